This is an optimization exercise on Yosys and OpenROAD, whose aim is a short achievable clock period and few clock cycles, not a production implementation.
Only simulation tests tie the RTL to the original design; equivalence was not proved.
Runs are listed by start time; runs that overlapped did not see each other's results, and the first one shown may already differ from the original design.
Some runs may be left out. An edit can pass the tests and still lose a function that they never use.
No activity file was given, so power comes from the tool's default toggle rates.

--- config.mk ---
export PLATFORM = sky130hd
export DESIGN_NAME = luu_core
export DESIGN_NICKNAME = luu_core
export VERILOG_FILES = /design/flow/design.v
export SDC_FILE = /design/flow/constraint.sdc
export NUM_CORES = 4
export LEC_CHECK = 0
export CAP_MARGIN = 20
export CORE_MARGIN = 2
export CORE_UTILIZATION = 40
export SLEW_MARGIN = 20
--- constraint.sdc ---
create_clock -name core_clock -period 7.0 [get_ports {clk}]
set_input_delay 1.4000 -clock core_clock [delete_from_list [all_inputs] [get_ports {clk}]]
set_output_delay 1.4000 -clock core_clock [all_outputs]
set_load 0.01 [all_outputs]
--- design.v ---
module alu(
	input wire		  clk,
	input wire 		  rst,
	input wire[31:0]  op1,
	input wire[31:0]  op2,
	input wire[3:0]   oprt,
	input wire  	  en,
	output reg[31:0]  res,
	output reg[10:0]  flag  
);
	wire[31:0] add1;
	wire[32:0] neg_op2, add_res;
	reg[32:0] add2;
	assign neg_op2 = (~op2 + 32'b1);
	assign add1 = op1;
	assign add_res = add1 + add2; 
	always @(*) begin
		case(oprt)
			4'b0000: begin  
				add2 = op2;
			end
			4'b0001: begin  
				add2 = neg_op2[31:0];
			end
			default: add2 = op2;
		endcase
		case(oprt)
			4'b0000: begin  
				res = add_res[31:0];
			end
			4'b0001: begin  
				res = add_res[31:0];
			end
			4'b0100: begin
				res = op1 >> op2;
			end
			4'b0101: begin
				res = op1 << op2;
			end
			4'b0110: begin
				res = op1 & op2;
			end
			4'b0111: begin
				res = op1 | op2;
			end
			4'b1000: begin
				res = ~op1;
			end
			4'b1001: begin
				res = op1 >>> op2;
			end
			4'b1010: begin
				res = op1 ^ op2;
			end
			4'b1011: begin
				res = op1 && op2;
			end
			4'b1100: begin
				res = op1 || op2;
			end
			4'b1101: begin
				res = !op1;
			end
			default: begin
				add2 = op2;
				res = 32'h80000000;
			end
		endcase
	end
	always @(posedge clk) begin
		if (~rst) begin
			flag <= 11'b0;  
		end
		else begin
			flag[0] <= res[31];
			flag[1] <= &(~res);
			flag[2] <= add_res[32];
			flag[3] <= (~(add1[31] ^ add2[31])) & (res[31] ^ add1[31]);
			flag[10:4] <= 7'b0;
		end
	end
endmodule
module ex(
	input wire[4:0]   rd_addr_i,
	input wire        ram_en_i,  
	input wire		  ram_rw_i, 
	input wire 	  	  J_i,
	input wire[3:0]   flag_t_i,
	input wire[3:0]   oprt_i,
	input wire		  wen_i,
	input wire[31:0]  op1_i,
	input wire[31:0]  op2_i, 
	input wire[31:0]  ram_indata_i,
	input wire[10:0]  flags_i,  
	input wire[31:0]  res_i,  
	input wire[31:0]  ram_data_i,  
	output wire[31:0] pc_addr_set_o,  
	output reg		  pc_set_o,  
	output reg 	  	  flush_o,  
	output wire  	  regs_wen_o,
	output wire[4:0]  regs_rd_o,
	output wire[31:0] regs_rd_data_o,
	output wire[3:0]  alu_oprt_o,  
 	output wire[31:0] alu_op1_o,  
	output wire[31:0] alu_op2_o,  
	output wire  	  alu_en_o,
	output wire 	  ram_en_o,
	output wire[31:0] ram_addr_o,  
	output wire  	  ram_rw_o,  
	output wire[31:0] ram_data_o  
);
	wire[15:0] flag_t;
	assign flag_t[7:0] = {~flags_i[3],flags_i[3],~flags_i[0],flags_i[0],~flags_i[2],flags_i[2],~flags_i[1],1'b0};
	assign flag_t[8] = flags_i[2] & (~flags_i[1]);
	assign flag_t[9] = ~flag_t[8];
	assign flag_t[11] = flags_i[0] ^ flags_i[3];
	assign flag_t[10] = ~flag_t[11];
	assign flag_t[13] = flags_i[1] | (flags_i[0] ^ flags_i[3]);
	assign flag_t[12] = ~flag_t[13];
	assign flag_t[15] = 1;
	assign flag_t[14] = flags_i[1];
	assign pc_addr_set_o = res_i;
	always @(*) begin
		if(J_i) begin  
			pc_set_o = 1'b1;
			flush_o = 1'b0;
		end
		else if(~(&(~flag_t_i)) && flag_t[flag_t_i]) begin  
			pc_set_o = 1'b1;
			flush_o = 1'b0;
		end
		else begin
			pc_set_o = 1'b0;
			flush_o = 1'b1;
		end
	end
	assign regs_wen_o = wen_i;
	assign regs_rd_o = rd_addr_i;
	assign alu_op1_o = op1_i;
	assign alu_op2_o = op2_i;
	assign alu_oprt_o = oprt_i;
	assign alu_en_o = ~ram_en_o | ram_rw_o;
	assign ram_en_o = ram_en_i;
	assign ram_rw_o = ram_rw_i;
	assign ram_addr_o = op1_i;
	assign ram_data_o = ram_indata_i;
	assign regs_rd_data_o = (ram_en_i & ~ram_rw_i) ? ram_data_i : res_i;
endmodule
module id(
	input wire[31:0]  inst_i,
	input wire[31:0]  inst_addr_i,
	input wire[31:0]  op1_i,op2_i,
	output wire[31:0] inst_o, 
	output wire[31:0] inst_addr_o,
	output wire[4:0]  rs1_addr_o, 
	output wire[4:0]  rs2_addr_o, 
	output reg[4:0]   rd_addr_o,
	output reg        ram_en_o,  
	output reg		  ram_rw_o, 
	output reg 	      J_o,
	output reg[3:0]   flag_t_o,
	output reg[3:0]   oprt_o,
	output reg		  wen_o,
	output reg[31:0]  op1_o,
	output reg[31:0]  op2_o,
	output reg[31:0]  ram_indata_o
);
	wire[2:0]  opcode;
	wire[3:0]  func;
	wire[4:0]  rs1;
	wire[4:0]  rs2;
	wire[4:0]  rd;
	wire[19:0] imm20;
	wire[14:0] imm15;
	assign opcode = inst_i[2:0];
	assign func = inst_i[6:3];
	assign rs1 = inst_i[11:7];
	assign rs2 = inst_i[16:12];
	assign rd =  inst_i[21:17];
	assign imm20 = inst_i[31:12];
	assign imm15 = inst_i[31:17];
	assign rs1_addr_o = rs1;
	assign rs2_addr_o = rs2;
	assign inst_addr_o = inst_addr_i;
	assign inst_o = inst_i;
	always @(*) begin
		if (opcode == 3'b101) begin
			ram_indata_o = op2_i;
		end
		else begin
			ram_indata_o = 32'b0;
		end
		case(opcode)
			3'b000:  begin
				case(func[1:0])
					2'b00: begin 
						op1_o = 32'b0;
						op2_o = {{12{imm20[19]}}, imm20};
						rd_addr_o = rs1;
						ram_en_o = 0;
						ram_rw_o = 0;
						J_o = 0;
						flag_t_o = 4'b0;
						oprt_o = 4'b0;
						wen_o = 1;
					end
					2'b01: begin 
						op1_o = op1_i;
						op2_o = ({{17{1'b0}}, imm15} << 17);
						rd_addr_o = rs1;
						ram_en_o = 0;
						ram_rw_o = 0;
						J_o = 0;
						flag_t_o = 4'b0;
						oprt_o = 4'b0;
						wen_o = 1;
					end
					2'b11: begin 
						op1_o = op1_i;
						op2_o = {{17{imm15[14]}}, imm15};
						rd_addr_o = rs2;
						ram_en_o = 0;
						ram_rw_o = 0;
						J_o = 0;
						flag_t_o = 4'b0;
						oprt_o = 4'b0;
						wen_o = 1;
					end
					default: begin
						op1_o = 32'b0;
						op2_o = 32'b0;
						rd_addr_o = 5'b0;
						ram_en_o = 0;
						ram_rw_o = 0;
						J_o = 0;
						flag_t_o = 4'b0;
						oprt_o = 4'b0;
						wen_o = 0;
					end
				endcase
			end
			3'b001: begin  
				op1_o = op1_i;
				op2_o = op2_i;
				rd_addr_o = rd;
				ram_en_o = 0;
				ram_rw_o = 0;
				J_o = 0;
				flag_t_o = 4'b0;
				oprt_o = func;
				wen_o = 1;
			end
			3'b010: begin 
				case(func[0]) 
					1'b0: begin  
						op1_o = op1_i;
						op2_o = {{12{imm20[19]}}, imm20};
						rd_addr_o = rd;
						ram_en_o = 0;
						ram_rw_o = 0;
						J_o = 1;
						flag_t_o = 4'b0;
						oprt_o = 4'b0;
						wen_o = 0;
					end
					1'b1: begin  
						op1_o = inst_addr_i;
						op2_o = {{12{imm20[19]}}, imm20};
						rd_addr_o = rs1;
						ram_en_o = 0;
						ram_rw_o = 0;
						J_o = 0;
						flag_t_o = 4'b0;
						oprt_o = 4'b0;
						wen_o = 1;
					end
					default: begin
						op1_o = 32'b0;
						op2_o = 32'b0;
						rd_addr_o = 5'b0;
						ram_en_o = 0;
						ram_rw_o = 0;
						J_o = 0;
						flag_t_o = 4'b0;
						oprt_o = 4'b0;
						wen_o = 0;
					end
				endcase
			end
			3'b011: begin  
				op1_o = op1_i;
				op2_o = {{12{imm20[19]}}, imm20};
				rd_addr_o = rd;
				ram_en_o = 0;
				ram_rw_o = 0;
				J_o = 0;
				flag_t_o = func;
				oprt_o = 4'b0;
				wen_o = 0;		
			end
			3'b100: begin  
				op1_o = op1_i;  
				op2_o = op2_i;
				rd_addr_o = rd; 
				ram_en_o = 1;
				ram_rw_o = 0;
				J_o = 0;
				flag_t_o = 4'b0;
				oprt_o = 4'b0;
				wen_o = 1;		
			end
			3'b101: begin  
				op1_o = op1_i;  
				op2_o = {{17{imm15[14]}}, imm15};  
				rd_addr_o = rs1;
				ram_en_o = 1;
				ram_rw_o = 1;
				J_o = 0;
				flag_t_o = 4'b0;
				oprt_o = 4'b0;
				wen_o = func[0];
			end
			default: begin
				op1_o = 32'b0;
				op2_o = 32'b0;
				rd_addr_o = 5'b0;
				ram_en_o = 0;
				ram_rw_o = 0;
				J_o = 0;
				flag_t_o = 4'b0;
				oprt_o = 4'b0;
				wen_o = 0;
			end
		endcase
	end
endmodule
module id_ex(
	input wire 	 	  clk,
	input wire  	  rst,
	input wire[4:0]   rd_addr_i,
	input wire        ram_en_i,  
	input wire		  ram_rw_i, 
	input wire 	  	  J_i,
	input wire[3:0]   flag_t_i,
	input wire[3:0]   oprt_i,
	input wire		  wen_i,
	input wire[31:0]  op1_i,
	input wire[31:0]  op2_i,
	input wire[31:0]  ram_ind_i,
	output reg[4:0]   rd_addr_o,
	output reg        ram_en_o,  
	output reg		  ram_rw_o, 
	output reg 	  	  J_o,
	output reg[3:0]   flag_t_o,
	output reg[3:0]   oprt_o,
	output reg		  wen_o,
	output reg[31:0]  op1_o,
	output reg[31:0]  op2_o,
	output reg[31:0]  ram_ind_o
);
	always @(posedge clk) begin
		if (~rst) begin  
			rd_addr_o <= 5'b0;
			ram_en_o <= 1'b0;  
			ram_rw_o <= 1'b0; 
			J_o <= 1'b0;
			flag_t_o <= 4'b0;
			oprt_o <= 4'b0;
			wen_o <= 1'b0;
			op1_o <= 32'b0;
			op2_o <= 32'b0;
			ram_ind_o <= 32'b0;
		end
		else begin
			rd_addr_o <= rd_addr_i;
			ram_en_o <= ram_en_i;  
			ram_rw_o <= ram_rw_i; 
			J_o <= J_i;
			flag_t_o <= flag_t_i;
			oprt_o <= oprt_i;
			wen_o <= wen_i;
			op1_o <= op1_i;
			op2_o <= op2_i;
			ram_ind_o <= ram_ind_i;
		end
	end
endmodule
module if_id(
	input wire 		 clk,
	input wire 		 rst,
	input wire[31:0] inst_i,
	input wire[31:0] inst_addr_i,
	output reg[31:0] inst_o,
	output reg[31:0] inst_addr_o
);
	always @(posedge clk) begin
		if (~rst) begin
			inst_o <= 32'b0;
			inst_addr_o <= 32'b0;
		end
		else begin
			inst_o <= inst_i;
			inst_addr_o <= inst_addr_i; 
		end
	end
endmodule
module ifetch(
	input wire[31:0]  inst_addr_i, 
	input wire[31:0]  inst_i,  
	output wire[31:0] inst_addr_2rom_o,  
	output wire[31:0] inst_addr_2nex_o,  
	output wire[31:0] inst_o  
);
	assign inst_addr_2rom_o = inst_addr_i;
	assign inst_addr_2nex_o = inst_addr_i;
	assign inst_o = inst_i;
endmodule
module pc(
	input wire       clk,
	input wire       rst,
	input wire		 set,
	input wire[31:0] set_pc,
	output reg[31:0] pc_o
);
	always @(posedge clk) begin
		if (~rst) begin
			pc_o <= 32'b0;  
		end
		else if(set) begin
			pc_o <= set_pc;
		end
		else begin
			pc_o <= pc_o + 32'd4;
		end
	end
endmodule
module regs(
	input wire 		  clk,
	input wire 		  rst,
	input wire[4:0]   rs1_i,
	input wire[4:0]   rs2_i,
	input wire[4:0]   rd_i,
	input wire 		  wen_i,
	input wire[31:0]  rd_data_i,
	output reg[31:0]  op1_o,
	output reg[31:0]  op2_o
);
	reg[31:0] registers[31:0];
	integer i;
	always @(posedge clk) begin
		if (!rst) begin
			for(i = 0;i < 32;i = i + 1) begin  
				registers[i] <= 32'b0;
			end
		end
		else begin
			if(wen_i) begin
				registers[rd_i] <= rd_data_i;
			end
		end
	end
	always @(*) begin
		if(rs1_i == 5'b0) begin
			op1_o = 32'b0;
		end
		else if(wen_i && (rs1_i == rd_i) ) begin
			op1_o = rd_data_i;
		end
		else begin
			op1_o = registers[rs1_i];
		end
		if(rs2_i == 5'b0) begin
			op2_o = 32'b0;
		end
		else if(wen_i && (rs2_i == rd_i) ) begin
			op2_o = rd_data_i; 
		end
		else begin
			op2_o = registers[rs2_i];
		end
	end
endmodule
module luu_core(
	input wire        clk,
	input wire        rst,  
	output wire[31:0] imem_addr,  
	input wire[31:0]  imem_data,  
	output wire       dmem_en,  
	output wire       dmem_we,
	output wire[31:0] dmem_addr,
	output wire[31:0] dmem_wdata,
	input wire[31:0]  dmem_rdata  
);
	wire[31:0] ifetch_rom_addr;
	wire[31:0] rom_ifetch_inst;
	wire[31:0] pc_ifetch_addr;
	wire[31:0] ifetch_ifid_addr;
	wire[31:0] ifetch_ifid_inst;
	wire[31:0] ifid_id_inst;
	wire[31:0] ifid_id_addr;
	wire[4:0]  id_regs_rs1_addr;
	wire[4:0]  id_regs_rs2_addr;
	wire[31:0] regs_id_op1;
	wire[31:0] regs_id_op2;
	wire       id_idex_ram_en, id_idex_ram_rw, id_idex_J, id_idex_wen;
	wire[3:0]  id_idex_flag, id_idex_oprt;
	wire[4:0]  id_idex_rd_addr;
	wire[31:0] id_idex_op1, id_idex_op2, id_idex_ram_ind;
	wire       idex_ex_ram_en, idex_ex_ram_rw, idex_ex_J, idex_ex_wen;
	wire[3:0]  idex_ex_flag, idex_ex_oprt;
	wire[4:0]  idex_ex_rd_addr;
	wire[31:0] idex_ex_op1, idex_ex_op2, idex_ex_ram_ind;
	wire	   ex_flush, ex_pc_set;
	wire[31:0] ex_pc_addr;
	wire  	   ex_ram_en;
	wire 	   ex_ram_rw;
	wire[31:0] ex_ram_addr, ex_ram_data, ram_ex_data;
	wire[31:0] ex_regs_rd_data;
	wire[4:0]  ex_regs_rd_addr;
	wire 	   ex_regs_wen;
	wire  	   ex_alu_en;
	wire[3:0]  ex_alu_oprt;
	wire[31:0] ex_alu_op1, ex_alu_op2, alu_ex_res;
	wire[10:0] alu_ex_flag;
	assign imem_addr = ifetch_rom_addr;
	assign rom_ifetch_inst = imem_data;
	assign dmem_en = ex_ram_en;
	assign dmem_we = ex_ram_rw;
	assign dmem_addr = ex_ram_addr;
	assign dmem_wdata = ex_ram_data;
	assign ram_ex_data = dmem_rdata;
	pc pc_insc(
		.clk   (clk),
		.rst   (rst),
		.set   (ex_pc_set),
		.set_pc(ex_pc_addr),
		.pc_o  (pc_ifetch_addr)
	);
	ifetch ifetch_insc(
		.inst_addr_i	 (pc_ifetch_addr),  
		.inst_i 		 (rom_ifetch_inst),  
		.inst_addr_2rom_o(ifetch_rom_addr),  
		.inst_addr_2nex_o(ifetch_ifid_addr),  
		.inst_o 		 (ifetch_ifid_inst)  
	);
	if_id if_id_insc(
		.clk 		(clk),
		.rst 		(rst & ex_flush),
		.inst_i 	(ifetch_ifid_inst),  
		.inst_addr_i(ifetch_ifid_addr),  
		.inst_o 	(ifid_id_inst),  
		.inst_addr_o(ifid_id_addr)  
	);
	id id_insc(
		.inst_i      (ifid_id_inst),
		.inst_addr_i (ifid_id_addr),
		.op1_i		 (regs_id_op1),
		.op2_i 		 (regs_id_op2),
		.inst_o 	 (), 
		.inst_addr_o (),
		.rs1_addr_o  (id_regs_rs1_addr), 
		.rs2_addr_o  (id_regs_rs2_addr), 
		.rd_addr_o   (id_idex_rd_addr),
		.ram_en_o    (id_idex_ram_en),  
		.ram_rw_o    (id_idex_ram_rw), 
		.J_o  	  	 (id_idex_J),
		.flag_t_o 	 (id_idex_flag),
		.oprt_o 	 (id_idex_oprt),
		.wen_o 		 (id_idex_wen),
		.op1_o		 (id_idex_op1),
		.op2_o		 (id_idex_op2),
		.ram_indata_o(id_idex_ram_ind)
	);
	id_ex id_ex_insc(
		.clk 	   (clk),
		.rst 	   (rst & ex_flush),
		.rd_addr_i (id_idex_rd_addr),
		.ram_en_i  (id_idex_ram_en),  
		.ram_rw_i  (id_idex_ram_rw), 
		.J_i	   (id_idex_J),
		.flag_t_i  (id_idex_flag),
		.oprt_i    (id_idex_oprt),
		.wen_i	   (id_idex_wen),
		.op1_i	   (id_idex_op1),
		.op2_i	   (id_idex_op2),
		.ram_ind_i (id_idex_ram_ind),
		.rd_addr_o (idex_ex_rd_addr),
		.ram_en_o  (idex_ex_ram_en),  
		.ram_rw_o  (idex_ex_ram_rw), 
		.J_o       (idex_ex_J),
		.flag_t_o  (idex_ex_flag),
		.oprt_o    (idex_ex_oprt),
		.wen_o     (idex_ex_wen),
		.op1_o     (idex_ex_op1),
		.op2_o     (idex_ex_op2),
		.ram_ind_o (idex_ex_ram_ind)
	);
	ex ex_insc(
		.rd_addr_i     (idex_ex_rd_addr),
		.ram_en_i      (idex_ex_ram_en),  
		.ram_rw_i      (idex_ex_ram_rw), 
		.J_i   	  	   (idex_ex_J),
		.flag_t_i      (idex_ex_flag),
		.oprt_i        (idex_ex_oprt),
		.wen_i         (idex_ex_wen),
		.op1_i         (idex_ex_op1),
		.op2_i         (idex_ex_op2), 
		.ram_indata_i  (idex_ex_ram_ind),
		.flags_i       (alu_ex_flag),  
		.res_i         (alu_ex_res),  
		.ram_data_i    (ram_ex_data),  
		.pc_addr_set_o (ex_pc_addr),  
		.pc_set_o      (ex_pc_set),  
		.flush_o       (ex_flush),  
		.regs_wen_o    (ex_regs_wen),
		.regs_rd_o 	   (ex_regs_rd_addr),
		.regs_rd_data_o(ex_regs_rd_data),
		.alu_oprt_o    (ex_alu_oprt),  
	 	.alu_op1_o     (ex_alu_op1),  
		.alu_op2_o     (ex_alu_op2),  
		.alu_en_o 	   (ex_alu_en),
		.ram_en_o      (ex_ram_en),
		.ram_addr_o    (ex_ram_addr),  
		.ram_rw_o      (ex_ram_rw),  
		.ram_data_o    (ex_ram_data)  
	);
	regs regs_insc(
		.clk  	   (clk),
		.rst  	   (rst),
		.rs1_i     (id_regs_rs1_addr),
		.rs2_i     (id_regs_rs2_addr),
		.rd_i      (ex_regs_rd_addr),
		.wen_i     (ex_regs_wen),
		.rd_data_i (ex_regs_rd_data),
		.op1_o 	   (regs_id_op1),
		.op2_o 	   (regs_id_op2)
	);
	alu alu_insc(
		.clk  (clk),
		.rst  (rst),
		.op1  (ex_alu_op1),
		.op2  (ex_alu_op2),
		.oprt (ex_alu_oprt),
		.en   (ex_alu_en),
		.res  (alu_ex_res),
		.flag (alu_ex_flag)  
	);
endmodule
--- run.sh ---
#!/bin/bash
# synth_recipe.tcl (not shown) runs the flow's synth.tcl, then flattens the netlist and writes it again
# the make line also repeats each setting of config.mk as NAME=value (left out here)
make -C /OpenROAD-flow-scripts/flow DESIGN_CONFIG=/design/flow/config.mk WORK_HOME=/design/flow/orfs CLKGATE_MAP_FILE= SYNTH_SCRIPT=/design/flow/synth_recipe.tcl finish
==> impl_results.md, run 1 <==
* Status: finished clean
* Max FFs per register at 1024
* Fraction of registers with async set/reset at 0%
* Synth cell types at 83
* Post-synth EDFFs at 1024
* Worst R2R End: id_ex_insc.op2_o[25]$_SDFF_PN0_
* Num ports at 164
* First-pass GRT wire length at 399.5 mm
* Hold Crit Class: flop to flop
* Post-route setup TNS at 0 ns
* GRT Util Overall at 33.01%
* Total number of vias at 51450
* Worst Min Path Start: if_id_insc.inst_addr_o[11]$_SDFF_PN0_
* Crit path required time at 7.68 ns
* Register name with the most flops: regs_insc.registers
* Synth Register Bits at 1237
* Vias in the first global route at 50440
* Place WS at 1.018 ns
* CP arrival at 6.81 ns
* Final ANT Viol Nets at 0
* Share of layout cells above drive strength 1 at 23.77%
* Pre-Repair DR Iteration Count at 7
* Critical path capture point type: flop
* Area growth syn-to-layout at 13.49%
* Detail Placement HPWL at 187.2 mm
* Reg2Reg Depth at 19
* Clk_skew at 0.04705 ns
* Hold-fix buffers at CTS at 0
* Final Hold Vio Count at 0
* Switching pwr at 5.848 mW
* Die area at 174700 um^2
* Die Ht at 418.0 um
* CP Class: flop to flop
* Clock power share at 37.5%
* Comb pwr share at 18.5%
* H-tree depth at 4
* Min-Delay Endpoint: id_ex_insc.op1_o[11]$_SDFF_PN0_
* Total core area at 169800 um^2
* Placed instance area at 73360 um^2
* Seq pwr share at 44.1%
* Fin crit share at 87.69%
* Achievable Freq at 162.9 MHz
* Power Density at 249.0 nW/um^2
* Startpoint class of the critical path: flop
* Largest net degree at the start of global routing at 115
* Max clock buf depth at 3
* Clock latency (worst-skew pair) at 0.82 ns
* Avg Cell Area, Syn at 12.87 um^2
* Top cell by count, worst path: a21oi_1
* Initial antenna violation count at 11
* Die Span X at 418.0 um
* Internal power at 13.52 mW
* Root Buffer: clkbuf_16
* Clock transition at path regs at 0.07 ns
* Drt drc at 0
* Final hold slack at 0.4417 ns
* TritonCTS clock tree: built
* Syn Inst Count at 5326
* Slowest cell on crit path: a21boi_0
* Clock sinks at 1237
* CTS Buf Count at 139
* RR Startpoint: id_ex_insc.op2_o[1]$_SDFF_PN0_
* CP cell instances: inv_2, ha_1, and4b_1, nand2_1, nor2_1, a31oi_1, xnor2_1, ha_1, a21oi_1, a21boi_0, and2_1, nand4_1, a21boi_0, o311ai_0, o31ai_4, buf_4, a21oi_1, a21oi_1, nor2_1
* Final setup margin at 0.8615 ns
* Initial core utilization at 40.37%
* Total congestion overflow at 0
* Register area share after synthesis at 51.07%
* Drt first-iter violations at 8487
* DRT Wirelength at 292.0 mm
* Post-CTS Setup Bufs at 0
* Unrepaired setup endpoints after global routing: no
* Critical path peak fanout at 34
* Synth Cell Area at 68560 um^2
* CP max stage delay at 0.52 ns
* Peak supply drop at 0.2562 mV
* Placement Rows at 151
* Synth warn at 7
* Buf/Inv on CP at 2
* Max-capacitance violation count at 0
* Crit path max-delay family: compound AO/OA/AOI/OAI gates
* Final critical-path required period at 6.139 ns
* Sw frac at 30.19%
* Tightest Pin Transition at 1.218 ns
* Predominant post-synthesis flop cell: edfxtp_1
* Design Area, Final at 77820 um^2
* Reg2Reg Setup Slack at 0.86 ns
* Fin. max-slew vios at 0
* Leak pwr at 26.28 nW
* Hold Path Stages at 1
* Resized Gates After CTS at 0
* Final nets at 5490
* Slew headroom at 18.26%
* Vias per cell at 6.729
* Avg WL per Cell at 38.19 um
* GP Congestion at 0.9958
* Port Buffers at 163
* # setup viols final at 0
placed cells by master, fill, tap and decap left out, types with 16 or more instances in the layout:
cell             count
ha_1               106
o221ai_1            18
o22ai_1             30
clkdlybuf4s50_1    162
clkinv_1            26
nand2_1            190
xor2_1              28
clkbuf_16          139
nand2_2             60
nor2_1            1222
a222oi_1            18
o21ai_0             87
buf_12              16
nand4_1             28
a21oi_1            130
nor2b_1             33
and3_1              89
nor3b_1             16
nand3_1             50
nor4_1              27
dfxtp_1            199
a31oi_1             25
buf_4              214
a32o_1              22
mux2_2              37
mux2i_1             91
a21o_1              21
a211oi_1            50
clkbuf_1            34
clkinv_2            20
mux4_2             691
edfxtp_1          1024
mux2i_4             19
nor3_1              43
xnor2_1             55
a22oi_1             31
inv_1               94
worst reg2reg max path, stage by stage, from the launching register on:
cell	delay, ns
dfxtp_2	0.34
inv_2	0.26
ha_1	0.33
and4b_1	0.33
nand2_1	0.15
nor2_1	0.32
a31oi_1	0.15
xnor2_1	0.23
ha_1	0.37
a21oi_1	0.30
a21boi_0	0.42
and2_1	0.21
nand4_1	0.13
a21boi_0	0.52
o311ai_0	0.38
o31ai_4	0.50
buf_4	0.42
a21oi_1	0.30
a21oi_1	0.26
nor2_1	0.08
routing by layer:
layer | wire length (um) | GRT usage [%]
met5 | 53 | 0
met4 | 21870 | 20.83
met3 | 33340 | 7.648
met2 | 137600 | 53.02
met1 | 99230 | 40.25
power groups by stage:
stage | logic [mW] | clock network (mW) | registers (mW)
CTS | 3.49 | 7.28 | 8.52
global route | 3.67 | 7.55 | 8.55
detailed placement | 3.48 | 0 | 8.68
floorplan | 2.09 | 0 | 8.51
global placement | 3.47 | 0 | 8.66
finish | 3.58 | 7.26 | 8.54
how the worst max path moves through the flow:
stage	start	endpoint	slack (ns)	depth (start not counted)
finish	id_ex_insc.op2_o[1]$_SDFF_PN0_	id_ex_insc.op2_o[25]$_SDFF_PN0_	0.86	19
global route	id_ex_insc.op2_o[2]$_SDFF_PN0_	id_ex_insc.op2_o[25]$_SDFF_PN0_	0.53	20
CTS	id_ex_insc.op2_o[1]$_SDFF_PN0_	id_ex_insc.op2_o[25]$_SDFF_PN0_	1.0	19
detailed placement	id_ex_insc.op2_o[1]$_SDFF_PN0_	id_ex_insc.op2_o[25]$_SDFF_PN0_	1.02	19
global placement	id_ex_insc.op2_o[1]$_SDFF_PN0_	id_ex_insc.op2_o[25]$_SDFF_PN0_	1.06	19
floorplan	id_ex_insc.oprt_o[2]$_SDFF_PN0_	id_ex_insc.op2_o[27]$_SDFF_PN0_	1.86	21
cell type report:
cell class                      instances  area, um^2
Multi-Input combinational cell       3449       31640
Clock inverter                         74       770.7
Fill cell                           15040       92030
Tap cell                             2218        2775
Sequential cell                      1237       35060
Clock buffer                          177        3646
Inverter                               98       367.9
Antenna cell                            2       5.005
Timing Repair Buffer                  392        3548
cells by family (layout without fill, tap and decap cells):
| logic type | count (synthesis) | in the layout | synth area share [%] |
|---|---|---|---|
| and+or+nand+nor | 1843 | 1843 | 11.39 |
| xor gates and xnor gates | 83 | 83 | 1.060 |
| AOI/OAI and AO/OA | 570 | 570 | 5.721 |
| other | 0 | 2 | 0 |
| adders and majority gates | 107 | 107 | 1.964 |
| muxes | 846 | 846 | 25.22 |
| buffers and inverters | 640 | 741 | 3.577 |
| DFF | 1237 | 1237 | 51.07 |
synthesized netlist by cell type (13+ instances only):
cell / number / area [um^2]
a31oi_1: 25 / 156.4
clkbuf_1: 449 / 1685
buf_1: 75 / 281.5
o22ai_1: 30 / 187.7
inv_1: 94 / 352.8
mux2i_1: 110 / 1101
nand2b_1: 16 / 100.1
nand3_1: 51 / 255.2
dfxtp_1: 213 / 4264
o221ai_1: 19 / 166.4
o21ai_0: 88 / 440.4
a21oi_1: 130 / 650.6
edfxtp_1: 1024 / 30750
nor4_1: 27 / 168.9
buf_2: 15 / 75.07
xor2_1: 28 / 245.2
nor3_1: 46 / 230.2
and3_1: 89 / 556.8
xnor2_1: 55 / 481.7
a32o_1: 22 / 220.2
mux2_2: 37 / 416.7
nor3b_1: 16 / 120.1
a22oi_1: 31 / 232.7
ha_1: 106 / 1326
nor2_1: 1223 / 4591
a21o_1: 21 / 157.7
a211oi_1: 53 / 397.9
nand2_1: 254 / 953.4
o211ai_1: 13 / 97.59
nor2b_1: 33 / 206.5
a222oi_1: 18 / 180.2
mux4_2: 691 / 15560
nand4_1: 28 / 175.2
metrics by stage:
stage / std cells / util [%] / power (mW)
floorplan: 5326 / - / 10.59
global placement: 7393 / 43.18 / 12.13
detailed placement: 7393 / 43.19 / 12.16
CTS: 7644 / 45.79 / 19.29
global route: 7645 / 45.81 / 19.78
finish: 7647 / 45.81 / 19.37
Testbench counts, summed over its fixed seeds: cycles 82,572.
==> run 2: changes to the inputs <==
==> design.v (replaced) <==
module luu_core(
	input wire        clk,
	input wire        rst,  
	output wire[31:0] imem_addr,  
	input wire[31:0]  imem_data,  
	output wire       dmem_en,  
	output wire       dmem_we,
	output wire[31:0] dmem_addr,
	output wire[31:0] dmem_wdata,
	input wire[31:0]  dmem_rdata  
);
	reg rst_q;
	always @(posedge clk) rst_q <= rst;
	reg [31:0] pc;
	wire       redirect;
	wire [31:0] redirect_pc;
	wire [31:0] fw = imem_data;
	wire [31:0] f_sx20 = {{12{fw[31]}}, fw[31:12]};
	wire        f_rs1z = (fw[11:7] == 5'd0);
	wire        f_isj  = (fw[2:0] == 3'b010) & ~fw[3];
	wire        f_isb  = (fw[2:0] == 3'b011);
	wire        f_back = (f_sx20 < pc);
	wire        f_pred = f_rs1z & (f_isj | (f_isb & ((fw[6:3] == 4'b1111) |
	                      ((fw[6:3] != 4'b0000) & f_back))));
	wire [31:0] pc_plus4 = pc + 32'd4;
	always @(posedge clk) begin
		if (~rst)
			pc <= 32'd0;
		else if (redirect)
			pc <= redirect_pc;
		else if (f_pred)
			pc <= f_sx20;
		else
			pc <= pc_plus4;
	end
	assign imem_addr = pc;
	reg        d_valid;
	reg [31:0] d_ir;
	reg [31:0] d_pc;
	reg        d_pred;
	always @(posedge clk) begin
		if (~rst)
			d_valid <= 1'b0;
		else
			d_valid <= ~redirect;
		d_ir   <= fw;
		d_pc   <= pc;
		d_pred <= f_pred;
	end
	wire [2:0]  op   = d_ir[2:0];
	wire [3:0]  func = d_ir[6:3];
	wire [4:0]  rs1  = d_ir[11:7];
	wire [4:0]  rs2  = d_ir[16:12];
	wire [4:0]  rdf  = d_ir[21:17];
	wire [31:0] sx20 = {{12{d_ir[31]}}, d_ir[31:12]};
	wire [31:0] sx15 = {{17{d_ir[31]}}, d_ir[31:17]};
	wire [31:0] hi15 = {d_ir[31:17], 17'd0};
	wire i_imm  = (op == 3'b000) & (func[1:0] == 2'b00);
	wire i_imls = (op == 3'b000) & (func[1:0] == 2'b01);
	wire i_addi = (op == 3'b000) & (func[1:0] == 2'b11);
	wire i_cal  = (op == 3'b001);
	wire i_j    = (op == 3'b010) & ~func[0];
	wire i_link = (op == 3'b010) &  func[0];
	wire i_b    = (op == 3'b011);
	wire i_ld   = (op == 3'b100);
	wire i_st   = (op == 3'b101);
	reg [31:0] rf [1:31];
	wire [31:0] e_wb;
	wire        e_rf_we;
	reg  [4:0]  e_rd;
	wire [31:0] rf1 = (rs1 == 5'd0) ? 32'd0 : rf[rs1];
	wire [31:0] rf2 = (rs2 == 5'd0) ? 32'd0 : rf[rs2];
	wire byp1 = e_rf_we & (e_rd == rs1) & (rs1 != 5'd0);
	wire byp2 = e_rf_we & (e_rd == rs2) & (rs2 != 5'd0);
	wire [31:0] r1 = byp1 ? e_wb : rf1;
	wire [31:0] r2 = byp2 ? e_wb : rf2;
	integer k;
	always @(posedge clk) begin
		if (~rst_q) begin
			for (k = 1; k < 32; k = k + 1) rf[k] <= 32'd0;
		end else if (e_rf_we & (e_rd != 5'd0)) begin
			rf[e_rd] <= e_wb;
		end
	end
	wire a_pc   = i_link;
	wire a_zero = i_imm | ~(i_imls | i_addi | i_cal | i_j | i_link | i_b | i_ld | i_st);
	wire [31:0] d_a = a_pc ? d_pc : (a_zero ? 32'd0 : r1);
	wire b_reg  = i_cal | i_ld;
	wire b_20   = i_imm | i_j | i_link | i_b;
	wire b_15   = i_addi | i_st;
	wire b_hi   = i_imls;
	wire [31:0] d_bimm = b_20 ? sx20 : b_15 ? sx15 : b_hi ? hi15 : 32'd0;
	wire d_sub = i_cal & (func == 4'b0001);
	wire [31:0] d_b = b_reg ? (d_sub ? ~r2 : r2) : d_bimm;
	wire s_sum  = ~i_cal | (func == 4'b0000) | (func == 4'b0001);
	wire s_shr  = i_cal & ((func == 4'b0100) | (func == 4'b1001));
	wire s_shl  = i_cal & (func == 4'b0101);
	wire s_and  = i_cal & (func == 4'b0110);
	wire s_or   = i_cal & (func == 4'b0111);
	wire s_not  = i_cal & (func == 4'b1000);
	wire s_xor  = i_cal & (func == 4'b1010);
	wire s_land = i_cal & (func == 4'b1011);
	wire s_lor  = i_cal & (func == 4'b1100);
	wire s_lnot = i_cal & (func == 4'b1101);
	wire s_def  = i_cal & ((func == 4'b0010) | (func == 4'b0011) |
	                       (func == 4'b1110) | (func == 4'b1111));
	wire d_wen = i_imm | i_imls | i_addi | i_cal | i_link | i_ld | (i_st & func[0]);
	wire [4:0] d_rd = (i_imm | i_imls | i_link | i_st) ? rs1 : i_addi ? rs2 : rdf;
	reg        e_valid;
	reg [31:0] e_a, e_b, e_sd, e_pc;
	reg        e_sub, e_wen, e_ld, e_j, e_b_, e_pred;
	reg [3:0]  e_cond;
	reg        e_men, e_mwe;
	reg        e_s_sum, e_s_shr, e_s_shl, e_s_and, e_s_or, e_s_not, e_s_xor,
	           e_s_land, e_s_lor, e_s_lnot, e_s_def;
	wire d_go = d_valid & ~redirect;
	always @(posedge clk) begin
		if (~rst) begin
			e_valid <= 1'b0;
			e_men   <= 1'b0;
			e_mwe   <= 1'b0;
		end else begin
			e_valid <= d_go;
			e_men   <= d_go & (i_ld | i_st);
			e_mwe   <= d_go & i_st;
		end
		e_a    <= d_a;
		e_b    <= d_b;
		e_sd   <= r2;
		e_pc   <= d_pc;
		e_sub  <= d_sub;
		e_wen  <= d_wen;
		e_rd   <= d_rd;
		e_ld   <= i_ld;
		e_j    <= i_j;
		e_b_   <= i_b;
		e_cond <= func;
		e_pred <= d_pred;
		e_s_sum <= s_sum; e_s_shr <= s_shr; e_s_shl <= s_shl; e_s_and <= s_and;
		e_s_or <= s_or; e_s_not <= s_not; e_s_xor <= s_xor; e_s_land <= s_land;
		e_s_lor <= s_lor; e_s_lnot <= s_lnot; e_s_def <= s_def;
	end
	wire [32:0] sum = {1'b0, e_a} + {1'b0, e_b} + {32'd0, e_sub};
	wire [31:0] b_true = e_sub ? ~e_b : e_b;        
	wire        big = |e_b[31:5];
	wire [31:0] shr = big ? 32'd0 : (e_a >> e_b[4:0]);
	wire [31:0] shl = big ? 32'd0 : (e_a << e_b[4:0]);
	wire a_nz = |e_a;
	wire b_nz = |e_b;
	wire [31:0] res =
		({32{e_s_sum}}  & sum[31:0]) |
		({32{e_s_shr}}  & shr) |
		({32{e_s_shl}}  & shl) |
		({32{e_s_and}}  & (e_a & e_b)) |
		({32{e_s_or}}   & (e_a | e_b)) |
		({32{e_s_not}}  & ~e_a) |
		({32{e_s_xor}}  & (e_a ^ e_b)) |
		{31'd0, e_s_land & a_nz & b_nz} |
		{31'd0, e_s_lor & (a_nz | b_nz)} |
		{31'd0, e_s_lnot & ~a_nz} |
		{e_s_def, 31'd0};
	wire bz_sub  = &e_b;                               
	wire bp31    = e_sub ? (e_b[31] ^ (&e_b[30:0])) : e_b[31];
	wire c_now   = sum[32] & ~(e_sub & bz_sub);
	wire v_now   = (e_a[31] == bp31) & (res[31] != e_a[31]);
	reg [31:0] fr;
	reg        fc, fv;
	wire fN = fr[31];
	wire fZ = (fr == 32'd0);
	wire fC = fc;
	wire fV = fv;
	reg cond_ok;
	always @(*) begin
		case (e_cond)
			4'b0000: cond_ok = 1'b0;
			4'b0001: cond_ok = ~fZ;
			4'b0010: cond_ok = fC;
			4'b0011: cond_ok = ~fC;
			4'b0100: cond_ok = fN;
			4'b0101: cond_ok = ~fN;
			4'b0110: cond_ok = fV;
			4'b0111: cond_ok = ~fV;
			4'b1000: cond_ok = fC & ~fZ;
			4'b1001: cond_ok = ~(fC & ~fZ);
			4'b1010: cond_ok = (fN == fV);
			4'b1011: cond_ok = (fN != fV);
			4'b1100: cond_ok = ~fZ & (fN == fV);
			4'b1101: cond_ok = fZ | (fN != fV);
			4'b1110: cond_ok = fZ;
			default: cond_ok = 1'b1;
		endcase
	end
	wire taken = e_j | (e_b_ & cond_ok);
	assign redirect = e_valid & (taken != e_pred);
	assign redirect_pc = taken ? sum[31:0] : (e_pc + 32'd4);
	always @(posedge clk) begin
		if (~rst) begin
			fr <= 32'd0;
			fc <= 1'b0;
			fv <= 1'b0;
		end else if (e_valid) begin
			fr <= taken ? 32'd0 : res;
			fc <= ~taken & c_now;
			fv <= ~taken & v_now;
		end
	end
	assign e_wb    = e_ld ? dmem_rdata : res;
	assign e_rf_we = e_valid & e_wen;
	assign dmem_en    = e_men;
	assign dmem_we    = e_mwe;
	assign dmem_addr  = e_a;
	assign dmem_wdata = e_sd;
endmodule
==> run 2 against run 1 <==
Net effect:
- synthesized area rose by 4.7%
- still clean on timing, DRC and antenna
- maximum frequency rose by 18%
- final area rose by 3.9%
- clock skew fell by 0.015 ns
- register-to-register slack improved by 0.92 ns
==> impl_results.md, run 2 <==
* Fin. max-slew vios at 0 (unchanged)
* Worst R2R End: e_b[4]$_DFF_P_
* Sw frac at 30.70% (+0.51 points)
* Crit path required time at 7.64 ns (-0.04 ns)
* Reg2Reg Depth at 11 (-8)
* Area growth syn-to-layout at 12.55%
* Max FFs per register at 1024 (unchanged)
* Port Buffers at 163 (unchanged)
* First-pass GRT wire length at 394.0 mm (-1.4%)
* Die area at 182900 um^2 (+4.7%)
* Worst Min Path Start: d_pred$_DFF_P_
* CP cell instances: buf_4, mux4_2, mux2_2, mux2i_1, nor2_1, o311ai_1, a41o_1, buf_4, o22ai_1, xnor2_1, o21ai_1
* Final nets at 5818 (+6.0%)
* Total number of vias at 53230 (+3.5%)
* Pwr Total at 21.11 mW (+9.0%)
* Startpoint class of the critical path: flop
* Fin crit share at 74.49% (-13 points)
* Resized Gates After CTS at 0 (unchanged)
* Clock latency (worst-skew pair) at 0.81 ns (about the same)
* Critical path capture point type: flop
* Max-capacitance violation count at 0 (unchanged)
* Max clock buf depth at 3 (unchanged)
* Peak supply drop at 0.2118 mV (-17%)
* CTS Buf Count at 145 (+4.3%)
* RR Startpoint: e_b[0]$_DFF_P_
* Pre-Repair DR Iteration Count at 7 (unchanged)
* GP Congestion at 0.9943 (-0.15%)
* Num ports at 164 (unchanged)
* Synth area leaders: edfxtp_1 43%, mux4_2 22%, dfxtp_1 8.1%
* Initial core utilization at 40.25% (-0.12 points)
* Commonest non-fill, non-tap cells in the layout: 1176 x nor2_1, 1024 x edfxtp_1, 692 x mux4_2
* Vias in the first global route at 52250 (+3.6%)
* H-tree depth at 4 (unchanged)
* DRT Wirelength at 282.1 mm (-3.4%)
* Vias per cell at 6.546 (-2.7%)
* Total congestion overflow at 0 (unchanged)
* Internal power at 14.63 mW (+8.2%)
* Placement Rows at 155 (+2.6%)
* Final Hold Vio Count at 0 (unchanged)
* Synth warn at 1 (-6)
* Final critical-path required period at 5.215 ns (-0.9240 ns)
* Post-CTS Setup Bufs at 0 (unchanged)
* Min-Delay Endpoint: e_pred$_DFF_P_
* Top cell type's share of synthesized area at 42.82% (-2.0 points)
* Seq pwr share at 43.9% (-0.2 points)
* Register area share after synthesis at 50.90% (-0.16 points)
* Reg area at 36600 um^2 (+4.4%)
* Share of layout cells above drive strength 1 at 21.96% (-1.8 points)
* Status: finished clean
* Avg WL per Cell at 34.69 um (-9.2%)
* Final setup margin at 1.785 ns (+0.9240 ns)
* Die Ht at 427.7 um (+2.3%)
* Final ANT Viol Nets at 0 (unchanged)
* Power Density at 261.2 nW/um^2 (+4.9%)
* Top-count cell post-synth: nor2_1
* Layout Utilization at 45.30% (-0.51 points)
* Critical path peak fanout at 42 (+24%)
* Switching pwr at 6.482 mW (+11%)
* Multi-input gate area in the final layout at 32730 um^2 (+3.4%)
* Achievable Freq at 191.8 MHz (+18%)
* Synth top cells by count: 1177 x nor2_1, 1024 x edfxtp_1, 692 x mux4_2
* Hold Path Stages at 0 (-1)
* Drt first-iter violations at 7526 (-11%)
* Top cell by count, worst path: buf_4
* Predominant post-synthesis flop cell: edfxtp_1
* Slowest cell on crit path: dfxtp_4
* TritonCTS clock tree: built
* Leak pwr at 28.93 nW (+10%)
* CP Class: flop to flop
* Initial antenna violation count at 13 (+2)
* CP max stage delay at 0.78 ns (+0.26 ns)
* Clk_skew at 0.03172 ns (-0.01533 ns)
* Avg Cell Area, Syn at 12.66 um^2 (-1.7%)
* Largest net degree at the start of global routing at 100 (-13%)
* Detail Placement HPWL at 183.2 mm (-2.1%)
* Slew headroom at 13.07% (-5.2 points)
* Most common cell after layout, fill and taps aside: nor2_1
* Unrepaired setup endpoints after global routing: no
* # setup viols final at 0 (unchanged)
* Clock power share at 36.8% (-0.7 points)
* Root Buffer: clkbuf_16
* Total core area at 178400 um^2 (+5.0%)
* Synth Register Bits at 1314 (+6.2%)
* Comb pwr share at 19.3% (+0.8 points)
* Reg2Reg Setup Slack at 1.79 ns (+0.92 ns)
* Place WS at 1.760 ns (+0.7426 ns)
* Hold Crit Class: flop to flop
* Hold-fix buffers at CTS at 0 (unchanged)
* Tightest Pin Transition at 1.304 ns (+0.08615 ns)
* Drt drc at 0 (unchanged)
* Post-route setup TNS at 0 ns (unchanged)
* Cell accounting for the most synthesized area: edfxtp_1
* CP arrival at 5.85 ns (-0.96 ns)
* Post-synth EDFFs at 1024 (unchanged)
* Clock transition at path regs at 0.06 ns (about the same)
* Die Span X at 427.7 um (+2.3%)
* Syn Inst Count at 5673 (+6.5%)
* Final hold slack at 0.3287 ns (-0.1131 ns)
* Fraction of registers with async set/reset at 0% (unchanged)
* GRT Util Overall at 30.53% (-2.5 points)
* Synth Cell Area at 71810 um^2 (+4.7%)
* Clock sinks at 1314 (+6.2%)
* Synth cell types at 99 (+19%)
* Filler Cell Count at 15910 (+5.8%)
* Register name with the most flops: rf
## run 2: worst max-delay path, delay by kind of cell (launching register included)
kind                   cells  cell delay [ns]
XOR/XNOR                   1             0.20
flip-flops                 1             0.78
AO/OA/AOI/OAI              4             1.61
AND/OR/NAND/NOR            1             0.06
multiplexers               3             1.18
buffers and inverters      2             1.11
## run 2: worst max path at each step
stage / from / endpoint / slack [ns] / depth (start not counted)
after floorplan: imem_data[31] / pc[1]$_SDFFE_PN0P_ / 3.01 / 9
final: e_b[0]$_DFF_P_ / e_b[4]$_DFF_P_ / 1.79 / 11
after CTS: e_b[0]$_DFF_P_ / e_b[27]$_DFF_P_ / 1.99 / 11
after global routing: e_b[0]$_DFF_P_ / e_b[4]$_DFF_P_ / 1.73 / 11
after detailed placement: imem_data[31] / pc[25]$_SDFF_PN0_ / 1.76 / 9
after global placement: imem_data[31] / pc[25]$_SDFF_PN0_ / 1.82 / 9
## run 2: cell type report
type / count / area share [%]
Clock inverter: 91 / 1.124
Sequential cell: 1314 / 45.28
Inverter: 167 / 0.7755
Multi-Input combinational cell: 3677 / 40.49
Antenna cell: 2 / 0.006192
Timing Repair Buffer: 347 / 3.885
Tap cell: 2355 / 3.646
Clock buffer: 179 / 4.789
## run 2: power by group through the flow
| stage | Combinational (mW) | Clock [mW] | Sequential (mW) |
|---|---|---|---|
| 6_report | 4.08 | 7.76 | 9.27 |
| 5_1_grt | 4.27 | 8.09 | 9.29 |
| 4_1_cts | 3.96 | 7.80 | 9.24 |
| 3_5_place_dp | 3.95 | 0 | 9.41 |
| 3_3_place_gp | 3.93 | 0 | 9.38 |
| 2_1_floorplan | 2.62 | 0 | 9.13 |
## run 2: per-layer routing
metal  part of all wire [%]  GRT usage, %  up-vias
li1                       -             -    21510
met1                     35         37.83    27290
met2                     46         47.83     3626
met3                     11         8.170      791
met4                    7.2         18.59       12
met5                  0.030             0        -
## run 2: cells by family after synthesis
family	synth area share, %
compound gates	7.419
fa+ha+maj	1.763
mux	23.83
buf+inv	4.056
flops	50.90
simple gates	10.89
other cells	0.005222
xor+xnor	1.134
## run 2: per-stage QoR
stage / cell area (um^2) / instances
after floorplan: 71930 / 5704
after global placement: 75950 / 7856
after detailed placement: 75980 / 7857
after CTS: 80760 / 8127
after global routing: 80820 / 8130
final: 80830 / 8132
Testbench counts for the RTL of run 2, summed over its fixed seeds: cycles 78,198.
==> run 3: changes to the inputs <==
--- a/config.mk
+++ b/config.mk
@@ -6,6 +6,8 @@
 export NUM_CORES = 4
 export LEC_CHECK = 0
+export ABC_CLOCK_PERIOD_IN_PS = 2000
 export CAP_MARGIN = 20
 export CORE_MARGIN = 2
 export CORE_UTILIZATION = 40
+export SETUP_SLACK_MARGIN = 4.5
 export SLEW_MARGIN = 20
==> run 3 against run 2 <==
Net effect:
- still clean
- routed wire length up 21%
- synthesized cell count unchanged
- sequential share of layout area down 8.4 points
- sequential cell count unchanged
- via count up 15%
- critical path depth unchanged
- clock power up 1%
- non-clock buffer count up 777
- maximum frequency up 42%
- sequential power down 1%
- synthesized area unchanged
- utilization up 11 points
- critical path type is now input port to flop
- largest power group unchanged
- highest routed layer unchanged
==> impl_results.md, run 3 <==
* Seq pwr share at 35.3% (-8.6 points)
* Detail Placement HPWL at 178.1 mm (-2.8%)
* Sw frac at 33.41% (+2.7 points)
* Root Buffer: clkbuf_16
* CTS Buf Count at 146 (+0.69%)
* Synth area leaders: edfxtp_1 43%, mux4_2 22%, dfxtp_1 8.1%
* Fin. max-slew vios at 0 (unchanged)
* Register name with the most flops: rf
* Placement Rows at 155 (unchanged)
* Synth Cell Area at 71810 um^2 (unchanged)
* Post-synth EDFFs at 1024 (unchanged)
* Most common cell after layout, fill and taps aside: edfxtp_1
* Synth warn at 1 (unchanged)
* Cell accounting for the most synthesized area: edfxtp_1
* First-pass GRT wire length at 454.0 mm (+15%)
* Max-capacitance violation count at 0 (unchanged)
* Drt drc at 0 (unchanged)
* Slew headroom at 14.15% (+1.1 points)
* Unrepaired setup endpoints after global routing: yes
* # setup viols final at 0 (unchanged)
* Hold Crit Class: flop to flop
* Slowest cell on crit path: nand4_1
* Clock sinks at 1314 (unchanged)
* Clock latency (worst-skew pair) at 0.83 ns (+0.02 ns)
* TritonCTS clock tree: built
* Area growth syn-to-layout at 39.70%
* Vias per cell at 6.841 (+4.5%)
* Critical path peak fanout at 4 (-90%)
* CP Class: input port to flop
* XOR/XNOR Fraction of Synth Area at 1.134% (unchanged)
* Top-count cell post-synth: nor2_1
* Synth Register Bits at 1314 (unchanged)
* Non-Filler Instances at 8938 (+9.9%)
* Avg WL per Cell at 38.11 um (+9.9%)
* Share of layout cells above drive strength 1 at 48.76% (+27 points)
* Fin crit share at 52.33% (-22 points)
* Crit path required time at 7.68 ns (+0.04 ns)
* Top cell type's share of synthesized area at 42.82% (unchanged)
* Num ports at 164 (unchanged)
* Final nets at 6630 (+14%)
* Largest net degree at the start of global routing at 79 (-21%)
* Placed cells at 7829 (-0.36%)
* Drt first-iter violations at 10140 (+35%)
* Filler Cell Count at 13780 (-13%)
* Pre-Repair DR Iteration Count at 9 (+2)
* Commonest non-fill, non-tap cells in the layout: 1024 x edfxtp_1, 711 x nor2_1, 692 x mux4_2
* Final Hold Vio Count at 0 (unchanged)
* Initial antenna violation count at 13 (unchanged)
* Syn Inst Count at 5673 (unchanged)
* Switching pwr at 8.683 mW (+34%)
* Peak supply drop at 0.1778 mV (-16%)
* Achievable Freq at 273.0 MHz (+42%)
* Clk_skew at 0.04880 ns (+0.01708 ns)
* Die area at 182900 um^2 (unchanged)
* Register area share after synthesis at 50.90% (unchanged)
* Fraction of registers with async set/reset at 0% (unchanged)
* Leak pwr at 35.54 nW (+23%)
* CP arrival at 4.34 ns (-1.51 ns)
* Hold-fix buffers at CTS at 0 (unchanged)
* Max FFs per register at 1024 (unchanged)
* Critical path capture point type: flop
* Comb pwr share at 34.5% (+15 points)
* Port Buffers at 163 (unchanged)
* Vias in the first global route at 58130 (+11%)
* Mux cell area share after synthesis at 23.83% (unchanged)
* Clock transition at path regs at 0.06 ns (about the same)
* Initial core utilization at 40.25% (unchanged)
* Synth top cells by count: 1177 x nor2_1, 1024 x edfxtp_1, 692 x mux4_2
* Die Ht at 427.7 um (unchanged)
* GRT Util Overall at 35.84% (+5.3 points)
* CP cell instances: buf_12, ha_4, nand4_1, a2111o_1, o211ai_1, buf_4, buf_6, a2111oi_4, buf_4, buf_6, a2111o_1
* Internal power at 17.31 mW (+18%)
* Predominant post-synthesis flop cell: edfxtp_1
* GP Congestion at 0.9704 (-2.4%)
* Synth Area in Compound Gates at 7.419% (unchanged)
* DRT Wirelength at 340.6 mm (+21%)
* H-tree depth at 4 (unchanged)
* Power Density at 259.0 nW/um^2 (-0.83%)
* Final ANT Viol Nets at 0 (unchanged)
* Post-route setup TNS at 0 ns (unchanged)
* Clock power share at 30.3% (-6.5 points)
* Status: finished clean
* Die Span X at 427.7 um (unchanged)
* Adder-cell share of the synthesized area at 1.763% (unchanged)
* Tightest Pin Transition at 1.288 ns (-0.01621 ns)
* Avg Cell Area, Syn at 12.66 um^2 (unchanged)
* Simple-gate share of the synthesized area at 10.89% (unchanged)
* Total congestion overflow at 0 (unchanged)
* Main combinational cell family by area after synthesis: multiplexers
* Startpoint class of the critical path: input port
* CP max stage delay at 0.65 ns (-0.13 ns)
* Final critical-path required period at 3.663 ns (-1.552 ns)
* Pwr Total at 25.99 mW (+23%)
* Synth cell types at 99 (unchanged)
* Total core area at 178400 um^2 (unchanged)
* Max clock buf depth at 3 (unchanged)
* Total number of vias at 61150 (+15%)
[run 3: cell counts after synthesis]
No cell type changed its count.
[run 3: cells by family after synthesis]
kind of cell               Yosys count
and+or+nand+nor                   1857
DFF                               1314
muxes                              837
AOI/OAI and AO/OA                  758
buffers and inverters              713
adders and majority gates          100
xor gates and xnor gates            93
other                                1
[run 3: worst max-delay path: cells and delay by family]
| kind | cells | cell delay, ns |
|---|---|---|
| AO/OA/AOI/OAI | 4 | 1.31 |
| adder cells (fa/ha/maj) | 1 | 0.26 |
| buffers and inverters | 5 | 0.70 |
| AND/OR/NAND/NOR | 1 | 0.65 |
[run 3: power groups by stage]
stage / registers [mW] / logic (mW) / clock network, mW
final: 9.17 / 8.96 / 7.87
after global routing: 9.18 / 9.02 / 8.16
after CTS: 9.12 / 7.47 / 7.84
after detailed placement: 9.38 / 4.09 / 0
after global placement: 9.36 / 4.06 / 0
after floorplan: 9.13 / 3.11 / 0
[run 3: worst paths after layout]
kind	from	to	slack [ns]	cells after the start
setup / recovery	imem_data[26]	pc[29]$_SDFF_PN0_	3.34	11
setup reg to reg	e_b[0]$_DFF_P_	rf[28][22]$_SDFFCE_PN0P_	3.35	16
hold reg to reg	d_pred$_DFF_P_	e_pred$_DFF_P_	0.33	0
hold / removal	d_pred$_DFF_P_	e_pred$_DFF_P_	0.33	0
[run 3: timing repair]
item	4_1_cts	5_1_grt
gates resized for setup	1716	1065
cloned	122	26
buffers inserted	543	151
pin swaps	199	252
endpoints found under the setup margin	2282	1771
[run 3: stage by stage]
step	cell area, um^2	util, %	hold WS [ns]	setup slack (ns)
finish	100300	56.23	0.3321	3.337
global route	100300	56.22	0.3549	3.335
CTS	94440	52.93	0.3372	3.449
detailed placement	76470	42.86	0.3179	1.565
global placement	76450	42.85	0.3110	1.588
floorplan	73930	-	0.3096	3.223
[run 3: layout make-up]
type | instances | area (um^2) | area share, %
diodes | 10 | 25.02 | 0.02494
clock buffers | 185 | 3892 | 3.880
repair inverters | 3 | 28.78 | 0.02868
flip-flops and latches | 1314 | 36960 | 36.84
clock inverters | 72 | 922.1 | 0.9191
inverters | 167 | 725.7 | 0.7233
well taps | 2355 | 2947 | 2.937
repair buffers | 1124 | 14840 | 14.79
multi-input cells | 3708 | 39990 | 39.86
[run 3: per-layer routing]
metal | track usage, % | share of wire, % | up-vias
li1 | - | - | 23380
met1 | 42.78 | 32 | 30730
met2 | 53.90 | 44 | 5600
met3 | 13.25 | 15 | 1439
met4 | 24.69 | 8.6 | 6
met5 | 0.05208 | 0.010 | -
==> run 4: changes to the inputs <==
--- a/design.v
+++ b/design.v
@@ -24,15 +24,16 @@
 	                      ((fw[6:3] != 4'b0000) & f_back))));
 	wire [31:0] pc_plus4 = pc + 32'd4;
-	always @(posedge clk) begin
-		if (~rst)
-			pc <= 32'd0;
-		else if (redirect)
-			pc <= redirect_pc;
-		else if (f_pred)
-			pc <= f_sx20;
-		else
-			pc <= pc_plus4;
-	end
-	assign imem_addr = pc;
+	wire [31:0] next_pc = redirect ? redirect_pc : (f_pred ? f_sx20 : pc_plus4);
+	reg [31:0] pc_n;
+	always @(posedge clk) begin
+		if (~rst) begin
+			pc   <= 32'd0;
+			pc_n <= 32'hFFFFFFFF;
+		end else begin
+			pc   <= next_pc;
+			pc_n <= ~next_pc;
+		end
+	end
+	assign imem_addr = ~pc_n;
 	reg        d_valid;
 	reg [31:0] d_ir;
@@ -66,24 +67,36 @@
 	wire i_st   = (op == 3'b101);
 	reg [31:0] rf [1:31];
-	wire [31:0] e_wb;
-	wire        e_rf_we;
-	reg  [4:0]  e_rd;
+	reg        w_we;
+	reg [4:0]  w_rd;
+	reg [31:0] w_data;
+	integer k;
+	always @(posedge clk) begin
+		if (~rst_q) begin
+			for (k = 1; k < 32; k = k + 1) rf[k] <= 32'd0;
+		end else if (w_we) begin
+			rf[w_rd] <= w_data;
+		end
+	end
 	wire [31:0] rf1 = (rs1 == 5'd0) ? 32'd0 : rf[rs1];
 	wire [31:0] rf2 = (rs2 == 5'd0) ? 32'd0 : rf[rs2];
-	wire byp1 = e_rf_we & (e_rd == rs1) & (rs1 != 5'd0);
-	wire byp2 = e_rf_we & (e_rd == rs2) & (rs2 != 5'd0);
-	wire [31:0] r1 = byp1 ? e_wb : rf1;
-	wire [31:0] r2 = byp2 ? e_wb : rf2;
-	integer k;
-	always @(posedge clk) begin
-		if (~rst_q) begin
-			for (k = 1; k < 32; k = k + 1) rf[k] <= 32'd0;
-		end else if (e_rf_we & (e_rd != 5'd0)) begin
-			rf[e_rd] <= e_wb;
-		end
-	end
+	reg         e_valid, e_wen, e_ld;
+	reg  [4:0]  e_rd;
+	wire [31:0] res;
+	wire        e_wr = e_valid & e_wen;      
+	wire be1 = e_wr & (e_rd == rs1);
+	wire be2 = e_wr & (e_rd == rs2);
+	wire bw1 = w_we & (w_rd == rs1);
+	wire bw2 = w_we & (w_rd == rs2);
+	wire [31:0] r1_early = (be1 & e_ld) ? dmem_rdata : bw1 ? w_data : rf1;
+	wire [31:0] r2_early = (be2 & e_ld) ? dmem_rdata : bw2 ? w_data : rf2;
+	wire ba1 = be1 & ~e_ld;
+	wire ba2 = be2 & ~e_ld;
+	wire [31:0] r1 = ba1 ? res : r1_early;
+	wire [31:0] r2 = ba2 ? res : r2_early;
 	wire a_pc   = i_link;
 	wire a_zero = i_imm | ~(i_imls | i_addi | i_cal | i_j | i_link | i_b | i_ld | i_st);
-	wire [31:0] d_a = a_pc ? d_pc : (a_zero ? 32'd0 : r1);
+	wire [31:0] a_other = a_pc ? d_pc : (a_zero ? 32'd0 : r1_early);
+	wire        a_res   = ba1 & ~a_pc & ~a_zero;
+	wire [31:0] d_a = a_res ? res : a_other;
 	wire b_reg  = i_cal | i_ld;
 	wire b_20   = i_imm | i_j | i_link | i_b;
@@ -92,5 +105,7 @@
 	wire [31:0] d_bimm = b_20 ? sx20 : b_15 ? sx15 : b_hi ? hi15 : 32'd0;
 	wire d_sub = i_cal & (func == 4'b0001);
-	wire [31:0] d_b = b_reg ? (d_sub ? ~r2 : r2) : d_bimm;
+	wire [31:0] b_other = b_reg ? (r2_early ^ {32{d_sub}}) : d_bimm;
+	wire        b_res   = ba2 & b_reg;
+	wire [31:0] d_b = b_res ? (res ^ {32{d_sub}}) : b_other;
 	wire s_sum  = ~i_cal | (func == 4'b0000) | (func == 4'b0001);
 	wire s_shr  = i_cal & ((func == 4'b0100) | (func == 4'b1001));
@@ -107,7 +122,7 @@
 	wire d_wen = i_imm | i_imls | i_addi | i_cal | i_link | i_ld | (i_st & func[0]);
 	wire [4:0] d_rd = (i_imm | i_imls | i_link | i_st) ? rs1 : i_addi ? rs2 : rdf;
-	reg        e_valid;
-	reg [31:0] e_a, e_b, e_sd, e_pc;
-	reg        e_sub, e_wen, e_ld, e_j, e_b_, e_pred;
+	reg [31:0] e_a, e_b, e_pc;
+	reg [31:0] m_addr, m_wdata;
+	reg        e_sub, e_j, e_b_, e_pred;
 	reg [3:0]  e_cond;
 	reg        e_men, e_mwe;
@@ -125,22 +140,26 @@
 			e_mwe   <= d_go & i_st;
 		end
-		e_a    <= d_a;
-		e_b    <= d_b;
-		e_sd   <= r2;
-		e_pc   <= d_pc;
-		e_sub  <= d_sub;
-		e_wen  <= d_wen;
-		e_rd   <= d_rd;
-		e_ld   <= i_ld;
-		e_j    <= i_j;
-		e_b_   <= i_b;
-		e_cond <= func;
-		e_pred <= d_pred;
+		e_a     <= d_a;
+		e_b     <= d_b;
+		m_addr  <= r1;
+		m_wdata <= r2;
+		e_pc    <= d_pc;
+		e_sub   <= d_sub;
+		e_wen   <= d_wen & (d_rd != 5'd0);
+		e_rd    <= d_rd;
+		e_ld    <= i_ld;
+		e_j     <= i_j;
+		e_b_    <= i_b;
+		e_cond  <= func;
+		e_pred  <= d_pred;
 		e_s_sum <= s_sum; e_s_shr <= s_shr; e_s_shl <= s_shl; e_s_and <= s_and;
 		e_s_or <= s_or; e_s_not <= s_not; e_s_xor <= s_xor; e_s_land <= s_land;
 		e_s_lor <= s_lor; e_s_lnot <= s_lnot; e_s_def <= s_def;
 	end
-	wire [32:0] sum = {1'b0, e_a} + {1'b0, e_b} + {32'd0, e_sub};
-	wire [31:0] b_true = e_sub ? ~e_b : e_b;        
+	wire [31:0] sum;
+	wire        cout;
+	wire [33:0] sum34 = {1'b0, e_a, 1'b1} + {1'b0, e_b, e_sub};
+	assign sum  = sum34[32:1];
+	assign cout = sum34[33];
 	wire        big = |e_b[31:5];
 	wire [31:0] shr = big ? 32'd0 : (e_a >> e_b[4:0]);
@@ -148,6 +167,5 @@
 	wire a_nz = |e_a;
 	wire b_nz = |e_b;
-	wire [31:0] res =
-		({32{e_s_sum}}  & sum[31:0]) |
+	wire [31:0] other =
 		({32{e_s_shr}}  & shr) |
 		({32{e_s_shl}}  & shl) |
@@ -160,7 +178,8 @@
 		{31'd0, e_s_lnot & ~a_nz} |
 		{e_s_def, 31'd0};
+	assign res = e_s_sum ? sum : other;
 	wire bz_sub  = &e_b;                               
 	wire bp31    = e_sub ? (e_b[31] ^ (&e_b[30:0])) : e_b[31];
-	wire c_now   = sum[32] & ~(e_sub & bz_sub);
+	wire c_now   = cout & ~(e_sub & bz_sub);
 	wire v_now   = (e_a[31] == bp31) & (res[31] != e_a[31]);
 	reg [31:0] fr;
@@ -193,5 +212,5 @@
 	wire taken = e_j | (e_b_ & cond_ok);
 	assign redirect = e_valid & (taken != e_pred);
-	assign redirect_pc = taken ? sum[31:0] : (e_pc + 32'd4);
+	assign redirect_pc = taken ? sum : (e_pc + 32'd4);
 	always @(posedge clk) begin
 		if (~rst) begin
@@ -205,9 +224,15 @@
 		end
 	end
-	assign e_wb    = e_ld ? dmem_rdata : res;
-	assign e_rf_we = e_valid & e_wen;
+	always @(posedge clk) begin
+		if (~rst)
+			w_we <= 1'b0;
+		else
+			w_we <= e_wr;
+		w_rd   <= e_rd;
+		w_data <= e_ld ? dmem_rdata : res;
+	end
 	assign dmem_en    = e_men;
 	assign dmem_we    = e_mwe;
-	assign dmem_addr  = e_a;
-	assign dmem_wdata = e_sd;
+	assign dmem_addr  = m_addr;
+	assign dmem_wdata = m_wdata;
 endmodule
==> run 4 against run 3 <==
Net effect:
- critical path type is now flop to flop
- die area up 9.1%
- sequential power is 9% higher
- clock skew is 0.030 ns higher
- sequential cell count grew 102
- first-iteration DRC count is 7.8% lower
- critical path depth up 5
- routed wire length grew 8.4%
- synthesized area increased by 9.2%
- synthesized cell count up 11%
- final area grew 3.7%
- sequential share of layout area grew 0.62 points
==> impl_results.md, run 4 <==
* Register name with the most flops: rf
* Port Buffers at 163 (unchanged)
* Crit path max-delay family: compound AO/OA/AOI/OAI gates
* Post-synth EDFFs at 1024 (unchanged)
* Fin. max-slew vios at 0 (unchanged)
* CP arrival at 4.30 ns (-0.04 ns)
* Syn Inst Count at 6291 (+11%)
* Final ANT Viol Nets at 0 (unchanged)
* Drt drc at 0 (unchanged)
* Hold Path Stages at 0 (unchanged)
* Die area at 199600 um^2 (+9.1%)
* Final hold slack at 0.3276 ns (-0.004490 ns)
* Synth area leaders: edfxtp_1 39%, mux4_2 17%, dfxtp_1 10%
* Power Density at 248.1 nW/um^2 (-4.2%)
* Min-Delay Endpoint: e_pred$_DFF_P_
* Share of layout cells above drive strength 1 at 41.97% (-6.8 points)
* Drt first-iter violations at 9353 (-7.8%)
* Top cell type's share of synthesized area at 39.22% (-3.6 points)
* Status: finished clean
* Num ports at 164 (unchanged)
* Reg2Reg Depth at 16 (unchanged)
* Worst R2R End: e_a[3]$_DFF_P_
* Synth cell types at 96 (-3.0%)
* CTS Buf Count at 159 (+8.9%)
* Total core area at 194800 um^2 (+9.2%)
* CP Class: flop to flop
* Initial core utilization at 40.25% (about the same)
* Worst Min Path Start: d_pred$_DFF_P_
* Total congestion overflow at 0 (unchanged)
* CP cell instances: buf_12, buf_4, buf_12, buf_12, buf_6, buf_6, buf_6, mux4_2, mux2i_4, nand3_2, o21a_1, o2111a_2, a211o_4, mux2i_4, a21oi_4, a22o_1
* Avg WL per Cell at 38.00 um (-0.30%)
* Commonest non-fill, non-tap cells in the layout: 1024 x edfxtp_1, 1014 x and2_1, 576 x mux4_2
* Fin crit share at 50.78% (-1.5 points)
* Initial antenna violation count at 26 (+13)
* Fraction of registers with async set/reset at 0% (unchanged)
* Clock latency (worst-skew pair) at 0.88 ns (+0.05 ns)
* Top-count cell post-synth: edfxtp_1
* Final Hold Vio Count at 0 (unchanged)
* First-pass GRT wire length at 503.4 mm (+11%)
* Slowest cell on crit path: mux4_2
* Largest net degree at the start of global routing at 58 (-27%)
* Leak pwr at 38.31 nW (+7.8%)
* Max clock buf depth at 3 (unchanged)
* Most common cell after layout, fill and taps aside: edfxtp_1
* Pre-Repair DR Iteration Count at 6 (-3)
* H-tree depth at 4 (unchanged)
* CP max stage delay at 0.44 ns (-0.21 ns)
* Avg Cell Area, Syn at 12.46 um^2 (-1.5%)
* Synth warn at 1 (unchanged)
* Reg2Reg Setup Slack at 3.45 ns (+0.10 ns)
* Synth Cell Area at 78400 um^2 (+9.2%)
* Die Ht at 446.7 um (+4.4%)
* Vias per cell at 6.558 (-4.1%)
* TritonCTS clock tree: built
* Cell accounting for the most synthesized area: edfxtp_1
* Synth top cells by count: 1024 x edfxtp_1, 1020 x and2_1, 576 x mux4_2
* DRT Wirelength at 369.3 mm (+8.4%)
* Tightest Pin Transition at 1.180 ns (-0.1080 ns)
* Placement Rows at 162 (+4.5%)
* Critical path peak fanout at 5 (+1)
* Slew headroom at 21.11% (+7.0 points)
* Root Buffer: clkbuf_16
* Detail Placement HPWL at 219.2 mm (+23%)
* RR Startpoint: e_b[1]$_DFF_P_
* Startpoint class of the critical path: flop
* Clock transition at path regs at 0.06 ns (about the same)
* Predominant post-synthesis flop cell: edfxtp_1
* Final nets at 7131 (+7.6%)
* Clock sinks at 1416 (+7.8%)
* GRT Util Overall at 36.42% (+0.58 points)
* Max-capacitance violation count at 0 (unchanged)
* Crit path required time at 7.74 ns (+0.06 ns)
* Final critical-path required period at 3.554 ns (-0.1084 ns)
* Peak supply drop at 0.2630 mV (+48%)
* Buf/Inv on CP at 7 (+2)
* Vias in the first global route at 61510 (+5.8%)
* GP Congestion at 1.026 (+5.8%)
* Critical path capture point type: flop
* Post-route setup TNS at 0 ns (unchanged)
* # setup viols final at 0 (unchanged)
* Hold Crit Class: flop to flop
* Clk_skew at 0.07881 ns (+0.03001 ns)
* Area growth syn-to-layout at 32.76%
* Register area share after synthesis at 49.23% (-1.7 points)
* Unrepaired setup endpoints after global routing: yes
* Synth Register Bits at 1416 (+7.8%)
* Achievable Freq at 281.3 MHz (+3.1%)
* Max FFs per register at 1024 (unchanged)
* Die Span X at 446.7 um (+4.4%)
* Total number of vias at 63740 (+4.2%)
==> run 4: cell types whose count changed after synthesis, sizes merged, moves of 49 or more <==
cell    before   now
and2        20  1021
nor2      1177   267
mux2i      107   240
mux4       693   576
dfxtp      290   392
clkbuf     365   436
a21oi      140   203
mux2        37    86
==> run 4: timing repair <==
| item | in CTS | in global routing |
|---|---|---|
| pin swaps | 283 | 186 |
| cloned | 63 | 3 |
| hold buffers | 0 | 0 |
| buffers inserted | 512 | 160 |
| gates resized for setup | 1960 | 381 |
| setup endpoints to repair | 2169 | 643 |
==> run 4: power breakdown <==
group          internal, mW  switching [mW]  leakage [nW]
Combinational          3.13            4.36          22.1
Clock                  4.59            3.72          2.43
Sequential             9.43           0.596          13.8
==> run 4: cell families (layout without fill, tap and decap cells) <==
group / count (synthesis) / in the layout / share of synthesized area (%)
and+or+nand+nor: 1918 / 1923 / 13.52
DFF: 1416 / 1416 / 49.23
AOI/OAI and AO/OA: 1042 / 1043 / 9.187
muxes: 902 / 902 / 20.85
buffers and inverters: 797 / 1589 / 4.317
xor gates and xnor gates: 117 / 117 / 1.307
adders and majority gates: 99 / 99 / 1.589
other: 0 / 7 / 0
==> run 4: worst max path at each step <==
stage	depth (start not counted)	startpoint	slack [ns]	end
after floorplan	10	imem_data[31]	3.68	pc[30]$_SDFF_PN0_
after global placement	10	imem_data[8]	0.07	pc[9]$_SDFF_PN0_
after detailed placement	9	imem_data[7]	1.45	pc[3]$_SDFF_PN0_
after CTS	16	e_b[1]$_DFF_P_	3.61	e_a[18]$_DFF_P_
after global routing	16	e_b[1]$_DFF_P_	3.46	e_a[3]$_DFF_P_
final	16	e_b[1]$_DFF_P_	3.45	e_a[3]$_DFF_P_
==> run 4: area by class of cell <==
| class | count | area, um^2 |
|---|---|---|
| Timing Repair Buffer | 1116 | 12820 |
| Multi-Input combinational cell | 4084 | 43140 |
| Timing Repair inverter | 4 | 41.29 |
| Inverter | 185 | 782.0 |
| Sequential cell | 1416 | 38990 |
| Fill cell | 15890 | 90700 |
| Clock inverter | 83 | 805.8 |
| Tap cell | 2624 | 3283 |
| Antenna cell | 7 | 17.52 |
| Clock buffer | 201 | 4207 |
==> run 4: per-stage QoR <==
| stage | cells | util [%] | cell area, um^2 | power [mW] | setup WS (ns) |
|---|---|---|---|---|---|
| final | 9720 | 53.44 | 104100 | 25.83 | 3.446 |
| after global routing | 9714 | 53.43 | 104100 | 26.23 | 3.459 |
| after CTS | 9550 | 51.87 | 101000 | 24.88 | 3.614 |
| after detailed placement | 8691 | 43.01 | 83780 | 14.84 | 1.449 |
| after global placement | 8688 | 42.99 | 83740 | 14.81 | 0.06512 |
| after floorplan | 6291 | - | 79990 | 12.60 | 3.684 |
==> run 4: routing by layer <==
metal,part of all wire [%],vias up,global-route usage (%)
met5,0.044,-,0
met4,11,24,31.55
met2,42,4874,52.53
li1,-,25180,-
met1,34,32160,42.79
met3,13,1501,13.36
Testbench counts for the RTL of run 4, summed over its fixed seeds: cycles 78,198.
==> run 5: changes to the inputs <==
==> design.v (replaced) <==
module luu_core(
	input wire        clk,
	input wire        rst,  
	output wire[31:0] imem_addr,  
	input wire[31:0]  imem_data,  
	output wire       dmem_en,  
	output wire       dmem_we,
	output wire[31:0] dmem_addr,
	output wire[31:0] dmem_wdata,
	input wire[31:0]  dmem_rdata  
);
	reg rst_q;
	always @(posedge clk) rst_q <= rst;
	reg [31:0] pc;
	reg [31:0] pc_n;           
	wire       redirect;       
	wire [31:0] redirect_pc;
	reg        pend;           
	reg [31:0] tgt_q;
	wire [31:0] fw = imem_data;
	wire [2:0]  f_op   = fw[2:0];
	wire [3:0]  f_func = fw[6:3];
	wire [4:0]  f_rs1  = fw[11:7];
	wire [4:0]  f_rs2  = fw[16:12];
	wire [31:0] f_sx20 = {{12{fw[31]}}, fw[31:12]};
	wire        f_rs1z = (f_rs1 == 5'd0);
	wire        f_isj  = (f_op == 3'b010) & ~f_func[0];
	wire        f_isb  = (f_op == 3'b011);
	wire        f_back = (fw[25:14] < pc[13:2]);
	wire        f_pred = f_rs1z & (f_isj | (f_isb & ((f_func == 4'b1111) |
	                      ((f_func != 4'b0000) & f_back))));
	wire [31:0] pc_plus4 = pc + 32'd4;
	wire        stall;          
	wire        hold_f = pend | redirect | stall;
	wire [31:0] seq_pc = pend ? tgt_q : redirect ? redirect_pc :
	                     stall ? pc : pc_plus4;
	wire [31:0] next_pc = (f_pred & ~hold_f) ? f_sx20 : seq_pc;
	always @(posedge clk) begin
		if (~rst) begin
			pc   <= 32'd0;
			pc_n <= 32'hFFFFFFFF;
		end else begin
			pc   <= next_pc;
			pc_n <= ~next_pc;
		end
	end
	assign imem_addr = ~pc_n;
	wire f_imm  = (f_op == 3'b000) & (f_func[1:0] == 2'b00);
	wire f_imls = (f_op == 3'b000) & (f_func[1:0] == 2'b01);
	wire f_addi = (f_op == 3'b000) & (f_func[1:0] == 2'b11);
	wire f_cal  = (f_op == 3'b001);
	wire f_link = (f_op == 3'b010) &  f_func[0];
	wire f_ld   = (f_op == 3'b100);
	wire f_st   = (f_op == 3'b101);
	wire [4:0] f_rdf = fw[21:17];
	wire f_wen = f_imm | f_imls | f_addi | f_cal | f_link | f_ld | (f_st & f_func[0]);
	wire [4:0] f_rd = (f_imm | f_imls | f_link | f_st) ? f_rs1 : f_addi ? f_rs2 : f_rdf;
	reg        d_valid;
	reg [31:0] d_ir;
	reg [31:0] d_pc;
	reg        d_pred;
	reg [31:1] d_oh1, d_oh2;            
	reg        d_a_pc, d_a_zero, d_b_reg, d_b_20, d_b_15, d_b_hi, d_sub;
	reg        d_s_oth;
	reg        d_s_sum, d_s_shr, d_s_shl, d_s_and, d_s_or, d_s_not, d_s_xor,
	           d_s_land, d_s_lor, d_s_lnot, d_s_def;
	reg        d_ld, d_st, d_j, d_b, d_wen, d_tfast;
	reg [4:0]  d_rd;
	integer j;
	always @(posedge clk) begin
		if (~rst)
			d_valid <= 1'b0;
		else if (redirect | pend)
			d_valid <= 1'b0;
		else if (~stall)
			d_valid <= 1'b1;
	end
	always @(posedge clk) if (~stall) begin
		d_ir   <= fw;
		d_pc   <= pc;
		d_pred <= f_pred;
		for (j = 1; j < 32; j = j + 1) begin
			d_oh1[j] <= (f_rs1 == j);
			d_oh2[j] <= (f_rs2 == j);
		end
		d_a_pc   <= f_link;
		d_a_zero <= f_imm | (f_op == 3'b000 & f_func[1:0] == 2'b10) | f_op[2] & f_op[1];
		d_b_reg  <= f_cal | f_ld;
		d_b_20   <= f_imm | (f_op == 3'b010) | f_isb;
		d_b_15   <= f_addi | f_st;
		d_b_hi   <= f_imls;
		d_sub    <= f_cal & (f_func == 4'b0001);
		d_s_sum  <= ~f_cal | (f_func == 4'b0000) | (f_func == 4'b0001);
		d_s_oth  <= f_cal & ~((f_func == 4'b0000) | (f_func == 4'b0001));
		d_s_shr  <= f_cal & ((f_func == 4'b0100) | (f_func == 4'b1001));
		d_s_shl  <= f_cal & (f_func == 4'b0101);
		d_s_and  <= f_cal & (f_func == 4'b0110);
		d_s_or   <= f_cal & (f_func == 4'b0111);
		d_s_not  <= f_cal & (f_func == 4'b1000);
		d_s_xor  <= f_cal & (f_func == 4'b1010);
		d_s_land <= f_cal & (f_func == 4'b1011);
		d_s_lor  <= f_cal & (f_func == 4'b1100);
		d_s_lnot <= f_cal & (f_func == 4'b1101);
		d_s_def  <= f_cal & ((f_func == 4'b0010) | (f_func == 4'b0011) |
		                     (f_func == 4'b1110) | (f_func == 4'b1111));
		d_ld     <= f_ld;
		d_st     <= f_st;
		d_j      <= f_isj;
		d_b      <= f_isb;
		d_wen    <= f_wen & (f_rd != 5'd0);
		d_rd     <= f_rd;
		d_tfast  <= f_rs1z | (fw[31:12] == 20'd0);   
	end
	wire [4:0]  rs1  = d_ir[11:7];
	wire [4:0]  rs2  = d_ir[16:12];
	wire [31:0] sx20 = {{12{d_ir[31]}}, d_ir[31:12]};
	wire [31:0] sx15 = {{17{d_ir[31]}}, d_ir[31:17]};
	wire [31:0] hi15 = {d_ir[31:17], 17'd0};
	reg [31:0] rf [1:31];
	reg        w_we;
	reg [4:0]  w_rd;
	reg [31:0] w_data;
	integer k;
	always @(posedge clk) begin
		if (~rst_q) begin
			for (k = 1; k < 32; k = k + 1) rf[k] <= 32'd0;
		end else if (w_we) begin
			rf[w_rd] <= w_data;
		end
	end
	reg [31:0] rf1, rf2;
	always @(*) begin
		rf1 = 32'd0;
		rf2 = 32'd0;
		for (k = 1; k < 32; k = k + 1) begin
			rf1 = rf1 | ({32{d_oh1[k]}} & rf[k]);
			rf2 = rf2 | ({32{d_oh2[k]}} & rf[k]);
		end
	end
	reg         e_valid, e_wen, e_ld;
	reg  [4:0]  e_rd;
	wire [31:0] res;
	wire        e_wr = e_valid & e_wen;      
	wire be1 = e_wr & (e_rd == rs1);
	wire be2 = e_wr & (e_rd == rs2);
	wire bw1 = w_we & (w_rd == rs1);
	wire bw2 = w_we & (w_rd == rs2);
	wire [31:0] r1_early = (be1 & e_ld) ? dmem_rdata : bw1 ? w_data : rf1;
	wire [31:0] r2_early = (be2 & e_ld) ? dmem_rdata : bw2 ? w_data : rf2;
	wire ba1 = be1 & ~e_ld;
	wire ba2 = be2 & ~e_ld;
	wire [31:0] r1 = ba1 ? sum : r1_early;
	wire [31:0] r2 = ba2 ? sum : r2_early;
	wire use1 = ~d_a_pc & ~d_a_zero;
	wire use2 = d_b_reg | d_st;
	wire hz1  = ba1 & use1 & (~e_s_sum | d_s_oth);
	wire hz2  = ba2 & use2 & (~e_s_sum | d_s_oth | d_sub);
	assign stall = d_valid & (hz1 | hz2);
	wire [31:0] a_other = d_a_pc ? d_pc : (d_a_zero ? 32'd0 : r1_early);
	wire        a_res   = ba1 & ~d_a_pc & ~d_a_zero;
	wire [31:0] d_a = a_res ? sum : a_other;
	wire [31:0] d_bimm = d_b_20 ? sx20 : d_b_15 ? sx15 : d_b_hi ? hi15 : 32'd0;
	wire [31:0] b_other = d_b_reg ? (r2_early ^ {32{d_sub}}) : d_bimm;
	wire        b_res   = ba2 & d_b_reg;
	wire [31:0] d_b_op  = b_res ? sum : b_other;
	reg [31:0] e_a, e_b, e_pc4;
	reg [31:0] e_sa, e_sb;                 
	reg [31:0] m_addr, m_wdata;
	reg        e_sub, e_j, e_b_, e_pred, e_tfast;
	reg [3:0]  e_cond;
	reg        e_men, e_mwe;
	reg        e_s_sum, e_s_shr, e_s_shl, e_s_and, e_s_or, e_s_not, e_s_xor,
	           e_s_land, e_s_lor, e_s_lnot, e_s_def;
	wire d_go = d_valid & ~redirect & ~pend & ~stall;
	always @(posedge clk) begin
		if (~rst) begin
			e_valid <= 1'b0;
			e_men   <= 1'b0;
			e_mwe   <= 1'b0;
		end else begin
			e_valid <= d_go;
			e_men   <= d_go & (d_ld | d_st);
			e_mwe   <= d_go & d_st;
		end
		e_a     <= d_a;
		e_b     <= d_b_op;
		if (d_s_oth) begin
			e_sa <= r1_early;
			e_sb <= r2_early;
		end
		m_addr  <= r1;
		m_wdata <= r2;
		e_pc4   <= d_pc + 32'd4;
		e_sub   <= d_sub;
		e_wen   <= d_wen;
		e_rd    <= d_rd;
		e_ld    <= d_ld;
		e_j     <= d_j;
		e_b_    <= d_b;
		e_tfast <= d_tfast;
		e_cond  <= d_ir[6:3];
		e_pred  <= d_pred;
		e_s_sum <= d_s_sum; e_s_shr <= d_s_shr; e_s_shl <= d_s_shl; e_s_and <= d_s_and;
		e_s_or <= d_s_or; e_s_not <= d_s_not; e_s_xor <= d_s_xor; e_s_land <= d_s_land;
		e_s_lor <= d_s_lor; e_s_lnot <= d_s_lnot; e_s_def <= d_s_def;
	end
	wire [33:0] sum34 = {1'b0, e_a, 1'b1} + {1'b0, e_b, e_sub};
	wire [31:0] sum   = sum34[32:1];
	wire        cout  = sum34[33];
	wire        big = |e_sb[31:5];
	wire [31:0] shr = big ? 32'd0 : (e_sa >> e_sb[4:0]);
	wire [31:0] shl = big ? 32'd0 : (e_sa << e_sb[4:0]);
	wire a_nz = |e_sa;
	wire b_nz = |e_sb;
	wire [31:0] other =
		({32{e_s_shr}}  & shr) |
		({32{e_s_shl}}  & shl) |
		({32{e_s_and}}  & (e_sa & e_sb)) |
		({32{e_s_or}}   & (e_sa | e_sb)) |
		({32{e_s_not}}  & ~e_sa) |
		({32{e_s_xor}}  & (e_sa ^ e_sb)) |
		{31'd0, e_s_land & a_nz & b_nz} |
		{31'd0, e_s_lor & (a_nz | b_nz)} |
		{31'd0, e_s_lnot & ~a_nz} |
		{e_s_def, 31'd0};
	assign res = e_s_sum ? sum : other;
	wire bz_sub  = &e_b;                               
	wire bp31    = e_sub ? (e_b[31] ^ (&e_b[30:0])) : e_b[31];
	wire c_now   = cout & ~(e_sub & bz_sub);
	wire v_now   = (e_a[31] == bp31) & (res[31] != e_a[31]);
	reg [31:0] fr;
	reg        fc, fv;
	wire fN = fr[31];
	wire fZ = (fr == 32'd0);
	wire fC = fc;
	wire fV = fv;
	reg cond_ok;
	always @(*) begin
		case (e_cond)
			4'b0000: cond_ok = 1'b0;
			4'b0001: cond_ok = ~fZ;
			4'b0010: cond_ok = fC;
			4'b0011: cond_ok = ~fC;
			4'b0100: cond_ok = fN;
			4'b0101: cond_ok = ~fN;
			4'b0110: cond_ok = fV;
			4'b0111: cond_ok = ~fV;
			4'b1000: cond_ok = fC & ~fZ;
			4'b1001: cond_ok = ~(fC & ~fZ);
			4'b1010: cond_ok = (fN == fV);
			4'b1011: cond_ok = (fN != fV);
			4'b1100: cond_ok = ~fZ & (fN == fV);
			4'b1101: cond_ok = fZ | (fN != fV);
			4'b1110: cond_ok = fZ;
			default: cond_ok = 1'b1;
		endcase
	end
	wire taken = e_j | (e_b_ & cond_ok);
	wire slow = taken & ~e_tfast;
	assign redirect = e_valid & (taken != e_pred);
	assign redirect_pc = ~taken ? e_pc4 : (e_a | e_b);
	always @(posedge clk) begin
		if (~rst)
			pend <= 1'b0;
		else
			pend <= e_valid & slow & ~pend;
		tgt_q <= sum;
	end
	always @(posedge clk) begin
		if (~rst) begin
			fr <= 32'd0;
			fc <= 1'b0;
			fv <= 1'b0;
		end else if (e_valid) begin
			fr <= taken ? 32'd0 : res;
			fc <= ~taken & c_now;
			fv <= ~taken & v_now;
		end
	end
	always @(posedge clk) begin
		if (~rst)
			w_we <= 1'b0;
		else
			w_we <= e_wr;
		w_rd   <= e_rd;
		w_data <= e_ld ? dmem_rdata : res;
	end
	assign dmem_en    = e_men;
	assign dmem_we    = e_mwe;
	assign dmem_addr  = m_addr;
	assign dmem_wdata = m_wdata;
endmodule
--- a/config.mk
+++ b/config.mk
@@ -6,5 +6,5 @@
 export NUM_CORES = 4
 export LEC_CHECK = 0
-export ABC_CLOCK_PERIOD_IN_PS = 2000
+export ABC_AREA = 1
 export CAP_MARGIN = 20
 export CORE_MARGIN = 2
==> run 5 against run 4 <==
Net effect:
- still clean on timing, DRC and antenna
- clock power rose by 13%
- die area rose by 0.88%
- register-to-register slack improved by 0.53 ns
- non-clock buffer count rose by 43
- sequential share of layout area rose by 2.6 points
- first-iteration DRC count rose by 91%
- final area rose by 4.9%
- hold slack improved by 0.017 ns
- sequential power rose by about 10%
- combinational power fell by 32%
- critical path depth fell by 9
- largest power group unchanged
==> impl_results.md, run 5 <==
* Fraction of registers with async set/reset at 0% (unchanged)
* Hold-fix buffers at CTS at 0 (unchanged)
* Area growth syn-to-layout at 38.03%
* Synth area leaders: edfxtp_1 46%, nand2_1 12%, dfxtp_1 9.1%
* Layout Utilization at 55.42% (+2.0 points)
* Sw frac at 31.95% (-1.7 points)
* Top cell type's share of synthesized area at 45.94% (+6.7 points)
* CP Class: flop to flop
* Cell accounting for the most synthesized area: edfxtp_1
* Synth Register Bits at 1571 (+11%)
* Power Density at 233.3 nW/um^2 (-6.0%)
* Critical path endpoint: m_addr[1]$_DFF_P_
* Max-capacitance violation count at 0 (unchanged)
* CTS Buf Count at 171 (+7.5%)
* Detail Placement HPWL at 269.3 mm (+23%)
* Total core area at 197000 um^2 (+1.1%)
* Worst R2R End: m_addr[1]$_DFF_P_
* Met3 wire length at 82.57 mm (+71%)
* First-pass GRT wire length at 620.8 mm (+23%)
* Switching pwr at 8.139 mW (-6.2%)
* Avg WL per Cell at 37.79 um (-0.54%)
* Hold Crit Class: flop to flop
* Unrepaired setup endpoints after global routing: yes
* Initial core utilization at 40.15% (-0.10 points)
* Internal power at 17.34 mW (+1.1%)
* # setup viols final at 0 (unchanged)
* Predominant post-synthesis flop cell: edfxtp_1
* Clock sinks at 1571 (+11%)
* Final setup margin at 3.974 ns (+0.5287 ns)
* Clock power share at 36.7% (+4.5 points)
* Crit path required time at 7.73 ns (about the same)
* Synth top cells by count: 2517 x nand2_1, 1460 x nor2_1, 1210 x edfxtp_1
* Register name with the most flops: rf
* Pre-Repair DR Iteration Count at 13 (+7)
* H-tree depth at 4 (unchanged)
* DRT Wirelength at 480.5 mm (+30%)
* Wire length on met1 at 150.3 mm (+20%)
* Fin crit share at 43.22% (-7.6 points)
* Post-synth EDFFs at 1210 (+18%)
* Synth Cell Area at 79100 um^2 (+0.89%)
* Critical path capture point type: flop
* Largest net degree at the start of global routing at 65 (+12%)
* Reg2Reg Depth at 7 (-9)
* Commonest non-fill, non-tap cells in the layout: 2142 x nand2_1, 1315 x nor2_1, 1210 x edfxtp_1
* Clock transition at path regs at 0.07 ns (about the same)
* Num ports at 164 (unchanged)
* Fin. max-slew vios at 0 (unchanged)
* Met2 wire len at 187.0 mm (+20%)
* Drt drc at 0 (unchanged)
* Avg Cell Area, Syn at 8.659 um^2 (-31%)
* Vias per cell at 6.733 (+2.7%)
* Final ANT Viol Nets at 0 (unchanged)
* Initial antenna violation count at 31 (+19%)
* Place WS at 1.860 ns (+0.4109 ns)
* CP arrival at 3.76 ns (-0.54 ns)
* Pwr Total at 25.47 mW (-1.4%)
* Final Hold Vio Count at 0 (unchanged)
* Slew headroom at 17.60% (-3.5 points)
* Synth warn at 1 (unchanged)
* Die Ht at 448.7 um (+0.44%)
* Port Buffers at 163 (unchanged)
* Worst Setup SP: d_oh1[27]$_DFFE_PN_
* Share of layout cells above drive strength 1 at 28.87% (-13 points)
* Total number of vias at 85620 (+34%)
* Leak pwr at 43.91 nW (+15%)
* Reg2Reg Setup Slack at 3.97 ns (+0.53 ns)
* Achievable Freq at 330.5 MHz (+17%)
* GP Congestion at 1.038 (+1.1%)
* Drt first-iter violations at 17850 (+91%)
* Vias in the first global route at 75710 (+23%)
* Die Span X at 448.7 um (+0.44%)
* Register area share after synthesis at 55.07% (+5.8 points)
* Placement Rows at 163 (+0.62%)
* Die area at 201300 um^2 (+0.88%)
* Root Buffer: clkbuf_16
* Max clock buf depth at 3 (unchanged)
* Startpoint class of the critical path: flop
* Synth cell types at 61 (-36%)
* Clk_skew at 0.08319 ns (+0.004377 ns)
* Post-route setup TNS at 0 ns (unchanged)
* Peak supply drop at 0.3025 mV (+15%)
* Total congestion overflow at 0 (unchanged)
* Status: finished clean
* Clock latency (worst-skew pair) at 0.92 ns (+0.04 ns)
* Top sig layer: met5
* Comb pwr share at 20.0% (-9.0 points)
* Most common cell after layout, fill and taps aside: nand2_1
* GRT Util Overall at 44.37% (+8.0 points)
* Final nets at 10120 (+42%)
* Critical path peak fanout at 32 (+27)
* Top-count cell post-synth: nand2_1
* Max FFs per register at 992 (-3.1%)
* TritonCTS clock tree: built
* Final critical-path required period at 3.026 ns (-0.5287 ns)
* Tightest Pin Transition at 1.236 ns (+0.05631 ns)
* RR Startpoint: d_oh1[27]$_DFFE_PN_
* Syn Inst Count at 9135 (+45%)
* Seq pwr share at 43.3% (+4.5 points)
[run 5: cell count changes after synthesis, moves of 186 or more]
cell and change:
nor2_1 +1194, mux2i_1 -219, edfxtp_1 +186, nand4_1 +242, inv_1 +477, nand2_1 +2256
mux4_2 -576, nand3_1 +238, o21ai_0 +194, and2_1 -1019
[run 5: area by class of cell]
type                       instances  area, um^2
tap                             2640        3303
inverter                         672        2680
antenna                           28       70.07
clock inverter                    78       792.0
timing repair buffer            1159       14250
fill                           17040       87830
sequential                      1571       43780
multi-input combinational       6330       39480
clock buffer                     232        4741
timing repair inverter             6       82.58
[run 5: through the flow]
stage          hold slack, ns  cell area, um^2  std cells
3_5_place_dp           0.3296            84080      11610
4_1_cts                0.3442           101300      12390
3_3_place_gp           0.3288            84010      11600
2_1_floorplan          0.3233            79360       9135
6_report               0.3449           109200      12720
5_1_grt                0.3463           109100      12690
[run 5: what timing repair did]
action / in CTS / in global routing
pin swaps: 377 / 583
hold endpoints to repair: 0 / 0
setup buffers: 410 / 259
gates resized for setup: 2200 / 1247
endpoints found under the setup margin: 1692 / 1017
cloned: 67 / 32
[run 5: kinds of logic after synthesis]
| family | count (synthesis) | synth area share (%) |
|---|---|---|
| AOI/OAI and AO/OA | 1309 | 10.83 |
| buffers and inverters | 1250 | 6.049 |
| xor gates and xnor gates | 100 | 1.107 |
| muxes | 21 | 0.2657 |
| adders and majority gates | 143 | 2.272 |
| and+or+nand+nor | 4741 | 24.40 |
| DFF | 1571 | 55.07 |
[run 5: worst min-delay path by stage]
| stage | cells after the start | from | to |
|---|---|---|---|
| floorplan | 0 | d_b$_DFFE_PN_ | e_b_$_DFF_P_ |
| global placement | 0 | d_tfast$_DFFE_PN_ | e_tfast$_DFF_P_ |
| detailed placement | 0 | d_tfast$_DFFE_PN_ | e_tfast$_DFF_P_ |
| CTS | 0 | d_tfast$_DFFE_PN_ | e_tfast$_DFF_P_ |
| global route | 0 | d_wen$_DFFE_PN_ | e_wen$_DFF_P_ |
| finish | 0 | d_wen$_DFFE_PN_ | e_wen$_DFF_P_ |
[run 5: routing by layer]
layer,GRT usage (%),up-vias
li1,-,32750
met1,49.74,40440
met2,61.17,9107
met3,22.36,3273
met4,39.94,53
met5,1.847,-
[run 5: worst max-delay path, stage by stage (launching register included)]
cell      delay [ns]
edfxtp_1        0.44
buf_8           0.27
a221oi_2        0.38
nand4_1         0.18
o41ai_4         0.98
a21oi_4         0.26
nand2_1         0.16
nand2_2         0.10
[run 5: power groups by stage]
stage / Combinational [mW] / Clock, mW / Sequential, mW
floorplan: 1.59 / 0 / 11.0
global placement: 3.27 / 0 / 11.1
detailed placement: 3.29 / 0 / 11.1
CTS: 4.15 / 9.21 / 11.0
global route: 5.09 / 9.62 / 11.0
finish: 5.10 / 9.35 / 11.0
Testbench counts for the RTL of run 5, summed over its fixed seeds: cycles 78,760.
==> run 6: changes to the inputs <==
--- a/design.v
+++ b/design.v
@@ -27,17 +27,29 @@
 	wire        f_isj  = (f_op == 3'b010) & ~f_func[0];
 	wire        f_isb  = (f_op == 3'b011);
-	wire        f_back = (fw[25:14] < pc[13:2]);
+	wire        f_back = (fw[21:14] < pc[9:2]);
 	wire        f_pred = f_rs1z & (f_isj | (f_isb & ((f_func == 4'b1111) |
 	                      ((f_func != 4'b0000) & f_back))));
 	wire [31:0] pc_plus4 = pc + 32'd4;
 	wire        stall;          
-	wire        hold_f = pend | redirect | stall;
-	wire [31:0] seq_pc = pend ? tgt_q : redirect ? redirect_pc :
-	                     stall ? pc : pc_plus4;
-	wire [31:0] next_pc = (f_pred & ~hold_f) ? f_sx20 : seq_pc;
+	wire        d_redirect;     
+	wire [31:0] d_target;
+	wire        e_red  = pend | redirect;
+	wire [31:0] base_pc = e_red ? (pend ? tgt_q : redirect_pc) :
+	                      stall ? pc : pc_plus4;
+	wire        use_f  = f_pred & ~e_red & ~stall;
+	wire        use_d  = d_redirect & ~e_red;
+	wire [31:0] next_pc = use_d ? d_target : use_f ? f_sx20 : base_pc;
+	reg  rst_qq;
+	always @(posedge clk) rst_qq <= rst_q;
+	wire capt = ~rst_q & rst_qq & (pc == 32'd0);
 	always @(posedge clk) begin
 		if (~rst) begin
-			pc   <= 32'd0;
-			pc_n <= 32'hFFFFFFFF;
+			if (capt) begin
+				pc   <= next_pc;
+				pc_n <= ~next_pc;
+			end else begin
+				pc   <= 32'd0;
+				pc_n <= 32'hFFFFFFFF;
+			end
 		end else begin
 			pc   <= next_pc;
@@ -65,11 +77,15 @@
 	reg        d_s_sum, d_s_shr, d_s_shl, d_s_and, d_s_or, d_s_not, d_s_xor,
 	           d_s_land, d_s_lor, d_s_lnot, d_s_def;
-	reg        d_ld, d_st, d_j, d_b, d_wen, d_tfast;
+	reg        d_ld, d_st, d_j, d_b, d_b0, d_jr, d_link, d_wen, d_tfast;
 	reg [4:0]  d_rd;
 	integer j;
 	always @(posedge clk) begin
-		if (~rst)
-			d_valid <= 1'b0;
-		else if (redirect | pend)
+		if (~rst) begin
+			if (capt)
+				d_valid <= 1'b1;
+			else
+				d_valid <= 1'b0;
+		end
+		else if (redirect | pend | d_redirect)
 			d_valid <= 1'b0;
 		else if (~stall)
@@ -80,8 +96,4 @@
 		d_pc   <= pc;
 		d_pred <= f_pred;
-		for (j = 1; j < 32; j = j + 1) begin
-			d_oh1[j] <= (f_rs1 == j);
-			d_oh2[j] <= (f_rs2 == j);
-		end
 		d_a_pc   <= f_link;
 		d_a_zero <= f_imm | (f_op == 3'b000 & f_func[1:0] == 2'b10) | f_op[2] & f_op[1];
@@ -108,4 +120,7 @@
 		d_j      <= f_isj;
 		d_b      <= f_isb;
+		d_b0     <= f_isb & f_rs1z;
+		d_jr     <= f_isj & ~f_rs1z & (fw[31:12] == 20'd0);
+		d_link   <= f_link;
 		d_wen    <= f_wen & (f_rd != 5'd0);
 		d_rd     <= f_rd;
@@ -129,25 +144,46 @@
 		end
 	end
-	reg [31:0] rf1, rf2;
-	always @(*) begin
-		rf1 = 32'd0;
-		rf2 = 32'd0;
-		for (k = 1; k < 32; k = k + 1) begin
-			rf1 = rf1 | ({32{d_oh1[k]}} & rf[k]);
-			rf2 = rf2 | ({32{d_oh2[k]}} & rf[k]);
+	wire [32*32-1:0] t1, t2;
+	assign t1[31:0] = 32'd0;
+	assign t2[31:0] = 32'd0;
+	genvar g;
+	generate
+		for (g = 1; g < 32; g = g + 1) begin : rd_and
+			assign t1[g*32 +: 32] = {32{d_oh1[g]}} & rf[g];
+			assign t2[g*32 +: 32] = {32{d_oh2[g]}} & rf[g];
 		end
-	end
+	endgenerate
+	wire [31:0] rf1, rf2;
+	or_tree32 ort1(.in(t1), .out(rf1));
+	or_tree32 ort2(.in(t2), .out(rf2));
 	reg         e_valid, e_wen, e_ld;
 	reg  [4:0]  e_rd;
 	wire [31:0] res;
 	wire        e_wr = e_valid & e_wen;      
-	wire be1 = e_wr & (e_rd == rs1);
-	wire be2 = e_wr & (e_rd == rs2);
-	wire bw1 = w_we & (w_rd == rs1);
-	wire bw2 = w_we & (w_rd == rs2);
-	wire [31:0] r1_early = (be1 & e_ld) ? dmem_rdata : bw1 ? w_data : rf1;
-	wire [31:0] r2_early = (be2 & e_ld) ? dmem_rdata : bw2 ? w_data : rf2;
-	wire ba1 = be1 & ~e_ld;
-	wire ba2 = be2 & ~e_ld;
+	always @(posedge clk) begin
+		for (j = 1; j < 32; j = j + 1) begin
+			d_oh1[j] <= stall ? (rs1 == j) : (f_rs1 == j);
+			d_oh2[j] <= stall ? (rs2 == j) : (f_rs2 == j);
+		end
+	end
+	reg  d_me1, d_me2, d_mw1, d_mw2;
+	always @(posedge clk) begin
+		d_me1 <= (d_rd == f_rs1);
+		d_me2 <= (d_rd == f_rs2);
+		d_mw1 <= stall ? (e_rd == rs1) : (e_rd == f_rs1);
+		d_mw2 <= stall ? (e_rd == rs2) : (e_rd == f_rs2);
+	end
+	wire be1 = e_wr & d_me1;
+	wire be2 = e_wr & d_me2;
+	wire bw1 = w_we & d_mw1;
+	wire bw2 = w_we & d_mw2;
+	reg  [31:0] e_lv;
+	reg         e_link;
+	wire [31:0] bv1 = be1 ? (e_ld ? dmem_rdata : e_lv) : w_data;
+	wire [31:0] bv2 = be2 ? (e_ld ? dmem_rdata : e_lv) : w_data;
+	wire [31:0] r1_early = (be1 | bw1) ? bv1 : rf1;
+	wire [31:0] r2_early = (be2 | bw2) ? bv2 : rf2;
+	wire ba1 = be1 & ~e_ld & ~e_link;
+	wire ba2 = be2 & ~e_ld & ~e_link;
 	wire [31:0] r1 = ba1 ? sum : r1_early;
 	wire [31:0] r2 = ba2 ? sum : r2_early;
@@ -157,4 +193,5 @@
 	wire hz2  = ba2 & use2 & (~e_s_sum | d_s_oth | d_sub);
 	assign stall = d_valid & (hz1 | hz2);
+	wire [31:0] d_pc4 = d_pc + 32'd4;
 	wire [31:0] a_other = d_a_pc ? d_pc : (d_a_zero ? 32'd0 : r1_early);
 	wire        a_res   = ba1 & ~d_a_pc & ~d_a_zero;
@@ -173,4 +210,42 @@
 	           e_s_land, e_s_lor, e_s_lnot, e_s_def;
 	wire d_go = d_valid & ~redirect & ~pend & ~stall;
+	wire [3:0] d_cond = d_ir[6:3];
+	wire       zfast;
+	wire       e_taken;
+	wire       fZ_r, fN_r, fC_r, fV_r;
+	function cond_eval(input [3:0] c, input n, input z, input cf, input v);
+		case (c)
+			4'b0000: cond_eval = 1'b0;
+			4'b0001: cond_eval = ~z;
+			4'b0010: cond_eval = cf;
+			4'b0011: cond_eval = ~cf;
+			4'b0100: cond_eval = n;
+			4'b0101: cond_eval = ~n;
+			4'b0110: cond_eval = v;
+			4'b0111: cond_eval = ~v;
+			4'b1000: cond_eval = cf & ~z;
+			4'b1001: cond_eval = ~(cf & ~z);
+			4'b1010: cond_eval = (n == v);
+			4'b1011: cond_eval = (n != v);
+			4'b1100: cond_eval = ~z & (n == v);
+			4'b1101: cond_eval = z | (n != v);
+			4'b1110: cond_eval = z;
+			default: cond_eval = 1'b1;
+		endcase
+	endfunction
+	wire d_zonly   = (d_cond == 4'b0001) | (d_cond == 4'b1110);
+	wire d_t_reg   = cond_eval(d_cond, fN_r, fZ_r, fC_r, fV_r);
+	wire d_t_fix   = cond_eval(d_cond, 1'b0, 1'b1, 1'b0, 1'b0);
+	wire d_t_z     = (d_cond == 4'b0001) ? ~zfast : zfast;
+	wire d_bv      = d_valid & d_b0;
+	wire en_r      = d_bv & ~e_valid;
+	wire en_f      = d_bv & e_valid & e_taken;
+	wire en_z      = d_bv & e_valid & ~e_taken & e_s_sum & d_zonly;
+	wire k_z       = (d_cond == 4'b0001) ^ d_pred;
+	wire en_jr     = d_valid & d_jr & (be1 ? e_link : bw1);
+	assign d_redirect = (en_r & (d_t_reg ^ d_pred)) | (en_f & (d_t_fix ^ d_pred)) |
+	                    (en_z & (zfast ^ k_z)) | en_jr;
+	assign d_target   = d_jr ? (be1 ? e_lv : w_data) : d_pred ? d_pc4 : sx20;
+	wire e_pred_n = en_jr | (en_r ? d_t_reg : en_f ? d_t_fix : en_z ? d_t_z : d_pred);
 	always @(posedge clk) begin
 		if (~rst) begin
@@ -191,5 +266,7 @@
 		m_addr  <= r1;
 		m_wdata <= r2;
-		e_pc4   <= d_pc + 32'd4;
+		e_lv    <= d_pc + sx20;
+		e_link  <= d_link;
+		e_pc4   <= d_pc4;
 		e_sub   <= d_sub;
 		e_wen   <= d_wen;
@@ -200,5 +277,5 @@
 		e_tfast <= d_tfast;
 		e_cond  <= d_ir[6:3];
-		e_pred  <= d_pred;
+		e_pred  <= e_pred_n;
 		e_s_sum <= d_s_sum; e_s_shr <= d_s_shr; e_s_shl <= d_s_shl; e_s_and <= d_s_and;
 		e_s_or <= d_s_or; e_s_not <= d_s_not; e_s_xor <= d_s_xor; e_s_land <= d_s_land;
@@ -214,14 +291,9 @@
 	wire b_nz = |e_sb;
 	wire [31:0] other =
-		({32{e_s_shr}}  & shr) |
-		({32{e_s_shl}}  & shl) |
-		({32{e_s_and}}  & (e_sa & e_sb)) |
-		({32{e_s_or}}   & (e_sa | e_sb)) |
-		({32{e_s_not}}  & ~e_sa) |
-		({32{e_s_xor}}  & (e_sa ^ e_sb)) |
-		{31'd0, e_s_land & a_nz & b_nz} |
-		{31'd0, e_s_lor & (a_nz | b_nz)} |
-		{31'd0, e_s_lnot & ~a_nz} |
-		{e_s_def, 31'd0};
+		((({32{e_s_shr}}  & shr) | ({32{e_s_shl}}  & shl)) |
+		 (({32{e_s_and}}  & (e_sa & e_sb)) | ({32{e_s_or}}   & (e_sa | e_sb)))) |
+		((({32{e_s_not}}  & ~e_sa) | ({32{e_s_xor}}  & (e_sa ^ e_sb))) |
+		 ({31'd0, (e_s_land & a_nz & b_nz) | (e_s_lor & (a_nz | b_nz)) | (e_s_lnot & ~a_nz)} |
+		  {e_s_def, 31'd0}));
 	assign res = e_s_sum ? sum : other;
 	wire bz_sub  = &e_b;                               
@@ -235,4 +307,10 @@
 	wire fC = fc;
 	wire fV = fv;
+	assign fN_r = fN;
+	assign fZ_r = fZ;
+	assign fC_r = fC;
+	assign fV_r = fV;
+	wire [31:0] zc = {e_a[30:0] | e_b[30:0], e_sub};
+	assign zfast = ~|(e_a ^ e_b ^ zc);
 	reg cond_ok;
 	always @(*) begin
@@ -257,4 +335,5 @@
 	end
 	wire taken = e_j | (e_b_ & cond_ok);
+	assign e_taken = taken;
 	wire slow = taken & ~e_tfast;
 	assign redirect = e_valid & (taken != e_pred);
@@ -291,2 +370,27 @@
 	assign dmem_wdata = m_wdata;
 endmodule
+module or_tree32(
+	input wire [32*32-1:0] in,
+	output wire [31:0]     out
+);
+	wire [16*32-1:0] l1;
+	wire [8*32-1:0]  l2;
+	wire [4*32-1:0]  l3;
+	wire [2*32-1:0]  l4;
+	genvar i;
+	generate
+		for (i = 0; i < 16; i = i + 1) begin : a1
+			assign l1[i*32 +: 32] = in[(2*i)*32 +: 32] | in[(2*i+1)*32 +: 32];
+		end
+		for (i = 0; i < 8; i = i + 1) begin : a2
+			assign l2[i*32 +: 32] = l1[(2*i)*32 +: 32] | l1[(2*i+1)*32 +: 32];
+		end
+		for (i = 0; i < 4; i = i + 1) begin : a3
+			assign l3[i*32 +: 32] = l2[(2*i)*32 +: 32] | l2[(2*i+1)*32 +: 32];
+		end
+		for (i = 0; i < 2; i = i + 1) begin : a4
+			assign l4[i*32 +: 32] = l3[(2*i)*32 +: 32] | l3[(2*i+1)*32 +: 32];
+		end
+	endgenerate
+	assign out = l4[31:0] | l4[63:32];
+endmodule
==> run 6 against run 5 <==
Net effect:
- still clean
- final area is 7.1% higher
- die area up 4.4%
- combinational power up 25%
- sequential share of layout area is 2.4 points lower
- clock power up 6.2%
- maximum frequency shrank 6.6%
- count of clock-buffer cells in the layout rose by 10
- largest cell class unchanged
- largest power group unchanged
- highest routed layer unchanged
==> impl_results.md, run 6 <==
* Leak pwr at 47.70 nW (+8.6%)
* Clock sinks at 1612 (+2.6%)
* Hold-fix buffers at CTS at 0 (unchanged)
* Fin crit share at 46.30% (+3.1 points)
* Port Buffers at 163 (unchanged)
* Achievable Freq at 308.5 MHz (-6.6%)
* Total number of vias at 89540 (+4.6%)
* CP max stage delay at 0.65 ns (-0.33 ns)
* Register area share after synthesis at 53.03% (-2.0 points)
* Power Density at 236.1 nW/um^2 (+1.2%)
* Synth area leaders: edfxtp_1 42%, dfxtp_1 11%, nand2_1 10%
* Post-route setup TNS at 0 ns (unchanged)
* Avg WL per Cell at 37.52 um (-0.71%)
* Top cell by count, worst path: nand2_1
* Synth Register Bits at 1612 (+2.6%)
* Peak supply drop at 0.2966 mV (-2.0%)
* Num ports at 164 (unchanged)
* Area growth syn-to-layout at 41.62%
* H-tree depth at 4 (unchanged)
* Fin. max-slew vios at 0 (unchanged)
* Clock transition at path regs at 0.07 ns (about the same)
* Vias in the first global route at 81290 (+7.4%)
* Avg Cell Area, Syn at 8.544 um^2 (-1.3%)
* Synth warn at 1 (unchanged)
* Top-count cell post-synth: nand2_1
* Placement Rows at 166 (+1.8%)
* Critical path capture point type: flop
* Clock latency (worst-skew pair) at 0.93 ns (about the same)
* Hold Crit Class: flop to flop
* Initial core utilization at 40.29% (+0.14 points)
* Most common cell after layout, fill and taps aside: nand2_1
* Synth Cell Area at 82590 um^2 (+4.4%)
* Unrepaired setup endpoints after global routing: yes
* Max clock buf depth at 3 (unchanged)
* Root Buffer: clkbuf_16
* Pre-Repair DR Iteration Count at 17 (+4)
* Filler Cell Count at 17410 (+2.1%)
* Die area at 210100 um^2 (+4.4%)
* Final Hold Vio Count at 0 (unchanged)
* Predominant post-synthesis flop cell: edfxtp_1
* Status: finished clean
* Reg2Reg Setup Slack at 3.76 ns (-0.22 ns)
* CP Class: flop to flop
* CTS Buf Count at 182 (+6.4%)
* DRT Wirelength at 508.8 mm (+5.9%)
* Synth cell types at 69 (+13%)
* Top cell type's share of synthesized area at 41.85% (-4.1 points)
* Drt first-iter violations at 16930 (-5.2%)
* Post-synth EDFFs at 1151 (-4.9%)
* Slowest cell on crit path: o41ai_4
* Syn Inst Count at 9666 (+5.8%)
* GRT Util Overall at 46.03% (+1.7 points)
* Clk_skew at 0.09392 ns (+0.01074 ns)
* Slew headroom at 20.69% (+3.1 points)
* Max-capacitance violation count at 0 (unchanged)
* GP Congestion at 1.103 (+6.3%)
* Synth top cells by count: 2271 x nand2_1, 1374 x nor2_1, 1151 x edfxtp_1
* Vias per cell at 6.603 (-1.9%)
* Die Ht at 458.4 um (+2.2%)
* Die Span X at 458.4 um (+2.2%)
* Share of layout cells above drive strength 1 at 32.03% (+3.2 points)
* Initial antenna violation count at 43 (+39%)
* First-pass GRT wire length at 668.4 mm (+7.7%)
* Total core area at 205000 um^2 (+4.1%)
* Register name with the most flops: rf
* # setup viols final at 0 (unchanged)
* TritonCTS clock tree: built
* Max FFs per register at 992 (unchanged)
* Detail Placement HPWL at 308.9 mm (+15%)
* Tightest Pin Transition at 1.190 ns (-0.04635 ns)
* Final ANT Viol Nets at 0 (unchanged)
* Final critical-path required period at 3.241 ns (+0.2154 ns)
* Critical path peak fanout at 5 (-84%)
* Cell accounting for the most synthesized area: edfxtp_1
* CP arrival at 4.02 ns (+0.26 ns)
* Commonest non-fill, non-tap cells in the layout: 1858 x nand2_1, 1256 x nor2_1, 1151 x edfxtp_1
* Pwr Total at 27.61 mW (+8.4%)
* Crit path required time at 7.78 ns (+0.05 ns)
* Largest net degree at the start of global routing at 74 (+14%)
* Startpoint class of the critical path: flop
* Total congestion overflow at 0 (unchanged)
* CP cell instances: buf_12, buf_4, buf_8, buf_6, a22o_1, a21oi_2, nand4_1, o41ai_4, nand3_2, nand2_2, o21ai_4, nand2_1, nand2_1
* Fraction of registers with async set/reset at 0% (unchanged)
* Drt drc at 0 (unchanged)
* Final nets at 10920 (+7.9%)
==> run 6: changes by cell type after synthesis, moves of 103 or more <==
cell     delta
a21oi_1   +103
nand4_1   -109
o22ai_1   +177
nand2_1   -246
inv_1     +239
o21ai_0   +188
==> run 6: logic make-up (layout without fill, tap and decap cells) <==
logic type | count (synthesis) | in the layout | synth area share [%]
buffers and inverters | 1528 | 2674 | 7.072
AO/OA/AOI/OAI | 1847 | 1847 | 14.21
XOR/XNOR | 122 | 122 | 1.294
AND/OR/NAND/NOR | 4365 | 4384 | 21.53
adder cells (fa/ha/maj) | 174 | 174 | 2.654
flip-flops | 1612 | 1612 | 53.03
multiplexers | 18 | 18 | 0.2197
other | 0 | 41 | 0
==> run 6: power breakdown <==
group / switching (mW) / internal, mW
sequential: 0.511 / 10.8
combinational: 4.35 / 2.01
clock: 4.41 / 5.52
total: 9.27 / 18.3
==> run 6: final cells by class <==
cell class	instances	area (um^2)	share of cell area [%]
clock inverters	96	937.1	0.8012
diodes	41	102.6	0.08772
well taps	2688	3363	2.875
clock buffers	242	5100	4.360
multi-input cells	6545	43390	37.10
inverters	934	3864	3.303
flip-flops and latches	1612	44120	37.72
repair buffers	1398	16030	13.71
repair inverters	4	52.55	0.04493
==> run 6: what timing repair did <==
item,4_1_cts,5_1_grt
setup endpoints to repair,1510,1075
setup buffers,618,281
resized for setup,2743,1219
pin swaps,525,597
gates cloned,59,16
==> run 6: stage by stage <==
stage	cells	instance area, um^2	utilization, %	setup WS (ns)	hold slack, ns
after floorplan	9666	82930	-	3.513	0.3233
after global placement	12210	87740	42.80	2.028	0.3245
after global routing	13540	116900	57.03	3.866	0.3460
after detailed placement	12210	87760	42.81	2.007	0.3310
after CTS	13220	109200	53.27	4.121	0.3403
final	13560	117000	57.06	3.759	0.3411
==> run 6: per-layer routing <==
metal | track usage, % | routed length (um) | up-vias
met5 | 1.240 | 599 | -
met1 | 51.90 | 162300 | 42410
met3 | 20.87 | 80600 | 2942
li1 | - | - | 35260
met2 | 64.89 | 203300 | 8888
met4 | 41.50 | 61970 | 34
==> run 6: path summary, 6_finish.rpt <==
path,to,cells after the start,startpoint
min reg2reg,e_s_and$_DFF_P_,0,d_s_and$_DFFE_PN_
max,e_a[16]$_DFF_P_,13,d_oh1[26]$_DFF_P_
min,e_s_and$_DFF_P_,0,d_s_and$_DFFE_PN_
max reg2reg,e_a[16]$_DFF_P_,13,d_oh1[26]$_DFF_P_
==> run 6: critical path, delay by kind of cell (launching register included) <==
family                 cells  cell delay (ns)
AO/OA/AOI/OAI              4             1.07
buffers and inverters      4             0.54
flip-flops                 1             0.42
AND/OR/NAND/NOR            5             1.09
Testbench counts for the RTL of run 6, summed over its fixed seeds: cycles 76,468.
==> run 7: changes to the inputs <==
--- a/config.mk
+++ b/config.mk
@@ -7,7 +7,7 @@
 export LEC_CHECK = 0
 export ABC_AREA = 1
-export CAP_MARGIN = 20
+export CAP_MARGIN = 40
 export CORE_MARGIN = 2
 export CORE_UTILIZATION = 40
 export SETUP_SLACK_MARGIN = 4.5
-export SLEW_MARGIN = 20
+export SLEW_MARGIN = 40
==> run 7 against run 6 <==
Net effect:
- non-clock buffer count decreased by 57
- count of clock-buffer cells in the layout decreased by 8
- clock skew decreased by 0.029 ns
- sequential cell count unchanged
- register-to-register slack improved by 0.12 ns
- highest routed layer unchanged
==> impl_results.md, run 7 <==
* TritonCTS clock tree: built
* Total core area at 205000 um^2 (unchanged)
* Predominant post-synthesis flop cell: edfxtp_1
* Startpoint class of the critical path: flop
* Final ANT Viol Nets at 0 (unchanged)
* Placed cells at 12210 (+0.033%)
* Max clock buf depth at 3 (unchanged)
* Fraction of registers with async set/reset at 0% (unchanged)
* Synth Register Bits at 1612 (unchanged)
* Top-count cell post-synth: nand2_1
* Drt first-iter violations at 16200 (-4.4%)
* Vias per cell at 6.602 (about the same)
* Cell count along the critical path at 20 (+7)
* Register name with the most flops: rf
* Num ports at 164 (unchanged)
* Max FFs per register at 992 (unchanged)
* Commonest non-fill, non-tap cells in the layout: 1868 x nand2_1, 1264 x nor2_1, 1151 x edfxtp_1
* Tightest Pin Transition at 1.039 ns (-0.1501 ns)
* Critical path peak fanout at 7 (+2)
* Pwr Total at 27.44 mW (-0.62%)
* Comb pwr share at 22.8% (-0.2 points)
* Unrepaired setup endpoints after global routing: yes
* Place WS at 1.959 ns (-0.04839 ns)
* Placement Rows at 166 (unchanged)
* Cell accounting for the most synthesized area: edfxtp_1
* Final setup margin at 3.876 ns (+0.1173 ns)
* Power Density at 236.1 nW/um^2 (about the same)
* Pre-Repair DR Iteration Count at 10 (-7)
* Peak supply drop at 0.2156 mV (-27%)
* Detail Placement HPWL at 308.9 mm (about the same)
* Synth top cells by count: 2271 x nand2_1, 1374 x nor2_1, 1151 x edfxtp_1
* CP arrival at 3.89 ns (-0.13 ns)
* Total number of vias at 89200 (-0.38%)
* Clock power share at 35.9% (about the same)
* Buf/Inv on CP at 4 (unchanged)
* Initial antenna violation count at 40 (-7.0%)
* Internal power at 18.16 mW (-0.99%)
* Final nets at 10860 (-0.51%)
* DRT Wirelength at 506.8 mm (-0.38%)
* # setup viols final at 0 (unchanged)
* GP Congestion at 1.103 (unchanged)
* Die Span X at 458.4 um (unchanged)
* Final Hold Vio Count at 0 (unchanged)
* Synth warn at 1 (unchanged)
* Area growth syn-to-layout at 40.72%
* Switching pwr at 9.278 mW (+0.12%)
* Hold Crit Class: flop to flop
* Top cell type's share of synthesized area at 41.85% (unchanged)
* Port Buffers at 163 (unchanged)
* Syn Inst Count at 9666 (unchanged)
* Vias in the first global route at 81300 (+0.021%)
* CP max stage delay at 0.33 ns (-0.32 ns)
* Post-route setup TNS at 0 ns (unchanged)
* Root Buffer: clkbuf_16
* Register area share after synthesis at 53.03% (unchanged)
* Sw frac at 33.81% (+0.25 points)
* CTS Buf Count at 182 (unchanged)
* Reg2Reg Depth at 20 (+7)
* Critical path capture point type: flop
* Fin crit share at 44.63% (-1.7 points)
* Die area at 210100 um^2 (unchanged)
* Synth area leaders: edfxtp_1 42%, dfxtp_1 11%, nand2_1 10%
* Slowest cell on crit path: dfxtp_2
* CP Class: flop to flop
* Avg Cell Area, Syn at 8.544 um^2 (unchanged)
* Layout Utilization at 56.69% (-0.36 points)
* Share of layout cells above drive strength 1 at 31.14% (-0.89 points)
* H-tree depth at 4 (unchanged)
* Total congestion overflow at 0 (unchanged)
* Slew headroom at 30.49% (+9.8 points)
* Max-capacitance violation count at 0 (unchanged)
* Top cell by count, worst path: nand2_2
* Clock sinks at 1612 (unchanged)
* Fin. max-slew vios at 0 (unchanged)
* Hold Path Stages at 0 (unchanged)
* Synth Cell Area at 82590 um^2 (unchanged)
* CP cell instances: inv_1, ha_4, inv_1, nand2_1, nand4_1, nor2_1, nand2_2, nor2_4, nand2_2, xor2_1, nand4_1, nand2_2, nor2_4, buf_12, nor2_8, buf_12, nor2_4, nand2_2, nand2_1, nand2_1
* Clk_skew at 0.06457 ns (-0.02936 ns)
* Final critical-path required period at 3.124 ns (-0.1173 ns)
* Status: finished clean
* Drt drc at 0 (unchanged)
* Most common cell after layout, fill and taps aside: nand2_1
* Achievable Freq at 320.1 MHz (+3.8%)
* Synth cell types at 69 (unchanged)
* GRT Util Overall at 46.12% (+0.091 points)
* Leak pwr at 47.33 nW (-0.79%)
* Initial core utilization at 40.29% (unchanged)
* Crit path max-delay family: simple AND/OR/NAND/NOR gates
* Die Ht at 458.4 um (unchanged)
* Avg WL per Cell at 37.51 um (about the same)
* Non-Filler Instances at 13510 (-0.36%)
* Crit path required time at 7.77 ns (about the same)
* Clock transition at path regs at 0.07 ns (about the same)
* Largest net degree at the start of global routing at 74 (unchanged)
* Clock latency (worst-skew pair) at 0.92 ns (about the same)
* Seq pwr share at 41.3% (+0.3 points)
* First-pass GRT wire length at 670.5 mm (+0.31%)
* Post-synth EDFFs at 1151 (unchanged)
[run 7: cell counts after synthesis]
Identical to the previous run, type by type.
[run 7: metal layers]
layer,vias up,track usage (%),wire length [um]
li1,35210,-,-
met1,42580,51.89,162300
met2,8544,65.52,205000
met3,2842,20.50,79180
met4,26,41.56,59920
met5,-,0.7348,511
[run 7: kinds of logic (layout without fill, tap and decap cells)]
kind of cell | Yosys count | after routing | share of synthesized area (%)
AOI/OAI and AO/OA | 1847 | 1847 | 14.21
DFF | 1612 | 1612 | 53.03
buffers and inverters | 1528 | 2619 | 7.072
other | 0 | 47 | 0
and+or+nand+nor | 4365 | 4384 | 21.53
muxes | 18 | 18 | 0.2197
adders and majority gates | 174 | 174 | 2.654
xor gates and xnor gates | 122 | 122 | 1.294
[run 7: layout make-up]
cell class / instances / area, um^2
clock buffers: 234 / 4893
inverters: 934 / 3879
fillers: 17570 / 88780
clock inverters: 105 / 1074
diodes: 47 / 117.6
repair inverters: 5 / 77.57
well taps: 2688 / 3363
repair buffers: 1341 / 15600
flip-flops and latches: 1612 / 44110
multi-input cells: 6545 / 43100
[run 7: final timing paths]
kind / startpoint / to / slack, ns
setup / recovery: e_a[3]$_DFF_P_ / pc_n[27]$_DFF_P_ / 3.88
hold / removal: d_s_and$_DFFE_PN_ / e_s_and$_DFF_P_ / 0.34
setup reg to reg: e_a[3]$_DFF_P_ / pc_n[27]$_DFF_P_ / 3.88
hold reg to reg: d_s_and$_DFFE_PN_ / e_s_and$_DFF_P_ / 0.34
[run 7: through the flow]
stage / instance area (um^2) / hold slack, ns
after floorplan: 82930 / 0.3233
after global placement: 87740 / 0.3245
after detailed placement: 87890 / 0.3310
after CTS: 109300 / 0.3471
after global routing: 116200 / 0.3470
final: 116200 / 0.3429
[run 7: power by group through the flow]
stage,registers (mW),logic [mW],clock network (mW)
after detailed placement,11.5,4.15,0
after CTS,11.3,5.33,9.75
final,11.3,6.26,9.86
after global placement,11.5,4.13,0
after floorplan,11.2,2.01,0
after global routing,11.3,6.27,10.1
[run 7: timing repair]
action / in CTS / in global routing
hold buffers: 0 / 0
setup endpoints to repair: 1440 / 1063
pin swaps: 506 / 549
resized for setup: 2730 / 1110
buffers inserted: 591 / 246
cloned: 68 / 7

re-timing with driven ports:
No port has a modelled driver above. Below, the same layouts with a new extraction and two added sets of constraints. Step 1 assumes that a clkbuf_16 drives the clock port and a buf_2 every other input. Step 2, shift: input delay + t, output delay - t, t = (earliest + latest rising clock arrival at the registers) / 2. This alone moves slack from input paths to output paths. Slacks: no drivers / after step 1 / after step 2; pairs: no drivers / after step 1.
run | t (ns) | setup slack, ns | cell pins on the clock port's net
run 1 | 0.875 | 0.861 / 0.861 / 0.861 | 1
run 2 | 0.874 | 1.785 / 1.785 / 1.732 | 1
run 3 | 0.887 | 3.337 / 3.345 / 2.471 | 1
run 4 | 0.931 | 3.446 / 3.446 / 3.020 | 1
run 5 | 0.970 | 3.974 / 3.974 / 3.216 | 1
run 6 | 0.983 | 3.759 / 3.759 / 3.213 | 1
run 7 | 0.983 | 3.876 / 3.876 / 3.228 | 1
After both steps every run listed still meets setup and hold. The setup slack of run 3, which loses most, moves by +0.008 ns with the drivers and by -0.866 ns with both steps.
